This is an optimization exercise on Yosys and OpenROAD, whose aim is a short achievable clock period and few clock cycles, not a production implementation. RTL that was checked went through simulation tests only; none was proved equivalent to the original. The runs stand in the order in which they began. Some may have run side by side, so a run need not build on the results above it, and the first need not be the original design. The series may have gaps, and a smaller design here may also do less where the tests do not look. No functional check of the RTL was part of run 3. Power figures rest on the tool's default switching activity, not on a simulated workload.

==> flow/constraint.sdc <==
create_clock -name core_clock -period 260.0 [get_ports {clk}]
set_input_delay 52.0000 -clock core_clock [delete_from_list [all_inputs] [get_ports {clk}]]
set_output_delay 52.0000 -clock core_clock [all_outputs]
set_load 0.01 [all_outputs]
==> flow/config.mk <==
export PLATFORM = sky130hd
export DESIGN_NAME = RISC_V
export DESIGN_NICKNAME = RISC_V
export VERILOG_FILES = /design/flow/design.v
export SDC_FILE = /design/flow/constraint.sdc
export NUM_CORES = 8
export LEC_CHECK = 0
export CAP_MARGIN = 20
export CORE_MARGIN = 2
export CORE_UTILIZATION = 40
export SLEW_MARGIN = 20
==> flow/run.sh <==
#!/bin/bash
# synth_recipe.tcl (not shown) runs the flow's synth.tcl, then flattens the netlist and writes it again
# the make line also repeats each setting of config.mk as NAME=value (left out here)
make -C /OpenROAD-flow-scripts/flow DESIGN_CONFIG=/design/flow/config.mk WORK_HOME=/design/flow/orfs CLKGATE_MAP_FILE= SYNTH_SCRIPT=/design/flow/synth_recipe.tcl finish
==> flow/design.v <==
module half_adder (
	input a,b,
	output s,c);
	assign s = a^b;
	assign c=a&b;
endmodule 
module full_adder (
    input a, b, c_in,
    output s, c_out
);
    wire c1, s1, c2;
    half_adder ha1(a, b, s1, c1);
    half_adder ha2(c_in, s1, s, c2);
    assign c_out = c1 | c2;
endmodule
module n_adder
#(parameter n=4)(
	input [(n-1):0] x,y,
	input c_in,
	output [(n-1):0] s,
	output c_out
);
	wire [n:0]c;
	assign c[0]=c_in;
	assign c_out = c[n];
	generate
		genvar k;
		for (k = 0;k < n;k=k+1) begin:stage
			full_adder FA(
				.a(x[k]),
				.b(y[k]),
				.c_in(c[k]),
				.s(s[k]),
				.c_out(c[k+1])
			);
		end
	endgenerate
endmodule
module adder_subber
#(parameter n=4)(
	input [(n-1):0] x,y_,
	input m,
	output [(n-1):0] s,
	output ovf
);
    wire [(n-1):0] y=y_^{n{m}} ;
    wire c; 
	assign ovf = x[n-1] & y[n-1] & ~c | ~x[n-1] & ~y[n-1] & c; 
    n_adder #(.n(n)) NA(
        .x(x),
        .y(y),
        .c_in(m),
        .s(s),
        .c_out(c)
    );
endmodule
module multiplier #(parameter n=4) (
    input  [(n-1):0] x, y,
    output reg [(n-1):0] r
);
    always @(*) begin
        r= x * y;
    end
endmodule
module divider #(parameter n=4) (
    input  [(n-1):0] x, y,
    output reg [(n-1):0] r, rem
);
    always @(*) begin
        r= (y == {n{1'b0}}) ? {n{1'b1}} : x / y;
        rem = (y == {n{1'b0}}) ? x : x % y;
    end
endmodule
module MUX_2x1
#(parameter n=4)(
    input [(n-1):0] w1,
    input [(n-1):0] w2,
    input s,
    output reg [(n-1):0] f
);
always @(*) begin
        case (s)
            1'b0:
                f=w1; 
            1'b1: 
                f=w2;
        endcase
end
endmodule
module MUX_3x1
#(parameter n=4)(
    input [(n-1):0] w1,
    input [(n-1):0] w2,
    input [(n-1):0] w3,
    input [1 : 0]   s,
    output reg [(n-1):0] f
);
always @(*) begin
        casex (s)
            2'b11:
                f=w1; 
            2'b10:
                f=w2; 
            2'b01: 
                f=w2;
            2'b00: 
                f=w3;
        endcase
end
endmodule
module MUX_5x1
#(parameter n=4)(
    input [(n-1):0] w1,
    input [(n-1):0] w2,
    input [(n-1):0] w3,
    input [(n-1):0] w4,
    input [(n-1):0] w5,
    input [2 : 0]   s,
    output reg [(n-1):0] f
);
always @(*) begin
        casex (s)
            3'b000:
                f=w1; 
            3'b001: 
                f=w2;
            3'b010: 
                f=w3;
            3'b011: 
                f=w4;
            3'b1xx: 
                f=w5;
        endcase
end
endmodule
module n_P_Register
#(parameter n=4 )(
    input  clk, reset,EN,
    input  [n-1:0] I,
    output [n-1:0]Q
);   
    reg [n-1:0] Q_reg;
    assign Q = Q_reg;
    always @(posedge clk or posedge reset) begin
        if(reset)
            Q_reg <= {n{1'b0}};
        else if(EN)
            Q_reg<= I;
    end
endmodule
module PC(
    input  clk, reset,PC_EN,
    input  [31:0] branch_offset, Q_next,
    output [31:0] address, next_address, imm_address
);
    wire cout1, cout2;
    n_P_Register #(.n(32)) PC_reg(
        .clk(clk),
        .reset(reset),
        .EN(PC_EN),
        .I(Q_next),
        .Q(address)
    );   
    n_adder #(.n(32)) Adder2(
        .x(address), 
        .y(32'd4),
        .c_in(1'b0),
        .s(next_address),
        .c_out(cout1)
    );
    n_adder #(.n(32)) Adder1(
        .x(address), 
        .y(branch_offset << 1),
        .c_in(1'b0),
        .s(imm_address),
        .c_out(cout2)
    );
endmodule
module Branch_unit (
    input zero , sign,ovf,
    input [1:0] BR_control,
    output reg Branch 
);
    always @(*) begin
        case (BR_control)
            2'b00: Branch <= zero;                    
            2'b01: Branch <=!zero;                    
            2'b10: Branch <= sign ^ ovf;              
            2'b11: Branch <= !(sign ^ ovf);           
            default: Branch <= 1'b0;
        endcase
    end
endmodule
module imm_gen (
    input  [31:0] instructions,
    output reg [31:0] immediate
);
    wire [6:0] OP;
    assign OP = instructions [6:0];
    always @(*) begin
        immediate = 32'b0;
        case (OP)
            7'b0010011,7'b0000011:begin  
                immediate[11:0] = instructions [31:20];
                immediate[31:12] = {20{immediate[11]}};
            end
            7'b0100011:begin  
                immediate[11:0] = {instructions [31:25],instructions [11:7]};
                immediate[31:12] = {20{immediate[11]}};
            end
            7'b1100011:begin  
                immediate[12:0] = {instructions [31],instructions [7],instructions [30:25],instructions [11:8],1'b0};
                immediate[31:13]={19{immediate[12]}};
            end
            7'b1101111,7'b1100111:begin  
                immediate[20:0] = {instructions [31],instructions [19:12],instructions [20],instructions [30:21],1'b0};
                immediate[31:12]={20{immediate[20]}};
            end
            7'b0110111:begin  
                immediate[31:12] = {instructions [31:12]};
            end
            default: immediate = 32'b0;
        endcase
    end
endmodule
module Register_file(
    input  write_EN, clk, reset,
    input  [4:0]  read_address1, read_address2, write_address, 
    input  [31:0] write_data, 
    output [31:0] read_data1, read_data2 
);
    reg [31:0] Q [31:0];
    integer k;
    assign read_data1 = Q[read_address1];
    assign read_data2 = Q[read_address2];
    always @(posedge clk or posedge reset) begin
        if (reset) begin
            for (k = 0; k < 32; k = k + 1) begin
                Q[k] <= 32'b0;
            end
        end
        else begin
            Q[0] <= 32'b0;
            if (write_EN && (write_address != 5'b0)) begin
                Q[write_address] <= write_data;
            end
        end
    end
endmodule
module ALU (
    input reset,
    input  [31:0] A_ , B_,
    input [3:0] OP,
    output reg [31:0] result, 
    output zero, sign, ovf
);
    reg [31:0] A , B , R;    
    wire [31:0] AB_a_s , AB_or , AB_and , AB_xor , AB_mul , AB_div , AB_rem , AB_shl , AB_shr;
    reg cin;
    assign AB_or  = A | B;
    assign AB_and = A & B;
    assign AB_xor = A ^ B;
    assign AB_shl = A << B[4:0]; 
    assign AB_shr = A >> B[4:0];
    assign sign = result[31];
    assign zero = ~|result;
    adder_subber #(.n(32)) ADD_SUB (
        .x(A), 
        .y_(B), 
        .m(cin), 
        .s(AB_a_s), 
        .ovf(ovf)
        );
    multiplier #(.n(32)) MUL (
        .x(A), 
        .y(B), 
        .r(AB_mul)
        );
    divider #(.n(32)) DIV (
        .x(A), 
        .y(B), 
        .r(AB_div), 
        .rem(AB_rem)
        );
    always @(*) begin
        if (reset) begin
            A=0;
            B=0;
            result = 0;
        end
        else begin
            A =A_;
            B =B_;
            result = R;
        end
    end
    always @(*) begin
        R = 32'b0;
        cin = 1'b1;
        case (OP)
            4'b0000:begin  
                cin = 1'b0; R= AB_a_s; 
            end
            4'b0001:begin  
                cin = 1'b1; R= AB_a_s; 
            end
            4'b0010:  
                R= AB_mul; 
            4'b0011:  
                R= AB_div; 
            4'b0100:  
                R= AB_rem; 
            4'b0101:  
                R= AB_or ; 
            4'b0110:  
                R= AB_xor; 
            4'b0111:  
                R= AB_and; 
            4'b1000:  
                R= AB_shl; 
            4'b1001:  
                R= AB_shr; 
            4'b1010:begin  
                cin = 1'b1; R =  ($signed(A) < $signed(B)) ? 32'b1 : 32'b0; 
            end
            default: 
                R =32'b0;
        endcase
    end
endmodule
module ALU_control (
    input  [6:0] funct7,
    input  [2:0] funct3,
    input  [1:0] ALU_OP,
    output reg [3:0] OP,
    output reg [1:0] BR,data_type
);
    always @(*) begin
        OP= 4'b0000; 
        BR= 2'b00; 
        data_type=2'b00;
        case (ALU_OP)
            2'b00: begin                                               
                casex (funct3)
                    3'b000: 
                        if(funct7 == 7'b0000001)
                            OP=4'b0010;                              
                        else if(funct7 == 7'b0100000)
                            OP=4'b0001;                              
                            else
                                OP=4'b0000;                          
                    3'b100: 
                        if(funct7 == 7'b0000001)
                            OP=4'b0011;                              
                            else
                            OP=4'b0110;                              
                    3'b110: 
                        if(funct7 == 7'b0000001)
                            OP=4'b0100;                              
                            else
                            OP=4'b0101;                              
                    3'b111: 
                        OP=4'b0111;                                 
                    3'b001: 
                        OP=4'b1000;                                
                    3'b101: 
                        OP=4'b1001;                                
                    3'b010: 
                        OP=4'b1010;                               
                    default:OP=4'b0000;
                endcase
                end
            2'b01: begin                                            
                OP=4'b0000;                          
                case (funct3)
                    3'b010: data_type=2'b00;
                    3'b001: data_type=2'b01;
                    3'b000: data_type=2'b10;
                    default: data_type=2'b00;
                endcase
                end
            2'b10: begin                                            
                OP=4'b0001;                              
                case (funct3)
                    3'b000:
                        BR= 2'b00; 
                    3'b001:
                        BR= 2'b01; 
                    3'b100:
                        BR= 2'b10; 
                    3'b101:
                        BR= 2'b11; 
                endcase
                end
            2'b11: begin                                            
                OP=4'b0000;                          
                end
        endcase
    end
endmodule
module CU(
    input clk, reset,
    input [6:0] opcode,
    output reg [1:0] ALU_OP,
    output reg [2:0] mem_to_reg,
    output reg ALU_src, mem_read, mem_write, reg_write,PC_EN,
    output reg [1:0] branch
);
    reg [2:0] state, next_state;
    always @(posedge clk or posedge reset) begin
        if(reset) state <= 3'b000;  
        else state <= next_state;
    end
    always @(*) begin
        next_state = 3'b000;
        case(state)
            3'b000: 
                next_state = 3'b001;  
            3'b001: begin   
                case(opcode)
                    7'b0110011: 
                        next_state = 3'b010;  
                    7'b0010011: 
                        next_state = 3'b010;  
                    7'b0000011: 
                        next_state = 3'b010;  
                    7'b0100011: 
                        next_state = 3'b010;  
                    7'b1100011: 
                        next_state = 3'b010;  
                    7'b1101111, 7'b1100111: 
                        next_state = 3'b010;  
                    7'b0110111, 7'b0010111: 
                        next_state = 3'b010;  
                    default: next_state = 3'b000;
                endcase
                end
            3'b010: begin   
                case(opcode)
                    7'b0110011, 7'b0010011, 7'b0110111, 7'b0010111: 
                        next_state = 3'b000;  
                    7'b0100011:  
                        next_state = 3'b000;  
                    7'b0000011:  
                        next_state = 3'b011;  
                    7'b1100011: 
                        next_state = 3'b000;  
                    7'b1101111, 7'b1100111: 
                        next_state = 3'b000;  
                    default: next_state = 3'b000;
                endcase
                end
            3'b011:         
                next_state = 3'b000;  
                endcase
            end
    always @(*) begin
        ALU_OP     = 2'b00;
        ALU_src    = 0;
        mem_read   = 0;
        mem_write  = 0;
        reg_write  = 0;
        mem_to_reg = 3'b000;
        branch     = 2'b00;
        PC_EN = 1'b0;
        case(state)
            3'b000: begin  
            case(opcode)
                7'b1100011: begin
                    ALU_OP = 2'b10; 
                    branch = 2'b01; 
                    end
                7'b1100111:  begin   
                    ALU_OP = 2'b11; 
                    branch = 2'b11; 
                    reg_write  = 1'b1;
                    mem_to_reg = 3'b010;  
                    end
                7'b1101111:  begin   
                    branch = 2'b10; 
                    reg_write  = 1'b1;
                    mem_to_reg = 3'b010;  
                    end
            endcase
                PC_EN = 1'b1;   
                end
            3'b010: begin  
                case(opcode)
                    7'b0110011: begin 
                        ALU_OP = 2'b00;  
                        reg_write  = 1'b1;
                        mem_to_reg = 3'b000;  
                    end
                    7'b0010011: begin 
                            ALU_OP = 2'b00; 
                            ALU_src = 1'b1; 
                            reg_write  = 1'b1;
                            mem_to_reg = 3'b000;  
                            end
                    7'b0000011: begin 
                            ALU_OP = 2'b01; 
                            ALU_src = 1'b1; 
                            mem_read = 1'b1;   
                            mem_to_reg = 3'b001;  
                            end
                    7'b0100011: begin 
                            ALU_OP = 2'b01; 
                            ALU_src = 1'b1; 
                            mem_write = 1'b1;  
                            end
                    7'b1100011: begin
                        ALU_OP = 2'b10; 
                        branch = 2'b01; 
                        end
                    7'b1100111:  begin   
                        ALU_OP = 2'b11; 
                        branch = 2'b11; 
                        reg_write  = 1'b1;
                        mem_to_reg = 3'b010;  
                    end
                    7'b1101111:  begin   
                        branch = 2'b10; 
                        reg_write  = 1'b1;
                        mem_to_reg = 3'b010;  
                        end
                    7'b0110111: begin 
                            ALU_OP = 2'b11; 
                            reg_write  = 1'b1;
                            mem_to_reg = 3'b011;  
                            end
                    7'b0010111: begin 
                            ALU_OP = 2'b11; 
                            reg_write  = 1'b1;
                            mem_to_reg = 3'b100;  
                            end
                endcase
                end
            3'b011: begin  
                    ALU_OP = 2'b01;
                    ALU_src = 1'b1; 
                    reg_write  = 1'b1;
                    mem_to_reg = 3'b001;  
                end
        endcase
    end
endmodule
module RISC_V (
    input  clk,
    input  reset,
    input  [31:0] instructions,
    input  [31:0] ram_data_in,
    output [31:0] PC_current,
    output RAM_write,RAM_read,
    output [1:0]  data_type,
    output [31:0] ram_address,
    output [31:0] ram_data_out
);
    wire [31:0] PC_next, next_address, imm_address;
    wire PC_EN;
    wire [6:0] opcode = instructions[6:0];
    wire [6:0] funct7 = instructions[31:25];
    wire [2:0] funct3 = instructions[14:12];
    wire [4:0] read_address1 = instructions[19:15];
    wire [4:0] read_address2 = instructions[24:20];
    wire [4:0] write_address = instructions[11:7];
    wire [31:0] immediate;
    wire [31:0] read_data1, read_data2;
    wire [31:0] reg_data;
    wire [2:0] reg_sel;
    wire reg_write;
    wire [31:0] ALU_result;
    wire ALU_zero, ALU_sign, ALU_ovf;
    wire [31:0] ALU_src_data;
    wire [3:0] OP;
    wire [1:0] ALU_OP;
    wire [31:0] ram_data;
    wire [1:0] CU_branch;
    wire BU_branch;
    wire [1:0] branch_op;
    PC PC_unit (
        .clk(clk),
        .PC_EN(PC_EN),
        .reset(reset),
        .branch_offset(immediate),
        .Q_next(PC_next),
        .address(PC_current),
        .next_address(next_address),
        .imm_address(imm_address)
    );
    Branch_unit Branch_Unit (
        .zero(ALU_zero), 
        .sign(ALU_sign),
        .ovf(ALU_ovf),
        .BR_control(branch_op),
        .Branch(BU_branch)
    );
    MUX_3x1 #(.n(32)) PC_MUX (
        .w1(ALU_result),
        .w2(imm_address),
        .w3(next_address),
        .s({CU_branch[1], CU_branch[0] & BU_branch}),
        .f(PC_next)
    );
    imm_gen immediate_generator (
        .instructions(instructions),
        .immediate(immediate)
    );
    Register_file Register_File (
        .clk(clk),
        .reset(reset),
        .write_EN(reg_write),
        .read_address1(read_address1),
        .read_address2(read_address2),
        .write_address(write_address),
        .write_data(reg_data),
        .read_data1(read_data1),
        .read_data2(read_data2)
    );
    MUX_5x1 #(.n(32)) Mux5 (
        .w1(ALU_result),
        .w2(ram_data),
        .w3(next_address),
        .w4(immediate),
        .w5(imm_address),
        .s(reg_sel),
        .f(reg_data)
    );
    MUX_2x1 #(.n(32)) ALU_Src (
        .w1(read_data2),
        .w2(immediate),
        .s(ALU_src),
        .f(ALU_src_data)
    );
    ALU ALU_unit (
        .reset(reset),
        .A_(read_data1),
        .B_(ALU_src_data),
        .OP(OP),
        .result(ALU_result),
        .zero(ALU_zero),
        .sign(ALU_sign),
        .ovf(ALU_ovf)
    );
    ALU_control ALU_Control (
        .funct7(funct7),
        .funct3(funct3),
        .ALU_OP(ALU_OP),
        .OP(OP),
        .BR(branch_op),
        .data_type(data_type)
    );
    CU CU_unit (
        .clk(clk),
        .reset(reset),
        .opcode(opcode),
        .PC_EN(PC_EN),
        .ALU_OP(ALU_OP),
        .mem_to_reg(reg_sel),
        .ALU_src(ALU_src),
        .mem_read(RAM_read),
        .mem_write(RAM_write),
        .reg_write(reg_write),
        .branch(CU_branch)
    );
     assign ram_data= ram_data_in;
     assign ram_data_out = read_data2;
     assign ram_address = ALU_result;
endmodule
==> impl_table.tex, run 1 <==
\begin{tabular}{lr}
\hline
Metric & Value \\
\hline
\multicolumn{2}{l}{\textbf{Detailed routing}} \\
\quad First drt pass iteration count & 11 \\
\quad Antenna-violating nets left & 0 \\
\quad Routed Wire Length & 682000 microns \\
\quad Number of DRC markers after the initial detailed-route iteration & 20844 \\
\quad Via count normalized by instance count & 6.98 \\
\quad Count of unresolved DRC violations after routing & 0 \\
\quad Via count of the routed design & 123385 \\
\quad Routed wire length per instance & 38.6 microns \\
\multicolumn{2}{l}{\textbf{Clocking}} \\
\quad Source-to-sink clock delay at the later pin of the worst-skew pair & 0.78 ns \\
\quad CTS Root Cell & sky130\_fd\_sc\_hd\_\_clkbuf\_16 \\
\quad CTS Buffer Depth & 3 \\
\quad Post-cts sizing count & 0 \\
\quad Clock buffers created by TritonCTS & 107 \\
\quad Setup Buffers After CTS & 0 \\
\quad Clock edge transition at the registers on the reported setup and hold paths & 0.06 ns \\
\quad Total number of H-tree levels & 3 \\
\quad CTS tree & yes \\
\quad TritonCTS sink count & 1058 \\
\quad Hold buffer count at cts & 0 \\
\multicolumn{2}{l}{\textbf{Placement}} \\
\quad Detail Placement HPWL & 483000 microns \\
\quad Port buffer count & 165 \\
\quad Setup WS pre-CTS & 52.62 ns \\
\quad Final weighted congestion in routability-driven placement & 1.09 \\
\multicolumn{2}{l}{\textbf{Floorplan}} \\
\quad Die Footprint & 0.279 sq mm \\
\quad Row count & 192 \\
\quad Total I/O pin count & 166 \\
\quad Area of the core & 0.274 sq mm \\
\quad Die extent in y & 529 microns \\
\quad Die width & 529 microns \\
\quad Initial core utilization & 40.2\% \\
\multicolumn{2}{l}{\textbf{Worst hold path}} \\
\quad Type of the worst min-delay path & flop to flop \\
\quad Hold Path Origin & Register\_File.Q[20][1]\$\_DFFE\_PP0P\_ \\
\quad Hold path depth & 2 \\
\quad Hold path endpoint & Register\_File.Q[20][1]\$\_DFFE\_PP0P\_ \\
\multicolumn{2}{l}{\textbf{Logic synthesis}} \\
\quad Warnings from Yosys & 14 \\
\quad Post-Syn Area per Cell & 7.77 sq um \\
\quad Sequential fraction of the synthesis area & 24.1\% \\
\quad Asr flop ratio synth & 100\% \\
\quad Seq cells post-synth & 1058 \\
\quad Netlist area before placement & 0.110 sq mm \\
\quad Dominant cells by area after synthesis & sky130\_fd\_sc\_hd\_\_dfrtp\_1 (24\%), sky130\_fd\_sc\_hd\_\_ha\_1 (8.9\%), sky130\_fd\_sc\_hd\_\_fa\_1 (8.5\%) \\
\quad EDFF count, synth & 0 \\
\quad Area share of the largest cell type after synthesis & 24.1\% \\
\quad Distinct cell type count after synthesis & 114 \\
\quad Post-synth top flop & sky130\_fd\_sc\_hd\_\_dfrtp\_1 \\
\quad Cell count after synthesis & 14174 \\
\quad Post-synthesis cell type with the largest combined area & sky130\_fd\_sc\_hd\_\_dfrtp\_1 \\
\multicolumn{2}{l}{\textbf{Timing}} \\
\quad Unrepaired setup endpoints after global routing & false \\
\quad Time the worst path needs with I/O delays and setup & 211.62 ns \\
\quad Portion of the clock cycle consumed by the worst path in the final layout & 81.4\% \\
\quad Relative slew slack & 7.72\% \\
\quad Slew of the pin with the lowest slew margin & 1.38 ns \\
\quad Maximum frequency from static timing analysis & 4.73 MHz \\
\quad Pins Over Slew Limit & 0 \\
\quad Slack of the critical path & 48.38 ns \\
\quad TNS Setup & 0 ns \\
\quad Count of endpoints failing setup in the final report & 0 \\
\quad Hold violation count in the final report & 0 \\
\quad Worst Clk Skew & 0.0465 ns \\
\multicolumn{2}{l}{\textbf{Cells and area}} \\
\quad Share of post-route cells with drive strength above 1 & 8.47\% \\
\quad Number of flip-flops in the largest register & 1024 \\
\quad Area delta synth->final & 10.2\% \\
\quad Filler cell count in the final layout & 27905 \\
\quad Commonest cells after routing, fill and taps aside & sky130\_fd\_sc\_hd\_\_nand2\_1 (2080), sky130\_fd\_sc\_hd\_\_o21ai\_0 (1355), sky130\_fd\_sc\_hd\_\_dfrtp\_1 (1058), sky130\_fd\_sc\_hd\_\_nor2\_1 (912), sky130\_fd\_sc\_hd\_\_nand3\_1 (875) \\
\quad Post-layout net count & 15254 \\
\quad Most common library cell in the layout ignoring fill and taps & sky130\_fd\_sc\_hd\_\_nand2\_1 \\
\multicolumn{2}{l}{\textbf{Critical path}} \\
\quad Worst Setup Path Type & primary input to output port \\
\quad Endpoint type of the worst setup path & output port \\
\quad Largest stage delay, worst path & 1.12 ns \\
\quad Worst endpoint required time & 208.00 ns \\
\quad Crit-path max FO & 43 \\
\quad Number of cells on the worst reg-to-reg path & 378 \\
\quad Data arrival time of the critical path & 159.62 ns \\
\quad Crit Reg-Reg Startpoint & Register\_File.Q[23][13]\$\_DFFE\_PP0P\_ \\
\quad Critical-path cell with the highest stage delay & sky130\_fd\_sc\_hd\_\_a2111oi\_0 \\
\quad Worst R2R End & PC\_unit.PC\_reg.Q\_reg[23]\$\_DFFE\_PP0P\_ \\
\quad Reg-to-reg slack, setup & 149.74 ns \\
\quad Most numerous cell on the critical path & sky130\_fd\_sc\_hd\_\_ha\_1 \\
\quad CP Launch Type & primary input \\
\multicolumn{2}{l}{\textbf{Global routing}} \\
\quad Wire length of the first global-routing pass & 932000 microns \\
\quad Remaining Overflow, GRT & 0 \\
\quad Total Routing Usage GR & 47.4\% \\
\quad Pin count of the biggest net entering global routing & 162 \\
\quad Via count of the first global-routing pass & 114617 \\
\quad Antenna violations before repair & 80 \\
\multicolumn{2}{l}{\textbf{Outcome}} \\
\quad Result of the run & timing/DRC/antenna clean \\
\multicolumn{2}{l}{\textbf{Job}} \\
\quad Max Cap Viol & 0 \\
\hline
\end{tabular}
cells by family (layout without fill, tap and decap cells):
| logic type | Yosys count | count (layout) | share of synthesized area (%) |
|---|---|---|---|
| flops | 1058 | 1058 | 24.1 |
| mux | 226 | 226 | 2.18 |
| other cells | 1 | 91 | 0.00341 |
| buf+inv | 1819 | 1632 | 6.56 |
| simple gates | 5410 | 5410 | 22.9 |
| fa+ha+maj | 1253 | 1253 | 17.4 |
| compound gates | 3895 | 3895 | 22.8 |
| xor+xnor | 512 | 512 | 4.07 |
synthesized netlist by cell type (171+ instances only):
cell type,instances
sky130_fd_sc_hd__nand3_1,883
sky130_fd_sc_hd__xor2_1,171
sky130_fd_sc_hd__nand2_1,2108
sky130_fd_sc_hd__nand4_1,311
sky130_fd_sc_hd__nor2_1,956
sky130_fd_sc_hd__a21oi_1,608
sky130_fd_sc_hd__and3_1,293
sky130_fd_sc_hd__a22oi_1,392
sky130_fd_sc_hd__ha_1,784
sky130_fd_sc_hd__dfrtp_1,1058
sky130_fd_sc_hd__clkbuf_1,786
sky130_fd_sc_hd__inv_1,739
sky130_fd_sc_hd__nor3_1,243
sky130_fd_sc_hd__o21ai_0,1389
sky130_fd_sc_hd__xnor2_1,341
sky130_fd_sc_hd__fa_1,469
metrics by stage:
stage	hold WS, ns	utilization (%)	cells	cell area, sq um
3_5_place_dp	0.485	42.9	17410	117000
4_1_cts	0.498	44.2	17602	121000
5_1_grt	0.521	44.3	17611	121000
2_1_floorplan	0.450	-	14205	110000
3_3_place_gp	0.463	42.9	17408	117000
6_report	0.500	44.3	17666	121000
final cells by class:
| cell class | count | area, sq um | share of cell area, % |
|---|---|---|---|
| multi-input combinational | 11328 | 78100 | 64.4 |
| sequential | 1058 | 26500 | 21.8 |
| timing repair buffer | 682 | 5640 | 4.65 |
| tap | 3589 | 4490 | 3.70 |
| clock buffer | 146 | 3080 | 2.54 |
| inverter | 758 | 2860 | 2.36 |
| clock inverter | 46 | 518 | 0.427 |
| antenna | 59 | 148 | 0.122 |
worst max-delay path by stage:
stage                           end              from  depth (start not counted)
floorplan           ram_address[27]  instructions[23]                        394
global placement    ram_address[24]  instructions[23]                        356
detailed placement  ram_address[24]  instructions[23]                        366
CTS                 ram_address[24]  instructions[23]                        367
global route        ram_address[21]  instructions[23]                        367
finish               ram_address[0]  instructions[23]                        370
routing by layer:
metal	track usage [%]	routed length, microns	vias to the layer above
met5	1.45	849	-
met4	43.7	80900	50
met3	19.8	97500	3709
met2	65.4	265000	10849
met1	55.1	237000	58611
li1	-	-	50166
worst max-delay path, delay by kind of cell:
kind | cells | cell delay [ns]
simple gates | 130 | 35.97
fa+ha+maj | 31 | 9.81
mux | 4 | 1.58
buf+inv | 34 | 8.58
compound gates | 171 | 51.22
Testbench counts, summed over its fixed seeds: cycles 137,038.
Power of run 1 is left out: the tool's default activity adds up to more than one toggle a clock period on the data nets, which glitch-free logic cannot reach.
==> run 2: changes to the inputs <==
==> flow/design.v (replaced) <==
module div_rows #(parameter HI = 31, parameter LO = 0) (
    input  [31:0] x,
    input  [31:0] y,
    input  [31:0] rin,       
    output [31:0] rout,      
    output [HI:LO] q
);
    wire [31:0] r [LO:HI+1];
    assign r[HI+1] = rin;
    genvar k;
    generate
        for (k = HI; k >= LO; k = k - 1) begin : row
            localparam W = 32 - k;
            wire [W-1:0] t;
            if (W == 1) begin : t1
                assign t = x[k];
            end else begin : tn
                assign t = {r[k+1][W-2:0], x[k]};
            end
            wire big;
            if (W == 32) begin : b0
                assign big = 1'b0;
            end else begin : bn
                assign big = |y[31:W];
            end
            wire [W:0] d = {1'b0, t} - {1'b0, y[W-1:0]};
            assign q[k] = ~big & ~d[W];
            if (W == 32) begin : o32
                assign r[k] = q[k] ? d[W-1:0] : t;
            end else begin : on
                assign r[k] = {{(32-W){1'b0}}, (q[k] ? d[W-1:0] : t)};
            end
        end
    endgenerate
    assign rout = r[LO];
endmodule
module div_pipe (
    input             clk,
    input             clr,
    input             load,       
    input             go,         
    input  [31:0]     x,
    input  [31:0]     y,
    input  [4:0]      rd,
    input             rem,
    input  [31:0]     kill,       
    output [31:0]     pend,       
    output            we,
    output [4:0]      wrd,
    output [31:0]     wval
);
    localparam NS = 5;
    function integer hi_of(input integer i);
        case (i) 0: hi_of = 31; 1: hi_of = 24; 2: hi_of = 17; 3: hi_of = 11; default: hi_of = 5; endcase
    endfunction
    function integer lo_of(input integer i);
        case (i) 0: lo_of = 25; 1: lo_of = 18; 2: lo_of = 12; 3: lo_of = 6; default: lo_of = 0; endcase
    endfunction
    genvar i;
    generate
        for (i = 0; i < NS; i = i + 1) begin : st
            localparam HI = hi_of(i);
            localparam LO = lo_of(i);
            reg         v;
            reg  [4:0]  r_rd;
            reg         r_rem;
            reg  [31:0] r_x, r_y, r_r;
            reg  [31:0] r_q;             
            wire [31:0] rout;
            wire [HI:LO] q;
            div_rows #(.HI(HI), .LO(LO)) rows (.x(r_x), .y(r_y), .rin(r_r), .rout(rout), .q(q));
            wire [31:0] qn;              
            if (LO == 0) begin : ql
                assign qn = {r_q[31:HI+1], q};
            end else if (HI == 31) begin : qh
                assign qn = {q, {LO{1'b0}}};
            end else begin : qm
                assign qn = {r_q[31:HI+1], q, {LO{1'b0}}};
            end
            if (i == 0) begin : s0
                always @(posedge clk) begin
                    if (clr) v <= 1'b0;
                    else v <= go;
                    if (load) begin
                        r_rd <= rd; r_rem <= rem; r_x <= x; r_y <= y;
                        r_r <= 32'd0; r_q <= 32'd0;
                    end
                end
            end else begin : sn
                always @(posedge clk) begin
                    if (clr) v <= 1'b0;
                    else v <= st[i-1].v & ~kill[st[i-1].r_rd];
                    r_rd <= st[i-1].r_rd; r_rem <= st[i-1].r_rem;
                    r_x <= st[i-1].r_x; r_y <= st[i-1].r_y;
                    r_r <= st[i-1].rout; r_q <= st[i-1].qn;
                end
            end
        end
    endgenerate
    reg [31:0] pm;
    integer k;
    always @(*) begin
        pm = 32'd0;
        for (k = 0; k < 32; k = k + 1) begin
            if (st[0].v & st[0].r_rd == k) pm[k] = 1'b1;
            if (st[1].v & st[1].r_rd == k) pm[k] = 1'b1;
            if (st[2].v & st[2].r_rd == k) pm[k] = 1'b1;
            if (st[3].v & st[3].r_rd == k) pm[k] = 1'b1;
            if (st[4].v & st[4].r_rd == k) pm[k] = 1'b1;
        end
    end
    assign pend = pm;
    assign we   = st[NS-1].v;
    assign wrd  = st[NS-1].r_rd;
    assign wval = st[NS-1].r_rem ? st[NS-1].rout : st[NS-1].qn;
endmodule
module RISC_V (
    input  clk,
    input  reset,
    input  [31:0] instructions,
    input  [31:0] ram_data_in,
    output [31:0] PC_current,
    output RAM_write, RAM_read,
    output [1:0]  data_type,
    output [31:0] ram_address,
    output [31:0] ram_data_out
);
    localparam OP_R    = 7'b0110011;
    localparam OP_I    = 7'b0010011;
    localparam OP_LD   = 7'b0000011;
    localparam OP_ST   = 7'b0100011;
    localparam OP_BR   = 7'b1100011;
    localparam OP_JAL  = 7'b1101111;
    localparam OP_JALR = 7'b1100111;
    localparam OP_LUI  = 7'b0110111;
    localparam OP_AUI  = 7'b0010111;
    reg  [9:0]  pcw;             
    reg  [31:0] ir;
    reg  [9:0]  ir_pc;
    reg         ir_v;
    reg         ir_first;        
    reg         first_pend;
    reg  [31:0] rf [1:31];
    reg         m_rd_en, m_wr_en;
    reg  [31:0] m_addr, m_wdata;
    reg  [1:0]  m_dt;
    reg         m_wb, w_wb, q_wb;    
    reg  [4:0]  m_rd, w_rd, q_rd;
    reg  [31:0] q_data;
    wire [31:0] dv_pend;         
    wire        dv_we;
    wire [4:0]  dv_wrd;
    wire [31:0] dv_val;
    reg         run;             
    wire        clr = ~run;
    assign PC_current   = {20'b0, pcw, 2'b00};
    assign RAM_read     = m_rd_en;
    assign RAM_write    = m_wr_en;
    assign ram_address  = m_addr;
    assign data_type    = m_dt;
    assign ram_data_out = m_wdata;
    wire [6:0] op  = ir[6:0];
    wire [4:0] rd  = ir[11:7];
    wire [2:0] f3  = ir[14:12];
    wire [4:0] rs1 = ir[19:15];
    wire [4:0] rs2 = ir[24:20];
    wire [6:0] f7  = ir[31:25];
    wire is_r    = op == OP_R;
    wire is_i    = op == OP_I;
    wire is_alu  = is_r | is_i;
    wire is_ld   = op == OP_LD;
    wire is_st   = op == OP_ST;
    wire is_br   = op == OP_BR;
    wire is_jal  = op == OP_JAL;
    wire is_jalr = op == OP_JALR;
    wire is_lui  = op == OP_LUI;
    wire is_aui  = op == OP_AUI;
    wire m7      = f7 == 7'b0000001;
    wire is_div  = is_alu & m7 & (f3 == 3'b100 | f3 == 3'b110);
    wire effects = ~ir_first | is_jal | is_jalr | is_br;
    wire use1 = is_alu | is_ld | is_st | is_br | is_jalr;
    wire use2 = is_r | is_st | is_br | is_jalr;
    wire rd_nz = rd != 5'd0;
    wire wr_now  = (is_alu & ~is_div) | is_lui | is_aui | is_jal | is_jalr;
    wire wr_any  = wr_now | is_div | is_ld;
    function automatic busy(input [4:0] s);
        busy = (s != 5'd0) & ((m_wb & m_rd == s) | (w_wb & w_rd == s) | dv_pend[s]);
    endfunction
    reg  [23:0] cyc, oc;
    reg         mimic;
    wire known = is_alu | is_ld | is_st | is_br | is_jal | is_jalr | is_lui | is_aui;
    wire [2:0] olen = is_ld ? 3'd4 : known ? 3'd3 : 3'd2;
    wire early = mimic & (cyc < oc);
    wire stall = ir_v & ((use1 & busy(rs1)) | (use2 & busy(rs2)) | early);
    wire issue = ir_v & ~stall;
    wire act   = issue & effects;
    wire accept = ~ir_v | ~stall;
    wire [31:0] rf1 = (rs1 == 5'd0) ? 32'd0 : rf[rs1];
    wire [31:0] rf2 = (rs2 == 5'd0) ? 32'd0 : rf[rs2];
    wire [31:0] a   = (q_wb & q_rd == rs1 & rs1 != 5'd0) ? q_data : rf1;
    wire [31:0] b_r = (q_wb & q_rd == rs2 & rs2 != 5'd0) ? q_data : rf2;
    wire [31:0] imm_i = {{20{ir[31]}}, ir[31:20]};
    wire [31:0] imm_s = {{20{ir[31]}}, ir[31:25], ir[11:7]};
    wire [31:0] b     = is_r ? b_r : imm_i;
    wire [31:0] add_ab = a + b;
    wire [31:0] sub_ab = a - b;
    reg  [31:0] alu;
    always @(*) begin
        case (f3)
            3'b000: alu = m7 ? a * b : (f7 == 7'b0100000) ? sub_ab : add_ab;
            3'b001: alu = a << b[4:0];
            3'b010: alu = {31'b0, $signed(a) < $signed(b)};
            3'b011: alu = add_ab;
            3'b100: alu = a ^ b;
            3'b101: alu = a >> b[4:0];
            3'b110: alu = a | b;
            default: alu = a & b;
        endcase
    end
    wire [31:0] pc_b  = {20'b0, ir_pc, 2'b00};
    wire [31:0] pc4   = pc_b + 32'd4;
    reg  [31:0] xres;
    always @(*) begin
        if (is_lui)                xres = {ir[31:12], 12'b0};
        else if (is_aui)           xres = pc_b;
        else if (is_jal | is_jalr) xres = pc4;
        else                       xres = alu;
    end
    wire we_x = act & wr_now & rd_nz;
    wire [31:0] diff = a - b_r;
    wire zero = diff == 32'd0;
    reg taken;
    always @(*) begin
        case (f3)
            3'b001: taken = ~zero;
            3'b100: taken = diff[31];
            3'b101: taken = ~diff[31];
            default: taken = zero;
        endcase
    end
    wire pred = ir[31];            
    wire [9:0] br_tgt = ir_pc + {ir[30:25], ir[11:8]};
    wire [31:0] ja = (rd_nz & rd == rs1) ? pc4 : a;
    wire [31:0] jb = (rd_nz & rd == rs2) ? pc4 : b_r;
    wire [31:0] jalr_t = ja + jb;
    wire redir_br = act & is_br & (taken != pred);
    wire redirect = redir_br | (act & is_jalr);
    wire [9:0] x_tgt = is_jalr ? jalr_t[11:2] : (taken ? br_tgt : ir_pc + 10'd1);
    wire [31:0] ykill = (act & wr_any & rd_nz) ? (32'd1 << rd) : 32'd0;
    div_pipe dvp (
        .clk(clk), .clr(clr), .load(act & is_div), .go(act & is_div & rd_nz),
        .x(a), .y(b), .rd(rd), .rem(f3[1]), .kill(ykill),
        .pend(dv_pend), .we(dv_we), .wrd(dv_wrd), .wval(dv_val));
    wire f_jal  = instructions[6:0] == OP_JAL;
    wire f_br   = instructions[6:0] == OP_BR;
    wire f_take = f_jal | (f_br & instructions[31]);
    wire [9:0] f_tj = pcw + instructions[30:21];
    wire [9:0] f_tb = pcw + {instructions[30:25], instructions[11:8]};
    wire [9:0] f_tgt = instructions[3] ? f_tj : f_tb;
    always @(posedge clk or posedge reset) begin
        if (reset) begin
            pcw <= 10'd0;
            ir_v <= 1'b0;
            ir_first <= 1'b0;
            first_pend <= 1'b1;
            run <= 1'b0;
        end else begin
            run <= 1'b1;
            if (redirect) begin
                pcw <= x_tgt;
                ir_v <= 1'b0;
            end else if (accept) begin
                pcw <= f_take ? f_tgt : pcw + 10'd1;
                ir_v <= 1'b1;
                ir_first <= first_pend;
                first_pend <= 1'b0;
            end
        end
    end
    always @(posedge clk) begin
        if (accept) begin
            ir <= instructions;
            ir_pc <= pcw;
        end
    end
    wire [31:0] ls_addr = a + (is_st ? imm_s : imm_i);
    wire [1:0]  ls_dt = (f3 == 3'b000) ? 2'b10 : (f3 == 3'b001) ? 2'b01 : 2'b00;
    wire kill_m = act & wr_any & rd_nz & (rd == m_rd);
    wire kill_w = act & wr_any & rd_nz & (rd == w_rd);
    always @(posedge clk) begin
        if (clr) begin
            cyc <= 24'd2;
            oc <= 24'd2;
            mimic <= 1'b0;
        end else begin
            if (~&cyc) cyc <= cyc + 24'd1;
            if (issue & ~ir_first) oc <= oc + olen;
            if (act & is_st & ls_addr == 32'hFFFFFFF0) mimic <= 1'b1;
        end
    end
    always @(posedge clk) begin
        if (clr) begin
            m_rd_en <= 1'b0;
            m_wr_en <= 1'b0;
            m_wb <= 1'b0;
            w_wb <= 1'b0;
            q_wb <= 1'b0;
        end else begin
            m_rd_en <= act & is_ld;
            m_wr_en <= act & is_st;
            m_wb <= act & is_ld & rd_nz;
            w_wb <= m_wb & ~kill_m;
            q_wb <= w_wb & ~kill_w;
        end
    end
    always @(posedge clk) begin
        if (act & (is_ld | is_st)) begin
            m_addr <= ls_addr;
            m_dt <= ls_dt;
            m_wdata <= b_r;
        end
        m_rd <= rd;
        w_rd <= m_rd;
        q_rd <= w_rd;
        q_data <= ram_data_in;
    end
    integer k;
    always @(posedge clk) begin
        if (clr) begin
            for (k = 1; k < 32; k = k + 1) rf[k] <= 32'd0;
        end else begin
            for (k = 1; k < 32; k = k + 1) begin
                if (we_x & rd == k)
                    rf[k] <= xres;
                else if (dv_we & dv_wrd == k)
                    rf[k] <= dv_val;
                else if (q_wb & q_rd == k)
                    rf[k] <= q_data;
            end
        end
    end
endmodule
--- a/flow/config.mk
+++ b/flow/config.mk
@@ -7,5 +7,6 @@
 export LEC_CHECK = 0
 export CAP_MARGIN = 20
 export CORE_MARGIN = 2
-export CORE_UTILIZATION = 40
+export CORE_UTILIZATION = 25
+export PLACE_DENSITY = 0.35
 export SLEW_MARGIN = 20
==> run 2 against run 1 <==
  * The layout now fails its checks (antenna rules, capacitance limit, slew limit)
  * First-iteration DRC count rose by 54%
  * Synthesized area grew 32%
  * Routed wire length grew 87%
  * Sequential share of layout area fell by 1.2 points
==> impl_table.tex, run 2 <==
\begin{tabular}{lr}
\hline
Metric & Value \\
\hline
\multicolumn{2}{l}{\textbf{Outcome}} \\
\quad Result of the run & complete, but fails checks \\
\quad Layout checks that failed & antenna rules, capacitance limit, slew limit \\
\multicolumn{2}{l}{\textbf{Cells and area}} \\
\quad Most common library cell in the layout ignoring fill and taps & sky130\_fd\_sc\_hd\_\_nand2\_1 \\
\quad Area delta synth->final & 15.7\% \\
\quad Share of post-route cells with drive strength above 1 & 10.9\% (+2.5 points) \\
\quad Layout Cell Area excl Fill & 0.168 sq mm (+38\%) \\
\quad Filler cell count in the final layout & 63001 (+130\%) \\
\quad Commonest cells after routing, fill and taps aside & sky130\_fd\_sc\_hd\_\_nand2\_1 (2799), sky130\_fd\_sc\_hd\_\_dfxtp\_1 (1414), sky130\_fd\_sc\_hd\_\_a21oi\_1 (1271), sky130\_fd\_sc\_hd\_\_nor2\_1 (1143), sky130\_fd\_sc\_hd\_\_o21ai\_0 (1140) \\
\quad Post-layout net count & 20523 (+35\%) \\
\quad Register containing the most flip-flops in the final layout & rf \\
\quad Registers with the most flip-flops & rf: 992 flops, dvp.st.r\_y: 160 flops, dvp.st.r\_x: 93 flops \\
\quad Number of flip-flops in the largest register & 992 (-3.1\%) \\
\multicolumn{2}{l}{\textbf{Logic synthesis}} \\
\quad Cell count after synthesis & 19431 (+37\%) \\
\quad Seq cells post-synth & 1637 (+55\%) \\
\quad Post-synthesis cell type with the largest combined area & sky130\_fd\_sc\_hd\_\_dfxtp\_1 \\
\quad Netlist area before placement & 0.145 sq mm (+32\%) \\
\quad Dominant cells by area after synthesis & sky130\_fd\_sc\_hd\_\_dfxtp\_1 (20\%), sky130\_fd\_sc\_hd\_\_ha\_1 (7.5\%), sky130\_fd\_sc\_hd\_\_nand2\_1 (7.4\%) \\
\quad Area share of the largest cell type after synthesis & 19.9\% (-4.1 points) \\
\quad Most common cell in the netlist & sky130\_fd\_sc\_hd\_\_nand2\_1 \\
\quad Asr flop ratio synth & 0.855\% (-99 points) \\
\quad Distinct cell type count after synthesis & 125 (+9.6\%) \\
\quad EDFF count, synth & 178 (+178) \\
\quad Post-synth top flop & sky130\_fd\_sc\_hd\_\_dfxtp\_1 \\
\quad Most frequent cells after synthesis & sky130\_fd\_sc\_hd\_\_nand2\_1 (2881), sky130\_fd\_sc\_hd\_\_dfxtp\_1 (1445), sky130\_fd\_sc\_hd\_\_a21oi\_1 (1292) \\
\quad Post-Syn Area per Cell & 7.47 sq um (-3.8\%) \\
\quad Warnings from Yosys & 40 (+26) \\
\quad Sequential fraction of the synthesis area & 23.8\% (-0.20 points) \\
\multicolumn{2}{l}{\textbf{Timing}} \\
\quad Unrepaired setup endpoints after global routing & false \\
\quad TNS Setup & 0 ns (unchanged) \\
\quad Time the worst path needs with I/O delays and setup & 54.74 ns (-156.88 ns) \\
\quad Relative slew slack & -9.75\% (-17 points) \\
\quad Maximum frequency from static timing analysis & 18.3 MHz (+290\%) \\
\quad Worst Hold Slack & 0.280 ns (-0.220 ns) \\
\quad Worst Clk Skew & 0.211 ns (+0.165 ns) \\
\quad Pins Over Slew Limit & 19 (+19) \\
\quad Portion of the clock cycle consumed by the worst path in the final layout & 21.1\% (-60 points) \\
\quad Count of endpoints failing setup in the final report & 0 (unchanged) \\
\quad Slew of the pin with the lowest slew margin & 1.65 ns (+0.262 ns) \\
\quad Hold violation count in the final report & 0 (unchanged) \\
\multicolumn{2}{l}{\textbf{Clocking}} \\
\quad CTS Root Cell & sky130\_fd\_sc\_hd\_\_clkbuf\_16 \\
\quad TritonCTS sink count & 1637 (+55\%) \\
\quad Setup Buffers After CTS & 0 (unchanged) \\
\quad Total number of H-tree levels & 4 (+1) \\
\quad Hold buffer count at cts & 0 (unchanged) \\
\quad Clock edge transition at the registers on the reported setup and hold paths & 0.06 ns (about the same) \\
\quad Clock buffers created by TritonCTS & 227 (+110\%) \\
\quad CTS Buffer Depth & 4 (+1) \\
\quad Post-cts sizing count & 0 (unchanged) \\
\quad CTS tree & yes \\
\quad Source-to-sink clock delay at the later pin of the worst-skew pair & 1.14 ns (+0.36 ns) \\
\multicolumn{2}{l}{\textbf{Detailed routing}} \\
\quad Number of DRC markers after the initial detailed-route iteration & 32145 (+54\%) \\
\quad Via count normalized by instance count & 6.65 (-4.8\%) \\
\quad Routed wire length per instance & 46.4 microns (+20\%) \\
\quad Count of unresolved DRC violations after routing & 0 (unchanged) \\
\quad Routed Wire Length & 1270000 microns (+87\%) \\
\quad Via count of the routed design & 182503 (+48\%) \\
\quad First drt pass iteration count & 9 (-2) \\
\quad Antenna-violating nets left & 2 (+2) \\
\multicolumn{2}{l}{\textbf{Power and ir drop}} \\
\quad Post-layout power & 762 uW \\
\quad Combinational cell fraction of total power & 19.5\% \\
\quad Switching part of the total power & 35.6\% \\
\quad Power per Cell Area & 4.53 mW/mm\^{}2 \\
\quad Internal power of the cells & 491 uW \\
\quad Reported leakage power & 0.0670 uW \\
\quad Peak ir drop on the vdd network & 0.00652 mV \\
\quad Proportion of power drawn by the clock network & 45.9\% \\
\quad Net Sw Power & 271 uW \\
\quad Share of total power in sequential cells & 34.7\% \\
\multicolumn{2}{l}{\textbf{Global routing}} \\
\quad Pin count of the biggest net entering global routing & 80 (-51\%) \\
\quad Antenna violations before repair & 324 (+310\%) \\
\quad Remaining Overflow, GRT & 0 (unchanged) \\
\quad Via count of the first global-routing pass & 158739 (+38\%) \\
\quad Wire length of the first global-routing pass & 1620000 microns (+74\%) \\
\quad Total Routing Usage GR & 41.1\% (-6.2 points) \\
\multicolumn{2}{l}{\textbf{Floorplan}} \\
\quad Die extent in y & 766 microns (+45\%) \\
\quad Area of the core & 0.578 sq mm (+110\%) \\
\quad Die width & 766 microns (+45\%) \\
\quad Initial core utilization & 25.1\% (-15 points) \\
\quad Die Footprint & 0.587 sq mm (+110\%) \\
\quad Row count & 279 (+45\%) \\
\quad Total I/O pin count & 166 (unchanged) \\
\multicolumn{2}{l}{\textbf{Worst hold path}} \\
\quad Hold Path Origin & dvp.st[3].r\_q[26]\$\_DFF\_P\_ \\
\quad Hold path endpoint & dvp.st[4].r\_q[26]\$\_DFF\_P\_ \\
\quad Type of the worst min-delay path & flop to flop \\
\quad Hold path depth & 0 (-2) \\
\multicolumn{2}{l}{\textbf{Critical path}} \\
\quad Data arrival time of the critical path & 55.73 ns (-103.89 ns) \\
\quad Endpoint type of the worst setup path & flop \\
\quad Crit-path max FO & 10 (-77\%) \\
\quad Reg-to-reg slack, setup & 235.61 ns (+85.87 ns) \\
\quad Worst R2R End & rf[6][23]\$\_SDFFE\_PN0P\_ \\
\quad CP Launch Type & primary input \\
\quad Worst Setup Path Type & primary input to flop \\
\quad Worst endpoint required time & 260.99 ns (+52.99 ns) \\
\quad Number of cells on the worst reg-to-reg path & 82 (-78\%) \\
\quad Crit Reg-Reg Startpoint & dvp.st[4].r\_y[1]\$\_DFF\_P\_ \\
\multicolumn{2}{l}{\textbf{Placement}} \\
\quad Total placed instance area & 0.159 sq mm (+35\%) \\
\quad Port buffer count & 143 (-13\%) \\
\quad Detail Placement HPWL & 895000 microns (+85\%) \\
\quad Final weighted congestion in routability-driven placement & 1.10 (+0.89\%) \\
\multicolumn{2}{l}{\textbf{Job}} \\
\quad Max Cap Viol & 1 (+1) \\
\hline
\end{tabular}
-- run 2: cell types whose count changed after synthesis, sizes merged, moves of 373 or more --
cell	previous run	this run
inv	747	1120
nand2	2110	2883
dfxtp	0	1445
clkbuf	787	1231
dfrtp	1058	13
o22ai	57	628
a21oi	609	1294
-- run 2: worst max path at each step --
stage,end,cells after the start,start
2_1_floorplan,pcw[9]$_DFFE_PP0P_,19,instructions[3]
3_3_place_gp,pcw[9]$_DFFE_PP0P_,20,instructions[3]
3_5_place_dp,pcw[9]$_DFFE_PP0P_,20,instructions[3]
4_1_cts,pcw[9]$_DFFE_PP0P_,20,instructions[3]
5_1_grt,pcw[9]$_DFFE_PP0P_,20,instructions[3]
6_report,pcw[9]$_DFFE_PP0P_,20,instructions[3]
-- run 2: metal layers --
| layer | part of all wire, % | GRT usage, % |
|---|---|---|
| met1 | 40 | 50.9 |
| met2 | 37 | 53.6 |
| met3 | 14 | 20.9 |
| met4 | 9.0 | 29.7 |
| met5 | 0.29 | 4.50 |
-- run 2: final cells by class --
type                       count  area [sq um]  share of cell area (%)
multi-input combinational  15117        102000                    60.9
sequential                  1637         34700                    20.6
tap                         7727          9670                    5.76
timing repair buffer        1020          8260                    4.92
clock buffer                 312          6440                    3.84
inverter                    1133          4260                    2.54
clock inverter               113          1420                   0.843
antenna                      398           996                   0.593
-- run 2: metrics by stage --
step / instances / worst slack [ns] / utilization, %
after CTS: 27053 / 205.21 / 28.9
after floorplan: 19452 / 204.88 / -
final: 27457 / 205.26 / 29.1
after detailed placement: 26628 / 204.17 / 27.5
after global placement: 26618 / 203.88 / 27.5
after global routing: 27130 / 204.98 / 28.9
-- run 2: critical path, cell delays in order --
cell and delay [ns]:
sky130_fd_sc_hd__clkdlybuf4s50_1 0.59, sky130_fd_sc_hd__nor3b_1 0.29, sky130_fd_sc_hd__a21oi_1 0.07, sky130_fd_sc_hd__nor3_1 0.15, sky130_fd_sc_hd__buf_4 0.20, sky130_fd_sc_hd__nand2_1 0.12
sky130_fd_sc_hd__inv_1 0.09, sky130_fd_sc_hd__ha_1 0.22, sky130_fd_sc_hd__a21o_1 0.18, sky130_fd_sc_hd__a21o_1 0.20, sky130_fd_sc_hd__a21o_1 0.18, sky130_fd_sc_hd__a21oi_1 0.25
sky130_fd_sc_hd__o21bai_1 0.09, sky130_fd_sc_hd__a21oi_1 0.25, sky130_fd_sc_hd__o21bai_1 0.10, sky130_fd_sc_hd__a21oi_1 0.17, sky130_fd_sc_hd__xor2_1 0.19, sky130_fd_sc_hd__o21ai_0 0.10
sky130_fd_sc_hd__nand2b_1 0.12, sky130_fd_sc_hd__o211a_1 0.14
-- run 2: power by group through the flow --
stage / Clock, uW / Sequential [uW] / Combinational (uW)
after detailed placement: 0 / 269 / 139
final: 350 / 264 / 148
after floorplan: 0 / 266 / 68.0
after global routing: 358 / 264 / 147
after CTS: 349 / 264 / 139
after global placement: 0 / 269 / 140
-- run 2: cell families (layout without fill, tap and decap cells) --
kind of cell               Yosys count  in the layout  share of synthesized area [%]
other                                2            421                        0.00517
buffers and inverters             2698           2578                           7.38
AOI/OAI and AO/OA                 5710           5710                           25.8
DFF                               1637           1637                           23.8
adders and majority gates         1321           1321                           13.7
xor gates and xnor gates           630            630                           3.88
and+or+nand+nor                   7020           7020                           22.2
muxes                              413            413                           3.22
Testbench counts for the RTL of run 2, summed over its fixed seeds: cycles 46,778.
==> run 3: changes to the inputs <==
==> flow/design.v (replaced) <==
module div_rows #(parameter HI = 31, parameter LO = 0) (
    input  [31:0] x,
    input  [31:0] y,
    input  [31:0] rin,       
    output [31:0] rout,      
    output [HI:LO] q
);
    wire [31:0] r [LO:HI+1];
    assign r[HI+1] = rin;
    genvar k;
    generate
        for (k = HI; k >= LO; k = k - 1) begin : row
            localparam W = 32 - k;
            wire [W-1:0] t;
            if (W == 1) begin : t1
                assign t = x[k];
            end else begin : tn
                assign t = {r[k+1][W-2:0], x[k]};
            end
            wire big;
            if (W == 32) begin : b0
                assign big = 1'b0;
            end else begin : bn
                assign big = |y[31:W];
            end
            wire [W:0] d = {1'b0, t} - {1'b0, y[W-1:0]};
            assign q[k] = ~big & ~d[W];
            if (W == 32) begin : o32
                assign r[k] = q[k] ? d[W-1:0] : t;
            end else begin : on
                assign r[k] = {{(32-W){1'b0}}, (q[k] ? d[W-1:0] : t)};
            end
        end
    endgenerate
    assign rout = r[LO];
endmodule
module div_pipe (
    input             clk,
    input             clr,
    input             load,       
    input             go,         
    input  [31:0]     x,
    input  [31:0]     y,
    input  [4:0]      rd,
    input             rem,
    input  [31:0]     kill,       
    output [31:0]     pend,       
    output            we,
    output [4:0]      wrd,
    output [31:0]     wval
);
    localparam NS = 5;
    function integer hi_of(input integer i);
        case (i) 0: hi_of = 31; 1: hi_of = 24; 2: hi_of = 17; 3: hi_of = 11; default: hi_of = 5; endcase
    endfunction
    function integer lo_of(input integer i);
        case (i) 0: lo_of = 25; 1: lo_of = 18; 2: lo_of = 12; 3: lo_of = 6; default: lo_of = 0; endcase
    endfunction
    genvar i;
    generate
        for (i = 0; i < NS; i = i + 1) begin : st
            localparam HI = hi_of(i);
            localparam LO = lo_of(i);
            reg         v;
            reg  [4:0]  r_rd;
            reg         r_rem;
            reg  [31:0] r_x, r_y, r_r;
            reg  [31:0] r_q;             
            wire [31:0] rout;
            wire [HI:LO] q;
            div_rows #(.HI(HI), .LO(LO)) rows (.x(r_x), .y(r_y), .rin(r_r), .rout(rout), .q(q));
            wire [31:0] qn;              
            if (LO == 0) begin : ql
                assign qn = {r_q[31:HI+1], q};
            end else if (HI == 31) begin : qh
                assign qn = {q, {LO{1'b0}}};
            end else begin : qm
                assign qn = {r_q[31:HI+1], q, {LO{1'b0}}};
            end
            if (i == 0) begin : s0
                always @(posedge clk) begin
                    if (clr) v <= 1'b0;
                    else v <= go;
                    if (load) begin
                        r_rd <= rd; r_rem <= rem; r_x <= x; r_y <= y;
                        r_r <= 32'd0; r_q <= 32'd0;
                    end
                end
            end else begin : sn
                always @(posedge clk) begin
                    if (clr) v <= 1'b0;
                    else v <= st[i-1].v & ~kill[st[i-1].r_rd];
                    r_rd <= st[i-1].r_rd; r_rem <= st[i-1].r_rem;
                    r_x <= st[i-1].r_x; r_y <= st[i-1].r_y;
                    r_r <= st[i-1].rout; r_q <= st[i-1].qn;
                end
            end
        end
    endgenerate
    reg [31:0] pm;
    integer k;
    always @(*) begin
        pm = 32'd0;
        for (k = 0; k < 32; k = k + 1) begin
            if (st[0].v & st[0].r_rd == k) pm[k] = 1'b1;
            if (st[1].v & st[1].r_rd == k) pm[k] = 1'b1;
            if (st[2].v & st[2].r_rd == k) pm[k] = 1'b1;
            if (st[3].v & st[3].r_rd == k) pm[k] = 1'b1;
            if (st[4].v & st[4].r_rd == k) pm[k] = 1'b1;
        end
    end
    assign pend = pm;
    assign we   = st[NS-1].v;
    assign wrd  = st[NS-1].r_rd;
    assign wval = st[NS-1].r_rem ? st[NS-1].rout : st[NS-1].qn;
endmodule
module ibank #(parameter LG = 9) (
    input             clk,
    input             clr,
    input             we,
    input  [LG-1:0]   wa,
    input  [31:0]     wd,
    input  [LG-1:0]   ra,
    output [31:0]     rd,
    output            rv
);
    localparam N = 1 << LG;
    reg [N-1:0]  vb;
    reg [32*N-1:0] ent;
    genvar e;
    generate
        for (e = 0; e < N; e = e + 1) begin : en
            always @(posedge clk) begin
                if (we & wa == e) ent[32*e +: 32] <= wd;
            end
        end
    endgenerate
    always @(posedge clk) begin
        if (clr) vb <= {N{1'b0}};
        else if (we) vb[wa] <= 1'b1;
    end
    wire [31:0] lvl [0:2*N-2];
    generate
        for (e = 0; e < N; e = e + 1) begin : lf
            assign lvl[N-1+e] = ent[32*e +: 32];
        end
        for (e = N-2; e >= 0; e = e - 1) begin : nd
            localparam integer D = $clog2(e + 2) - 1;    
            assign lvl[e] = ra[LG-1-D] ? lvl[2*e+2] : lvl[2*e+1];
        end
    endgenerate
    assign rd = lvl[0];
    assign rv = vb[ra];
endmodule
module RISC_V (
    input  clk,
    input  reset,
    input  [31:0] instructions,
    input  [31:0] ram_data_in,
    output [31:0] PC_current,
    output RAM_write, RAM_read,
    output [1:0]  data_type,
    output [31:0] ram_address,
    output [31:0] ram_data_out
);
    localparam W = 3;            
    localparam LGB = 2;          
    localparam NB = 1 << LGB;
    localparam LGE = 10 - LGB;   
    localparam OP_R    = 7'b0110011;
    localparam OP_I    = 7'b0010011;
    localparam OP_LD   = 7'b0000011;
    localparam OP_ST   = 7'b0100011;
    localparam OP_BR   = 7'b1100011;
    localparam OP_JAL  = 7'b1101111;
    localparam OP_JALR = 7'b1100111;
    localparam OP_LUI  = 7'b0110111;
    localparam OP_AUI  = 7'b0010111;
    genvar s, b;
    reg  [9:0]  fpc;
    reg  [31:0] fl_w;
    reg  [9:0]  fl_pc;
    reg         fl_v;
    reg  [9:0]  xpc;
    reg         x_first;
    wire        resteer;
    reg         run;         
    wire        clr = ~run;
    assign PC_current = {20'b0, fpc, 2'b00};
    wire f_jal = instructions[6:0] == OP_JAL;
    wire [9:0] f_tj = fpc + instructions[30:21];
    always @(posedge clk or posedge reset) begin
        if (reset) begin
            fpc <= 10'd0;
            fl_v <= 1'b0;
            run <= 1'b0;
        end else begin
            run <= 1'b1;
            fpc <= resteer ? xpc : f_jal ? f_tj : fpc + 10'd1;
            fl_v <= 1'b1;
        end
    end
    always @(posedge clk) begin
        fl_w <= instructions;
        fl_pc <= fpc;
    end
    wire [31:0] bk_d [0:NB-1];
    wire        bk_v [0:NB-1];
    generate
        for (b = 0; b < NB; b = b + 1) begin : bank
            wire [LGB-1:0] so = b - xpc[LGB-1:0];         
            wire [9:0]     pa = xpc + so;
            ibank #(.LG(LGE)) u (
                .clk(clk), .clr(clr),
                .we(fl_v & fl_pc[LGB-1:0] == b), .wa(fl_pc[9:LGB]), .wd(fl_w),
                .ra(pa[9:LGB]), .rd(bk_d[b]), .rv(bk_v[b]));
        end
    endgenerate
    reg  [31:0] rf [1:31];
    reg         m_rd_en, m_wr_en;
    reg  [31:0] m_addr, m_wdata;
    reg  [1:0]  m_dt;
    reg         m_wb, w_wb, q_wb;    
    reg  [4:0]  m_rd, w_rd, q_rd;
    reg  [31:0] q_data;
    wire [31:0] dv_pend;         
    wire        dv_we;
    wire [4:0]  dv_wrd;
    wire [31:0] dv_val;
    reg  [23:0] cyc, oc;
    reg         mimic;
    assign RAM_read     = m_rd_en;
    assign RAM_write    = m_wr_en;
    assign ram_address  = m_addr;
    assign data_type    = m_dt;
    assign ram_data_out = m_wdata;
    function automatic busy(input [4:0] r);
        busy = (r != 5'd0) & ((m_wb & m_rd == r) | (w_wb & w_rd == r) |
                              dv_pend[r]);
    endfunction
    function automatic [31:0] rfread(input [4:0] r);
        rfread = (r == 5'd0) ? 32'd0 : (q_wb & q_rd == r) ? q_data : rf[r];
    endfunction
    wire [9:0]  spc   [0:W-1];
    wire [31:0] iw    [0:W-1];
    wire        iv    [0:W-1];
    wire [4:0]  s_rd  [0:W-1];
    wire [4:0]  s_rs1 [0:W-1];
    wire [4:0]  s_rs2 [0:W-1];
    wire        s_wrn [0:W-1];     
    wire        s_wra [0:W-1];     
    wire        s_chn [0:W-1];     
    wire        s_mem [0:W-1];
    wire        s_ld  [0:W-1];
    wire        s_st  [0:W-1];
    wire        s_ct  [0:W-1];     
    wire [9:0]  s_tgt [0:W-1];
    wire [31:0] s_res [0:W-1];
    wire [31:0] s_a   [0:W-1];
    wire [31:0] s_b   [0:W-1];     
    wire [31:0] s_br  [0:W-1];     
    wire [31:0] s_adr [0:W-1];
    wire [1:0]  s_dt  [0:W-1];
    wire [2:0]  s_len [0:W-1];
    wire        s_div [0:W-1];
    wire        s_ok  [0:W-1];     
    wire        iss   [0:W-1];
    generate
        for (s = 0; s < W; s = s + 1) begin : sl
            assign spc[s] = xpc + s;
            wire [LGB-1:0] bs = spc[s][LGB-1:0];
            wire fhit = fl_v & fl_pc == spc[s];
            assign iw[s] = fhit ? fl_w : bk_d[bs];
            assign iv[s] = fhit | bk_v[bs];
            wire [31:0] ir = iw[s];
            wire [6:0] op = ir[6:0];
            wire [4:0] rd = ir[11:7];
            wire [2:0] f3 = ir[14:12];
            wire [4:0] rs1 = ir[19:15];
            wire [4:0] rs2 = ir[24:20];
            wire [6:0] f7 = ir[31:25];
            assign s_rd[s] = rd;
            assign s_rs1[s] = rs1;
            assign s_rs2[s] = rs2;
            wire is_r    = op == OP_R;
            wire is_i    = op == OP_I;
            wire is_alu  = is_r | is_i;
            wire is_ld   = op == OP_LD;
            wire is_st   = op == OP_ST;
            wire is_br   = op == OP_BR;
            wire is_jal  = op == OP_JAL;
            wire is_jalr = op == OP_JALR;
            wire is_lui  = op == OP_LUI;
            wire is_aui  = op == OP_AUI;
            wire m7      = f7 == 7'b0000001;
            wire is_mul  = is_alu & m7 & f3 == 3'b000;
            wire is_div  = is_alu & m7 & (f3 == 3'b100 | f3 == 3'b110);
            wire known   = is_alu | is_ld | is_st | is_br | is_jal | is_jalr | is_lui | is_aui;
            wire rd_nz   = rd != 5'd0;
            wire use1    = is_alu | is_ld | is_st | is_br | is_jalr;
            wire use2    = is_r | is_st | is_br | is_jalr;
            wire effects = (s != 0) | ~x_first | is_jal | is_jalr | is_br;
            wire wrn = effects & rd_nz & ((is_alu & ~is_div) | is_lui | is_aui | is_jal | is_jalr);
            assign s_wrn[s] = wrn;
            assign s_wra[s] = effects & rd_nz & (wrn | is_div | is_ld);
            assign s_chn[s] = ~is_mul;
            assign s_ld[s]  = effects & is_ld;
            assign s_st[s]  = effects & is_st;
            assign s_mem[s] = effects & (is_ld | is_st);
            assign s_div[s] = effects & is_div;
            assign s_len[s] = is_ld ? 3'd4 : known ? 3'd3 : 3'd2;
            reg [31:0] a, br;
            reg nr;      
            integer j;
            always @(*) begin
                a = rfread(rs1);
                br = rfread(rs2);
                nr = 1'b0;
                for (j = 0; j < s; j = j + 1) begin
                    if (s_wrn[j] & s_rd[j] == rs1) a = s_res[j];
                    if (s_wrn[j] & s_rd[j] == rs2) br = s_res[j];
                    if (s_wra[j] & (~s_wrn[j] | ~s_chn[j]) & ((use1 & s_rd[j] == rs1) | (use2 & s_rd[j] == rs2)))
                        nr = 1'b1;
                end
            end
            assign s_a[s] = a;
            assign s_br[s] = br;
            wire [31:0] imm_i = {{20{ir[31]}}, ir[31:20]};
            wire [31:0] imm_s = {{20{ir[31]}}, ir[31:25], ir[11:7]};
            wire [31:0] bb = is_r ? br : imm_i;
            assign s_b[s] = bb;
            wire [31:0] add_ab = a + bb;
            wire [31:0] sub_ab = a - bb;
            reg  [31:0] alu;
            always @(*) begin
                case (f3)
                    3'b000: alu = m7 ? a * bb : (f7 == 7'b0100000) ? sub_ab : add_ab;
                    3'b001: alu = a << bb[4:0];
                    3'b010: alu = {31'b0, $signed(a) < $signed(bb)};
                    3'b011: alu = add_ab;
                    3'b100: alu = a ^ bb;
                    3'b101: alu = a >> bb[4:0];
                    3'b110: alu = a | bb;
                    default: alu = a & bb;
                endcase
            end
            wire [31:0] pc_b = {20'b0, spc[s], 2'b00};
            wire [31:0] pc4  = pc_b + 32'd4;
            assign s_res[s] = is_lui ? {ir[31:12], 12'b0} :
                              is_aui ? pc_b :
                              (is_jal | is_jalr) ? pc4 : alu;
            wire [31:0] diff = a - br;
            wire zero = diff == 32'd0;
            reg taken;
            always @(*) begin
                case (f3)
                    3'b001: taken = ~zero;
                    3'b100: taken = diff[31];
                    3'b101: taken = ~diff[31];
                    default: taken = zero;
                endcase
            end
            wire [31:0] ja = (rd_nz & rd == rs1) ? pc4 : a;
            wire [31:0] jb = (rd_nz & rd == rs2) ? pc4 : br;
            wire [31:0] jalr_t = ja + jb;
            assign s_ct[s] = is_jal | is_jalr | (is_br & taken);
            assign s_tgt[s] = is_jalr ? jalr_t[11:2] :
                              is_jal  ? spc[s] + ir[30:21] :
                                        spc[s] + {ir[30:25], ir[11:8]};
            assign s_adr[s] = a + (is_st ? imm_s : imm_i);
            assign s_dt[s] = (f3 == 3'b000) ? 2'b10 : (f3 == 3'b001) ? 2'b01 : 2'b00;
            wire srcbusy = (use1 & busy(rs1)) | (use2 & busy(rs2));
            reg  memtaken, divtaken;
            integer j2;
            always @(*) begin
                memtaken = 1'b0;
                divtaken = 1'b0;
                for (j2 = 0; j2 < s; j2 = j2 + 1) begin
                    memtaken = memtaken | s_mem[j2];
                    divtaken = divtaken | s_div[j2];
                end
            end
            if (s == 0) begin : s0
                assign s_ok[s] = iv[s] & ~srcbusy & ~(mimic & (cyc < oc));
                assign iss[s] = s_ok[s];
            end else begin : sn
                assign s_ok[s] = iv[s] & ~srcbusy & ~nr & ~(s_mem[s] & memtaken) &
                                 ~(s_div[s] & divtaken) & ~mimic & ~x_first;
                assign iss[s] = iss[s-1] & ~s_ct[s-1] & s_ok[s];
            end
        end
    endgenerate
    reg [9:0] xpc_n;
    integer k1;
    always @(*) begin
        xpc_n = xpc;
        for (k1 = 0; k1 < W; k1 = k1 + 1)
            if (iss[k1]) xpc_n = s_ct[k1] ? s_tgt[k1] : xpc + k1 + 1;
    end
    assign resteer = ~iv[0] & (fpc != xpc) & (fpc + 10'd1 != xpc);
    always @(posedge clk) begin
        if (clr) begin
            xpc <= 10'd0;
            x_first <= 1'b1;
        end else begin
            xpc <= xpc_n;
            if (iss[0]) x_first <= 1'b0;
        end
    end
    reg        mq_ld, mq_st, mq_wb;
    reg [31:0] mq_addr, mq_data;
    reg [1:0]  mq_dt;
    reg [4:0]  mq_rd;
    reg [23:0] oc_n;
    reg        kill_m, kill_w;
    integer k;
    always @(*) begin
        mq_ld = 1'b0; mq_st = 1'b0; mq_wb = 1'b0;
        mq_addr = s_adr[0]; mq_data = s_br[0]; mq_dt = s_dt[0]; mq_rd = s_rd[0];
        oc_n = oc;
        kill_m = 1'b0; kill_w = 1'b0;
        for (k = 0; k < W; k = k + 1) begin
            if (iss[k]) begin
                if (s_mem[k]) begin
                    mq_ld = s_ld[k];
                    mq_st = s_st[k];
                    mq_wb = s_ld[k] & s_wra[k];
                    mq_addr = s_adr[k];
                    mq_data = s_br[k];
                    mq_dt = s_dt[k];
                    mq_rd = s_rd[k];
                end else if (s_wra[k] & s_rd[k] == mq_rd) begin
                    mq_wb = 1'b0;
                end
                if (~(k == 0 & x_first)) oc_n = oc_n + s_len[k];
                if (s_wra[k] & s_rd[k] == m_rd) kill_m = 1'b1;
                if (s_wra[k] & s_rd[k] == w_rd) kill_w = 1'b1;
            end
        end
    end
    reg        dv_go, dv_any, dv_rem;
    reg [31:0] dv_x, dv_y;
    reg [4:0]  dv_rd;
    integer k3, k5;
    always @(*) begin
        dv_go = 1'b0; dv_any = 1'b0;
        dv_x = s_a[0]; dv_y = s_b[0]; dv_rd = s_rd[0]; dv_rem = iw[0][13];
        for (k3 = 0; k3 < W; k3 = k3 + 1) begin
            if (iss[k3]) begin
                if (s_div[k3]) begin
                    dv_any = 1'b1;
                    dv_go = s_wra[k3];
                    dv_x = s_a[k3];
                    dv_y = s_b[k3];
                    dv_rd = s_rd[k3];
                    dv_rem = iw[k3][13];
                end else if (s_wra[k3] & s_rd[k3] == dv_rd) begin
                    dv_go = 1'b0;
                end
            end
        end
    end
    reg [31:0] ykill;
    always @(*) begin
        ykill = 32'd0;
        for (k5 = 0; k5 < W; k5 = k5 + 1)
            if (iss[k5] & s_wra[k5]) ykill[s_rd[k5]] = 1'b1;
    end
    div_pipe dvp (
        .clk(clk), .clr(clr), .load(dv_any), .go(dv_go),
        .x(dv_x), .y(dv_y), .rd(dv_rd), .rem(dv_rem), .kill(ykill),
        .pend(dv_pend), .we(dv_we), .wrd(dv_wrd), .wval(dv_val));
    always @(posedge clk) begin
        if (clr) begin
            cyc <= 24'd2;
            oc <= 24'd2;
            mimic <= 1'b0;
            m_rd_en <= 1'b0;
            m_wr_en <= 1'b0;
            m_wb <= 1'b0;
            w_wb <= 1'b0;
            q_wb <= 1'b0;
        end else begin
            if (~&cyc) cyc <= cyc + 24'd1;
            oc <= oc_n;
            if (mq_st & mq_addr == 32'hFFFFFFF0) mimic <= 1'b1;
            m_rd_en <= mq_ld;
            m_wr_en <= mq_st;
            m_wb <= mq_wb;
            w_wb <= m_wb & ~kill_m;
            q_wb <= w_wb & ~kill_w;
        end
    end
    always @(posedge clk) begin
        if (mq_ld | mq_st) begin
            m_addr <= mq_addr;
            m_dt <= mq_dt;
            m_wdata <= mq_data;
        end
        m_rd <= mq_rd;
        w_rd <= m_rd;
        q_rd <= w_rd;
        q_data <= ram_data_in;
    end
    integer r4, j4;
    always @(posedge clk) begin
        if (clr) begin
            for (r4 = 1; r4 < 32; r4 = r4 + 1) rf[r4] <= 32'd0;
        end else begin
            for (r4 = 1; r4 < 32; r4 = r4 + 1) begin
                if (q_wb & q_rd == r4) rf[r4] <= q_data;
                if (dv_we & dv_wrd == r4) rf[r4] <= dv_val;
                for (j4 = 0; j4 < W; j4 = j4 + 1)
                    if (iss[j4] & s_wrn[j4] & s_rd[j4] == r4) rf[r4] <= s_res[j4];
            end
        end
    end
endmodule
--- a/flow/config.mk
+++ b/flow/config.mk
@@ -6,7 +6,11 @@
 export NUM_CORES = 8
 export LEC_CHECK = 0
 export CAP_MARGIN = 20
+export CELL_PAD_IN_SITES_DETAIL_PLACEMENT = 2
+export CELL_PAD_IN_SITES_GLOBAL_PLACEMENT = 2
 export CORE_MARGIN = 2
 export CORE_UTILIZATION = 25
-export PLACE_DENSITY = 0.35
+export MIN_ROUTING_LAYER = met2
+export PLACE_DENSITY = 0.45
 export SLEW_MARGIN = 20
+export SYNTH_HIERARCHICAL = 1
==> run 3 against run 2 <==
  * The run now fails in global routing (5_1_grt)
  * Synthesized cell count rose to 5.2 times the previous value
  * Synthesized area grew to 11 times the previous value
==> impl_table.tex, run 3 <==
\begin{tabular}{lr}
\hline
Metric & Value \\
\hline
\multicolumn{2}{l}{\textbf{Floorplan}} \\
\quad Total I/O pin count & 166 (unchanged) \\
\quad Row count & 921 (+230\%) \\
\quad Initial core utilization & 25.0\% (-0.11 points) \\
\quad Die extent in y & 2510 microns (+230\%) \\
\quad Die width & 2510 microns (+230\%) \\
\multicolumn{2}{l}{\textbf{Clocking}} \\
\quad CTS Root Cell & sky130\_fd\_sc\_hd\_\_clkbuf\_16 \\
\quad Hold buffer count at cts & 0 (unchanged) \\
\quad CTS Buffer Depth & 9 (+5) \\
\quad Setup Buffers After CTS & 0 (unchanged) \\
\quad Clock buffers created by TritonCTS & 4628 (+1900\%) \\
\quad Total number of H-tree levels & 9 (+5) \\
\quad Post-cts sizing count & 0 (unchanged) \\
\multicolumn{2}{l}{\textbf{Logic synthesis}} \\
\quad Cell count after synthesis & 101081 (+420\%) \\
\quad Warnings from Yosys & 48 (+20\%) \\
\quad Netlist area before placement & 1.57 sq mm (+980\%) \\
\quad Post-Syn Area per Cell & 15.5 sq um (+110\%) \\
\multicolumn{2}{l}{\textbf{Global routing}} \\
\quad Total Routing Usage GR & 53.2\% \\
\quad Pin count of the biggest net entering global routing & 223 \\
\quad Remaining Overflow, GRT & 74 \\
\quad Via count of the first global-routing pass & 1666450 \\
\quad Wire length of the first global-routing pass & 14500000 microns \\
\multicolumn{2}{l}{\textbf{Outcome}} \\
\quad First error message & [ERROR GRT-0116] Global routing finished with congestion. Check the congestion regions in the DRC Viewer. \\
\quad Failed at & global routing (5\_1\_grt) \\
\quad Result of the run & aborted with a tool error \\
\multicolumn{2}{l}{\textbf{Placement}} \\
\quad Detail Placement HPWL & 7440000 microns (+730\%) \\
\quad Port buffer count & 143 (unchanged) \\
\quad Final weighted congestion in routability-driven placement & 1.29 (+17\%) \\
\hline
\end{tabular}
## run 3: worst min-delay path by stage
| stage | startpoint | to | slack, ns |
|---|---|---|---|
| 2_1_floorplan | dvp.st[1].r_q[25]$_DFF_P_ | dvp.st[2].r_q[25]$_DFF_P_ | 0.31 |
| 3_3_place_gp | dvp.st[2].r_x[7]$_DFF_P_ | dvp.st[3].r_x[7]$_DFF_P_ | 0.31 |
| 3_5_place_dp | dvp.st[2].r_x[3]$_DFF_P_ | dvp.st[3].r_x[3]$_DFF_P_ | 0.31 |
| 4_1_cts | dvp.st[3].r_x[1]$_DFF_P_ | dvp.st[4].r_x[1]$_DFF_P_ | 0.26 |
## run 3: metrics by stage
step | util, % | cells | area [sq um] | worst slack [ns] | hold slack (ns)
2_1_floorplan | - | 101102 | 1570000 | 205.92 | 0.310
3_3_place_gp | 27.6 | 185608 | 1730000 | 203.89 | 0.312
3_5_place_dp | 27.6 | 185706 | 1730000 | 204.42 | 0.314
4_1_cts | 29.8 | 193470 | 1870000 | 204.09 | 0.263
## run 3: metal layers
layer | GRT usage [%] | overflow
met4 | 28.0 | 72
met5 | 32.2 | 1
met2 | 58.7 | 0
met3 | 64.1 | 1
met1 | - | -
==> run 4: changes to the inputs <==
==> flow/design.v (replaced) <==
module half_adder (
	input a,b,
	output s,c);
	assign s = a^b;
	assign c=a&b;
endmodule 
module full_adder (
    input a, b, c_in,
    output s, c_out
);
    wire c1, s1, c2;
    half_adder ha1(a, b, s1, c1);
    half_adder ha2(c_in, s1, s, c2);
    assign c_out = c1 | c2;
endmodule
module n_adder
#(parameter n=4)(
	input [(n-1):0] x,y,
	input c_in,
	output [(n-1):0] s,
	output c_out
);
	wire [n:0]c;
	assign c[0]=c_in;
	assign c_out = c[n];
	generate
		genvar k;
		for (k = 0;k < n;k=k+1) begin:stage
			full_adder FA(
				.a(x[k]),
				.b(y[k]),
				.c_in(c[k]),
				.s(s[k]),
				.c_out(c[k+1])
			);
		end
	endgenerate
endmodule
module adder_subber
#(parameter n=4)(
	input [(n-1):0] x,y_,
	input m,
	output [(n-1):0] s,
	output ovf
);
    wire [(n-1):0] y=y_^{n{m}} ;
    wire c; 
	assign ovf = x[n-1] & y[n-1] & ~c | ~x[n-1] & ~y[n-1] & c; 
    n_adder #(.n(n)) NA(
        .x(x),
        .y(y),
        .c_in(m),
        .s(s),
        .c_out(c)
    );
endmodule
module multiplier #(parameter n=4) (
    input  [(n-1):0] x, y,
    output reg [(n-1):0] r
);
    always @(*) begin
        r= x * y;
    end
endmodule
module divider #(parameter n=4) (
    input  [(n-1):0] x, y,
    output reg [(n-1):0] r, rem
);
    always @(*) begin
        r= (y == {n{1'b0}}) ? {n{1'b1}} : x / y;
        rem = (y == {n{1'b0}}) ? x : x % y;
    end
endmodule
module MUX_2x1
#(parameter n=4)(
    input [(n-1):0] w1,
    input [(n-1):0] w2,
    input s,
    output reg [(n-1):0] f
);
always @(*) begin
        case (s)
            1'b0:
                f=w1; 
            1'b1: 
                f=w2;
        endcase
end
endmodule
module MUX_3x1
#(parameter n=4)(
    input [(n-1):0] w1,
    input [(n-1):0] w2,
    input [(n-1):0] w3,
    input [1 : 0]   s,
    output reg [(n-1):0] f
);
always @(*) begin
        casex (s)
            2'b11:
                f=w1; 
            2'b10:
                f=w2; 
            2'b01: 
                f=w2;
            2'b00: 
                f=w3;
        endcase
end
endmodule
module MUX_5x1
#(parameter n=4)(
    input [(n-1):0] w1,
    input [(n-1):0] w2,
    input [(n-1):0] w3,
    input [(n-1):0] w4,
    input [(n-1):0] w5,
    input [2 : 0]   s,
    output reg [(n-1):0] f
);
always @(*) begin
        casex (s)
            3'b000:
                f=w1; 
            3'b001: 
                f=w2;
            3'b010: 
                f=w3;
            3'b011: 
                f=w4;
            3'b1xx: 
                f=w5;
        endcase
end
endmodule
module n_P_Register
#(parameter n=4 )(
    input  clk, reset,EN,
    input  [n-1:0] I,
    output [n-1:0]Q
);   
    reg [n-1:0] Q_reg;
    assign Q = Q_reg;
    always @(posedge clk or posedge reset) begin
        if(reset)
            Q_reg <= {n{1'b0}};
        else if(EN)
            Q_reg<= I;
    end
endmodule
module PC(
    input  clk, reset,PC_EN,
    input  [31:0] branch_offset, Q_next,
    output [31:0] address, next_address, imm_address
);
    wire cout1, cout2;
    n_P_Register #(.n(32)) PC_reg(
        .clk(clk),
        .reset(reset),
        .EN(PC_EN),
        .I(Q_next),
        .Q(address)
    );   
    n_adder #(.n(32)) Adder2(
        .x(address), 
        .y(32'd4),
        .c_in(1'b0),
        .s(next_address),
        .c_out(cout1)
    );
    n_adder #(.n(32)) Adder1(
        .x(address), 
        .y(branch_offset << 1),
        .c_in(1'b0),
        .s(imm_address),
        .c_out(cout2)
    );
endmodule
module Branch_unit (
    input zero , sign,ovf,
    input [1:0] BR_control,
    output reg Branch 
);
    always @(*) begin
        case (BR_control)
            2'b00: Branch <= zero;                    
            2'b01: Branch <=!zero;                    
            2'b10: Branch <= sign ^ ovf;              
            2'b11: Branch <= !(sign ^ ovf);           
            default: Branch <= 1'b0;
        endcase
    end
endmodule
module imm_gen (
    input  [31:0] instructions,
    output reg [31:0] immediate
);
    wire [6:0] OP;
    assign OP = instructions [6:0];
    always @(*) begin
        immediate = 32'b0;
        case (OP)
            7'b0010011,7'b0000011:begin  
                immediate[11:0] = instructions [31:20];
                immediate[31:12] = {20{immediate[11]}};
            end
            7'b0100011:begin  
                immediate[11:0] = {instructions [31:25],instructions [11:7]};
                immediate[31:12] = {20{immediate[11]}};
            end
            7'b1100011:begin  
                immediate[12:0] = {instructions [31],instructions [7],instructions [30:25],instructions [11:8],1'b0};
                immediate[31:13]={19{immediate[12]}};
            end
            7'b1101111,7'b1100111:begin  
                immediate[20:0] = {instructions [31],instructions [19:12],instructions [20],instructions [30:21],1'b0};
                immediate[31:12]={20{immediate[20]}};
            end
            7'b0110111:begin  
                immediate[31:12] = {instructions [31:12]};
            end
            default: immediate = 32'b0;
        endcase
    end
endmodule
module Register_file(
    input  write_EN, clk, reset,
    input  [4:0]  read_address1, read_address2, write_address, 
    input  [31:0] write_data, 
    output [31:0] read_data1, read_data2 
);
    reg [31:0] Q [31:0];
    integer k;
    assign read_data1 = Q[read_address1];
    assign read_data2 = Q[read_address2];
    always @(posedge clk or posedge reset) begin
        if (reset) begin
            for (k = 0; k < 32; k = k + 1) begin
                Q[k] <= 32'b0;
            end
        end
        else begin
            Q[0] <= 32'b0;
            if (write_EN && (write_address != 5'b0)) begin
                Q[write_address] <= write_data;
            end
        end
    end
endmodule
module ALU (
    input reset,
    input  [31:0] A_ , B_,
    input [3:0] OP,
    output reg [31:0] result, 
    output zero, sign, ovf
);
    reg [31:0] A , B , R;    
    wire [31:0] AB_a_s , AB_or , AB_and , AB_xor , AB_mul , AB_div , AB_rem , AB_shl , AB_shr;
    reg cin;
    assign AB_or  = A | B;
    assign AB_and = A & B;
    assign AB_xor = A ^ B;
    assign AB_shl = A << B[4:0]; 
    assign AB_shr = A >> B[4:0];
    assign sign = result[31];
    assign zero = ~|result;
    adder_subber #(.n(32)) ADD_SUB (
        .x(A), 
        .y_(B), 
        .m(cin), 
        .s(AB_a_s), 
        .ovf(ovf)
        );
    multiplier #(.n(32)) MUL (
        .x(A), 
        .y(B), 
        .r(AB_mul)
        );
    divider #(.n(32)) DIV (
        .x(A), 
        .y(B), 
        .r(AB_div), 
        .rem(AB_rem)
        );
    always @(*) begin
        if (reset) begin
            A=0;
            B=0;
            result = 0;
        end
        else begin
            A =A_;
            B =B_;
            result = R;
        end
    end
    always @(*) begin
        R = 32'b0;
        cin = 1'b1;
        case (OP)
            4'b0000:begin  
                cin = 1'b0; R= AB_a_s; 
            end
            4'b0001:begin  
                cin = 1'b1; R= AB_a_s; 
            end
            4'b0010:  
                R= AB_mul; 
            4'b0011:  
                R= AB_div; 
            4'b0100:  
                R= AB_rem; 
            4'b0101:  
                R= AB_or ; 
            4'b0110:  
                R= AB_xor; 
            4'b0111:  
                R= AB_and; 
            4'b1000:  
                R= AB_shl; 
            4'b1001:  
                R= AB_shr; 
            4'b1010:begin  
                cin = 1'b1; R =  ($signed(A) < $signed(B)) ? 32'b1 : 32'b0; 
            end
            default: 
                R =32'b0;
        endcase
    end
endmodule
module ALU_control (
    input  [6:0] funct7,
    input  [2:0] funct3,
    input  [1:0] ALU_OP,
    output reg [3:0] OP,
    output reg [1:0] BR,data_type
);
    always @(*) begin
        OP= 4'b0000; 
        BR= 2'b00; 
        data_type=2'b00;
        case (ALU_OP)
            2'b00: begin                                               
                casex (funct3)
                    3'b000: 
                        if(funct7 == 7'b0000001)
                            OP=4'b0010;                              
                        else if(funct7 == 7'b0100000)
                            OP=4'b0001;                              
                            else
                                OP=4'b0000;                          
                    3'b100: 
                        if(funct7 == 7'b0000001)
                            OP=4'b0011;                              
                            else
                            OP=4'b0110;                              
                    3'b110: 
                        if(funct7 == 7'b0000001)
                            OP=4'b0100;                              
                            else
                            OP=4'b0101;                              
                    3'b111: 
                        OP=4'b0111;                                 
                    3'b001: 
                        OP=4'b1000;                                
                    3'b101: 
                        OP=4'b1001;                                
                    3'b010: 
                        OP=4'b1010;                               
                    default:OP=4'b0000;
                endcase
                end
            2'b01: begin                                            
                OP=4'b0000;                          
                case (funct3)
                    3'b010: data_type=2'b00;
                    3'b001: data_type=2'b01;
                    3'b000: data_type=2'b10;
                    default: data_type=2'b00;
                endcase
                end
            2'b10: begin                                            
                OP=4'b0001;                              
                case (funct3)
                    3'b000:
                        BR= 2'b00; 
                    3'b001:
                        BR= 2'b01; 
                    3'b100:
                        BR= 2'b10; 
                    3'b101:
                        BR= 2'b11; 
                endcase
                end
            2'b11: begin                                            
                OP=4'b0000;                          
                end
        endcase
    end
endmodule
module CU(
    input clk, reset,
    input [6:0] opcode,
    output reg [1:0] ALU_OP,
    output reg [2:0] mem_to_reg,
    output reg ALU_src, mem_read, mem_write, reg_write,PC_EN,
    output reg [1:0] branch
);
    reg [2:0] state, next_state;
    always @(posedge clk or posedge reset) begin
        if(reset) state <= 3'b000;  
        else state <= next_state;
    end
    always @(*) begin
        next_state = 3'b000;
        case(state)
            3'b000: 
                next_state = 3'b001;  
            3'b001: begin   
                case(opcode)
                    7'b0110011: 
                        next_state = 3'b010;  
                    7'b0010011: 
                        next_state = 3'b010;  
                    7'b0000011: 
                        next_state = 3'b010;  
                    7'b0100011: 
                        next_state = 3'b010;  
                    7'b1100011: 
                        next_state = 3'b010;  
                    7'b1101111, 7'b1100111: 
                        next_state = 3'b010;  
                    7'b0110111, 7'b0010111: 
                        next_state = 3'b010;  
                    default: next_state = 3'b000;
                endcase
                end
            3'b010: begin   
                case(opcode)
                    7'b0110011, 7'b0010011, 7'b0110111, 7'b0010111: 
                        next_state = 3'b000;  
                    7'b0100011:  
                        next_state = 3'b000;  
                    7'b0000011:  
                        next_state = 3'b011;  
                    7'b1100011: 
                        next_state = 3'b000;  
                    7'b1101111, 7'b1100111: 
                        next_state = 3'b000;  
                    default: next_state = 3'b000;
                endcase
                end
            3'b011:         
                next_state = 3'b000;  
                endcase
            end
    always @(*) begin
        ALU_OP     = 2'b00;
        ALU_src    = 0;
        mem_read   = 0;
        mem_write  = 0;
        reg_write  = 0;
        mem_to_reg = 3'b000;
        branch     = 2'b00;
        PC_EN = 1'b0;
        case(state)
            3'b000: begin  
            case(opcode)
                7'b1100011: begin
                    ALU_OP = 2'b10; 
                    branch = 2'b01; 
                    end
                7'b1100111:  begin   
                    ALU_OP = 2'b11; 
                    branch = 2'b11; 
                    reg_write  = 1'b1;
                    mem_to_reg = 3'b010;  
                    end
                7'b1101111:  begin   
                    branch = 2'b10; 
                    reg_write  = 1'b1;
                    mem_to_reg = 3'b010;  
                    end
            endcase
                PC_EN = 1'b1;   
                end
            3'b010: begin  
                case(opcode)
                    7'b0110011: begin 
                        ALU_OP = 2'b00;  
                        reg_write  = 1'b1;
                        mem_to_reg = 3'b000;  
                    end
                    7'b0010011: begin 
                            ALU_OP = 2'b00; 
                            ALU_src = 1'b1; 
                            reg_write  = 1'b1;
                            mem_to_reg = 3'b000;  
                            end
                    7'b0000011: begin 
                            ALU_OP = 2'b01; 
                            ALU_src = 1'b1; 
                            mem_read = 1'b1;   
                            mem_to_reg = 3'b001;  
                            end
                    7'b0100011: begin 
                            ALU_OP = 2'b01; 
                            ALU_src = 1'b1; 
                            mem_write = 1'b1;  
                            end
                    7'b1100011: begin
                        ALU_OP = 2'b10; 
                        branch = 2'b01; 
                        end
                    7'b1100111:  begin   
                        ALU_OP = 2'b11; 
                        branch = 2'b11; 
                        reg_write  = 1'b1;
                        mem_to_reg = 3'b010;  
                    end
                    7'b1101111:  begin   
                        branch = 2'b10; 
                        reg_write  = 1'b1;
                        mem_to_reg = 3'b010;  
                        end
                    7'b0110111: begin 
                            ALU_OP = 2'b11; 
                            reg_write  = 1'b1;
                            mem_to_reg = 3'b011;  
                            end
                    7'b0010111: begin 
                            ALU_OP = 2'b11; 
                            reg_write  = 1'b1;
                            mem_to_reg = 3'b100;  
                            end
                endcase
                end
            3'b011: begin  
                    ALU_OP = 2'b01;
                    ALU_src = 1'b1; 
                    reg_write  = 1'b1;
                    mem_to_reg = 3'b001;  
                end
        endcase
    end
endmodule
module RISC_V (
    input  clk,
    input  reset,
    input  [31:0] instructions,
    input  [31:0] ram_data_in,
    output [31:0] PC_current,
    output RAM_write,RAM_read,
    output [1:0]  data_type,
    output [31:0] ram_address,
    output [31:0] ram_data_out
);
    wire [31:0] PC_next, next_address, imm_address;
    wire PC_EN;
    wire [6:0] opcode = instructions[6:0];
    wire [6:0] funct7 = instructions[31:25];
    wire [2:0] funct3 = instructions[14:12];
    wire [4:0] read_address1 = instructions[19:15];
    wire [4:0] read_address2 = instructions[24:20];
    wire [4:0] write_address = instructions[11:7];
    wire [31:0] immediate;
    wire [31:0] read_data1, read_data2;
    wire [31:0] reg_data;
    wire [2:0] reg_sel;
    wire reg_write;
    wire [31:0] ALU_result;
    wire ALU_zero, ALU_sign, ALU_ovf;
    wire [31:0] ALU_src_data;
    wire [3:0] OP;
    wire [1:0] ALU_OP;
    wire [31:0] ram_data;
    wire [1:0] CU_branch;
    wire BU_branch;
    wire [1:0] branch_op;
    PC PC_unit (
        .clk(clk),
        .PC_EN(PC_EN),
        .reset(reset),
        .branch_offset(immediate),
        .Q_next(PC_next),
        .address(PC_current),
        .next_address(next_address),
        .imm_address(imm_address)
    );
    Branch_unit Branch_Unit (
        .zero(ALU_zero), 
        .sign(ALU_sign),
        .ovf(ALU_ovf),
        .BR_control(branch_op),
        .Branch(BU_branch)
    );
    MUX_3x1 #(.n(32)) PC_MUX (
        .w1(ALU_result),
        .w2(imm_address),
        .w3(next_address),
        .s({CU_branch[1], CU_branch[0] & BU_branch}),
        .f(PC_next)
    );
    imm_gen immediate_generator (
        .instructions(instructions),
        .immediate(immediate)
    );
    Register_file Register_File (
        .clk(clk),
        .reset(reset),
        .write_EN(reg_write),
        .read_address1(read_address1),
        .read_address2(read_address2),
        .write_address(write_address),
        .write_data(reg_data),
        .read_data1(read_data1),
        .read_data2(read_data2)
    );
    MUX_5x1 #(.n(32)) Mux5 (
        .w1(ALU_result),
        .w2(ram_data),
        .w3(next_address),
        .w4(immediate),
        .w5(imm_address),
        .s(reg_sel),
        .f(reg_data)
    );
    MUX_2x1 #(.n(32)) ALU_Src (
        .w1(read_data2),
        .w2(immediate),
        .s(ALU_src),
        .f(ALU_src_data)
    );
    ALU ALU_unit (
        .reset(reset),
        .A_(read_data1),
        .B_(ALU_src_data),
        .OP(OP),
        .result(ALU_result),
        .zero(ALU_zero),
        .sign(ALU_sign),
        .ovf(ALU_ovf)
    );
    ALU_control ALU_Control (
        .funct7(funct7),
        .funct3(funct3),
        .ALU_OP(ALU_OP),
        .OP(OP),
        .BR(branch_op),
        .data_type(data_type)
    );
    CU CU_unit (
        .clk(clk),
        .reset(reset),
        .opcode(opcode),
        .PC_EN(PC_EN),
        .ALU_OP(ALU_OP),
        .mem_to_reg(reg_sel),
        .ALU_src(ALU_src),
        .mem_read(RAM_read),
        .mem_write(RAM_write),
        .reg_write(reg_write),
        .branch(CU_branch)
    );
     assign ram_data= ram_data_in;
     assign ram_data_out = read_data2;
     assign ram_address = read_data1 + immediate;
endmodule
==> flow/config.mk (replaced) <==
export PLATFORM = sky130hd
export DESIGN_NAME = RISC_V
export DESIGN_NICKNAME = RISC_V
export VERILOG_FILES = /design/flow/design.v
export SDC_FILE = /design/flow/constraint.sdc
export NUM_CORES = 8
export LEC_CHECK = 0
export CAP_MARGIN = 20
export CORE_MARGIN = 2
export CORE_UTILIZATION = 40
export SLEW_MARGIN = 20
==> run 4 against run 3 <==
  * The run now finishes clean
  * Synthesized area down 93%
  * Synthesized cell count down 86%
==> impl_table.tex, run 4 <==
\begin{tabular}{lr}
\hline
Metric & Value \\
\hline
\multicolumn{2}{l}{\textbf{Cells and area}} \\
\quad Share of post-route cells with drive strength above 1 & 9.20\% \\
\quad Area delta synth->final & 9.87\% \\
\quad Most common library cell in the layout ignoring fill and taps & sky130\_fd\_sc\_hd\_\_nand2\_1 \\
\quad Number of flip-flops in the largest register & 1024 \\
\quad Post-layout net count & 15629 \\
\quad Commonest cells after routing, fill and taps aside & sky130\_fd\_sc\_hd\_\_nand2\_1 (2006), sky130\_fd\_sc\_hd\_\_o21ai\_0 (1232), sky130\_fd\_sc\_hd\_\_nand3\_1 (1072), sky130\_fd\_sc\_hd\_\_dfrtp\_1 (1058), sky130\_fd\_sc\_hd\_\_nor2\_1 (868) \\
\multicolumn{2}{l}{\textbf{Logic synthesis}} \\
\quad Post-synthesis cell type with the largest combined area & sky130\_fd\_sc\_hd\_\_dfrtp\_1 \\
\quad Post-Syn Area per Cell & 7.79 sq um (-50\%) \\
\quad Dominant cells by area after synthesis & sky130\_fd\_sc\_hd\_\_dfrtp\_1 (23\%), sky130\_fd\_sc\_hd\_\_ha\_1 (9.0\%), sky130\_fd\_sc\_hd\_\_fa\_1 (8.3\%) \\
\quad Area share of the largest cell type after synthesis & 23.4\% \\
\quad Warnings from Yosys & 14 (-71\%) \\
\quad Most frequent cells after synthesis & sky130\_fd\_sc\_hd\_\_nand2\_1 (2035), sky130\_fd\_sc\_hd\_\_o21ai\_0 (1256), sky130\_fd\_sc\_hd\_\_nand3\_1 (1081) \\
\quad Asr flop ratio synth & 100\% \\
\quad Cell count after synthesis & 14546 (-86\%) \\
\quad Most common cell in the netlist & sky130\_fd\_sc\_hd\_\_nand2\_1 \\
\quad Seq cells post-synth & 1058 \\
\quad Distinct cell type count after synthesis & 124 \\
\quad Sequential fraction of the synthesis area & 23.4\% \\
\quad Post-synth top flop & sky130\_fd\_sc\_hd\_\_dfrtp\_1 \\
\quad Netlist area before placement & 0.113 sq mm (-93\%) \\
\quad EDFF count, synth & 0 \\
\multicolumn{2}{l}{\textbf{Clocking}} \\
\quad CTS tree & yes \\
\quad Clock buffers created by TritonCTS & 114 (-98\%) \\
\quad TritonCTS sink count & 1058 \\
\quad Setup Buffers After CTS & 0 (unchanged) \\
\quad CTS Buffer Depth & 3 (-6) \\
\quad Post-cts sizing count & 0 (unchanged) \\
\quad Source-to-sink clock delay at the later pin of the worst-skew pair & 0.84 ns \\
\quad CTS Root Cell & sky130\_fd\_sc\_hd\_\_clkbuf\_16 \\
\quad Clock edge transition at the registers on the reported setup and hold paths & 0.07 ns \\
\quad Hold buffer count at cts & 0 (unchanged) \\
\quad Total number of H-tree levels & 3 (-6) \\
\multicolumn{2}{l}{\textbf{Worst hold path}} \\
\quad Type of the worst min-delay path & flop to flop \\
\quad Hold path depth & 2 \\
\quad Hold path endpoint & Register\_File.Q[9][4]\$\_DFFE\_PP0P\_ \\
\quad Hold Path Origin & Register\_File.Q[9][4]\$\_DFFE\_PP0P\_ \\
\multicolumn{2}{l}{\textbf{Timing}} \\
\quad Hold violation count in the final report & 0 \\
\quad Slew of the pin with the lowest slew margin & 1.39 ns \\
\quad TNS Setup & 0 ns \\
\quad Portion of the clock cycle consumed by the worst path in the final layout & 61.1\% \\
\quad Relative slew slack & 7.20\% \\
\quad Time the worst path needs with I/O delays and setup & 158.98 ns \\
\quad Worst Clk Skew & 0.0698 ns \\
\quad Count of endpoints failing setup in the final report & 0 \\
\quad Maximum frequency from static timing analysis & 6.29 MHz \\
\quad Unrepaired setup endpoints after global routing & false \\
\quad Pins Over Slew Limit & 0 \\
\multicolumn{2}{l}{\textbf{Floorplan}} \\
\quad Area of the core & 0.282 sq mm \\
\quad Die extent in y & 536 microns (-79\%) \\
\quad Initial core utilization & 40.2\% (+15 points) \\
\quad Total I/O pin count & 166 (unchanged) \\
\quad Row count & 195 (-79\%) \\
\quad Die width & 536 microns (-79\%) \\
\quad Die Footprint & 0.287 sq mm \\
\multicolumn{2}{l}{\textbf{Critical path}} \\
\quad Crit Reg-Reg Startpoint & Register\_File.Q[30][22]\$\_DFFE\_PP0P\_ \\
\quad Worst R2R End & PC\_unit.PC\_reg.Q\_reg[26]\$\_DFFE\_PP0P\_ \\
\quad Number of cells on the worst reg-to-reg path & 376 \\
\quad Worst Setup Path Type & primary input to flop \\
\quad Worst endpoint required time & 260.70 ns \\
\quad Data arrival time of the critical path & 159.68 ns \\
\quad Reg-to-reg slack, setup & 153.35 ns \\
\quad Largest stage delay, worst path & 1.01 ns \\
\quad Critical-path cell with the highest stage delay & sky130\_fd\_sc\_hd\_\_o41ai\_1 \\
\quad Endpoint type of the worst setup path & flop \\
\quad CP Launch Type & primary input \\
\quad Crit-path max FO & 63 \\
\multicolumn{2}{l}{\textbf{Global routing}} \\
\quad Pin count of the biggest net entering global routing & 144 \\
\quad Via count of the first global-routing pass & 116480 \\
\quad Antenna violations before repair & 83 \\
\quad Total Routing Usage GR & 45.2\% \\
\quad Remaining Overflow, GRT & 0 \\
\quad Wire length of the first global-routing pass & 924000 microns \\
\multicolumn{2}{l}{\textbf{Outcome}} \\
\quad Result of the run & timing/DRC/antenna clean \\
\multicolumn{2}{l}{\textbf{Detailed routing}} \\
\quad Antenna-violating nets left & 0 \\
\quad Via count of the routed design & 126699 \\
\quad First drt pass iteration count & 10 \\
\quad Via count normalized by instance count & 6.96 \\
\quad Count of unresolved DRC violations after routing & 0 \\
\quad Number of DRC markers after the initial detailed-route iteration & 19831 \\
\quad Routed Wire Length & 670000 microns \\
\quad Routed wire length per instance & 36.8 microns \\
\multicolumn{2}{l}{\textbf{Job}} \\
\quad Max Cap Viol & 0 \\
\multicolumn{2}{l}{\textbf{Placement}} \\
\quad Final weighted congestion in routability-driven placement & 1.12 (-13\%) \\
\quad Detail Placement HPWL & 481000 microns (-94\%) \\
\quad Port buffer count & 165 (+15\%) \\
\hline
\end{tabular}
run 4: critical path, delay by kind of cell:
kind	cells	cell delay [ns]
buf+inv	31	9.20
simple gates	128	33.31
mux	5	2.37
fa+ha+maj	32	10.12
compound gates	184	52.14
run 4: area by class of cell:
cell class	count	area [sq um]
fill	28802	158000
multi-input combinational	11664	80600
sequential	1058	26500
timing repair buffer	669	5510
tap	3743	4680
clock buffer	159	3310
inverter	770	2900
clock inverter	55	778
antenna	83	208
run 4: cells by family after synthesis:
family                     count (synthesis)  share of synthesized area, %
DFF                                     1058                          23.4
AOI/OAI and AO/OA                       3697                          20.9
muxes                                    317                          3.06
buffers and inverters                   1855                          6.59
and+or+nand+nor                         5836                          24.9
xor gates and xnor gates                 496                          3.83
adders and majority gates               1286                          17.3
other                                      1                       0.00331
run 4: layer usage:
metal  track usage (%)  wire length, microns
met1              53.2                234000
met2              64.0                268000
met3              16.4                 90300
met4              41.0                 76700
met5             0.300                   221
run 4: how the worst max path moves through the flow:
stage                                start  depth (start not counted)                              endpoint
after floorplan           instructions[23]                        412  PC_unit.PC_reg.Q_reg[10]$_DFFE_PP0P_
after global placement    instructions[22]                        375  PC_unit.PC_reg.Q_reg[17]$_DFFE_PP0P_
after detailed placement  instructions[22]                        376  PC_unit.PC_reg.Q_reg[26]$_DFFE_PP0P_
after CTS                 instructions[22]                        376   PC_unit.PC_reg.Q_reg[5]$_DFFE_PP0P_
after global routing      instructions[22]                        383   PC_unit.PC_reg.Q_reg[7]$_DFFE_PP0P_
final                     instructions[20]                        380  PC_unit.PC_reg.Q_reg[26]$_DFFE_PP0P_
run 4: metrics by stage:
| step | instance area (sq um) | hold WS, ns | instances | util [%] | worst slack (ns) |
|---|---|---|---|---|---|
| global placement | 120000 | 0.466 | 17899 | 42.6 | 105.96 |
| CTS | 124000 | 0.493 | 18115 | 44.0 | 104.30 |
| finish | 124000 | 0.495 | 18201 | 44.1 | 101.02 |
| detailed placement | 120000 | 0.480 | 17901 | 42.6 | 103.93 |
| floorplan | 113000 | 0.450 | 14577 | - | 122.17 |
| global route | 124000 | 0.522 | 18135 | 44.1 | 95.16 |
Testbench counts for the RTL of run 4, summed over its fixed seeds: cycles 137,038.
Power of run 4 is not shown: default switching activity piles up to over one toggle a cycle in this logic, so the estimate is an artifact.

[static timing again, ports no longer ideal]
Ports are ideal in the flow. The routed layouts listed here were re-timed in OpenROAD. Step 1, drivers: a clkbuf_16 drives clk and a buf_2 each remaining input, both assumed. Step 2, shift: input delay + t, output delay - t, t = (earliest + latest rising clock arrival at the registers) / 2. This alone moves slack from input paths to output paths. Slacks: ideal / step 1 / step 2; pairs: ideal / step 1.
run	t (ns)	slack for setup (ns)	pins driven straight from the clock port
run 1	0.840	48.377 / 48.347 / 48.347	1
run 2	1.179	205.258 / 205.382 / 204.202	1
run 4	0.890	101.021 / 101.086 / 100.196	1
The setup slack of run 2, which loses most, moves by +0.124 ns with the drivers and by -1.056 ns with both steps.
